Context: an optimization exercise on an open-source flow, tuned for small area. The choices shown serve that exercise and are no tape-out recipe.
RTL that was checked went through simulation tests only; none was proved equivalent to the original.
The runs stand in the order in which they began. Some may have run side by side, so a run need not build on the results above it, and the first need not be the original design.
The series may have gaps, and a smaller design here may also do less where the tests do not look.
No functional check of the RTL was part of run 4.
Power and IR drop assume default switching activity.

File: run.sh
#!/bin/bash
# synth_recipe.tcl (not shown) runs the flow's synth.tcl, then flattens the netlist and writes it again
# the make line also repeats each setting of config.mk as NAME=value (left out here)
make -C /OpenROAD-flow-scripts/flow DESIGN_CONFIG=/design/flow/config.mk WORK_HOME=/design/flow/orfs CLKGATE_MAP_FILE= SYNTH_SCRIPT=/design/flow/synth_recipe.tcl finish
File: config.mk
export PLATFORM = sky130hd
export DESIGN_NAME = joltage
export DESIGN_NICKNAME = joltage
export VERILOG_FILES = /design/flow/design.v
export SDC_FILE = /design/flow/constraint.sdc
export NUM_CORES = 4
export LEC_CHECK = 0
export CAP_MARGIN = 20
export CORE_MARGIN = 2
export CORE_UTILIZATION = 70
export SLEW_MARGIN = 20
File: constraint.sdc
create_clock -name core_clock -period 25.0 [get_ports {clk}]
set_input_delay 5.0000 -clock core_clock [delete_from_list [all_inputs] [get_ports {clk}]]
set_output_delay 5.0000 -clock core_clock [all_outputs]
set_load 0.01 [all_outputs]
File: design.v
module joltage #(parameter int LENGTH = 100) (
    input logic clk, rst, start, data_valid,
    input logic [4*LENGTH-1:0] line_flat,
    output logic [15:0] joltage1_out,
    output logic [63:0] joltage2_out,
    output logic done
    );
    localparam int NB = LENGTH - 12;           
    localparam logic [7:0] T0 = 8'd28;         
    function automatic logic [3:0] half(input logic cin, input logic [3:0] d);
        half[0] = d[1] ^ cin;
        half[1] = d[2] ^ (cin & d[1]);
        half[2] = d[3] ^ (cin & ~(d[2] & d[1]));
        half[3] = cin & (d[3] | (d[2] & d[1]));
    endfunction
    function automatic logic ge(input logic [3:0] a, input logic [3:0] b);
        logic g3, g2, g1, e3, e2, e1;
        g3 = a[3] & ~b[3];  e3 = ~(a[3] ^ b[3]);
        g2 = a[2] & ~b[2];  e2 = ~(a[2] ^ b[2]);
        g1 = a[1] & ~b[1];  e1 = ~(a[1] ^ b[1]);
        ge = g3 | (e3 & (g2 | (e2 & (g1 | (e1 & (a[0] | ~b[0]))))));
    endfunction
    logic [7:0] t;
    logic run, clr, done_q;
    assign done = done_q;
    logic ph_r, ph_s, ph_d, p1_force, fin;
    logic [6:0] c;
    assign c        = t[6:0];
    assign ph_d     = run & t[7];
    assign ph_r     = run & ~t[7] & (t < 8'd40);
    assign ph_s     = run & ~t[7] & (t >= 8'd40);
    assign p1_force = ph_r & (t < 8'd30);
    assign fin      = run & (t == 8'd207);
    always_ff @(posedge clk) begin : ctrl
        t <= data_valid ? T0 : t + 8'd1;
        if (rst) begin
            run    <= 1'b0;
            done_q <= 1'b0;
            clr    <= 1'b1;
        end else begin
            if (data_valid) run <= 1'b1;
            else if (fin) run <= 1'b0;
            if (start) done_q <= 1'b0;
            else if (fin) done_q <= 1'b1;
            if (fin) clr <= 1'b0;
        end
    end
    logic [3:0] buf_q [0:NB-1];
    genvar s;
    generate
        for (s = 0; s < NB; s++) begin : g_buf
            localparam int DIG = (s + 12) % NB;
            always_ff @(posedge clk)
                buf_q[s] <= ~((line_flat[4*DIG +: 4] & {4{data_valid}}) |
                              (buf_q[(s + NB - 1) % NB] & {4{run}}));
        end
    endgenerate
    logic [3:0] x;            
    assign x = buf_q[NB-1] ^ {4{~t[0]}};
    logic [3:0] cur [0:11];
    logic [3:0] y;
    assign y = ph_r ? cur[11] : x;
    logic en [0:11];
    always_comb begin : p2_en
        en[0] = ph_r | (ph_s & ge(y, cur[0]));
        for (int z = 1; z < 12; z++)
            en[z] = en[z-1] & (ph_r | ge(cur[z-1], cur[z]));
    end
    logic p2_dd;
    assign p2_dd = ph_d & (c >= 7'd16);
    genvar i;
    generate
        for (i = 0; i < 12; i++) begin : g_cur
            always_ff @(posedge clk) begin
                if (data_valid)
                    cur[i] <= line_flat[4*(NB+i) +: 4];
                else if (p2_dd)
                    cur[i] <= (i == 0) ? half(1'b0, cur[0]) : half(cur[(i+11)%12][0], cur[i]);
                else if (en[i])
                    cur[i] <= (i == 0) ? y : cur[(i+11)%12];
            end
        end
    endgenerate
    logic [3:0] p1 [0:1];
    logic en1_0, en1_1;
    assign en1_0 = p1_force | ((ph_r | ph_s) & ge(y, p1[0]));
    assign en1_1 = en1_0 & (p1_force | ge(p1[0], p1[1]));
    always_ff @(posedge clk) begin : p1_seq
        if (ph_d) begin
            p1[0] <= half(1'b0, p1[0]);
            p1[1] <= half(p1[0][0], p1[1]);
        end else begin
            if (en1_0) p1[0] <= y;
            if (en1_1) p1[1] <= p1[0];
        end
    end
    logic [79:0] ring;
    logic cy, a_bit, r_bit, sum_bit, cout;
    assign a_bit   = (c < 7'd16) ? p1[1][0] : cur[11][0];
    assign r_bit   = ring[0] & ~clr;
    assign sum_bit = r_bit ^ a_bit ^ cy;
    assign cout    = (r_bit & a_bit) | (r_bit & cy) | (a_bit & cy);
    always_ff @(posedge clk) begin : totals
        if (ph_d)
            ring <= {sum_bit, ring[79:1]};
        cy <= ph_d & (c != 7'd15) & cout;
    end
    assign joltage1_out = ring[15:0];
    assign joltage2_out = ring[79:16];
endmodule
==> results of run 1 <==
==> power by group through the flow <==
stage / combinational, µW / clock, µW / sequential (µW)
after floorplan: 111 / 0 / 937
after detailed placement: 204 / 0 / 954
after global placement: 186 / 0 / 949
==> per-stage QoR <==
| step | instance area (µm²) | hold slack, ns | cells | total power (µW) | utilization (%) |
|---|---|---|---|---|---|
| 2_1_floorplan | 17500 | 0.390 | 1466 | 1050 | - |
| 3_3_place_gp | 22400 | 0.392 | 2176 | 1140 | 91.7 |
| 3_5_place_dp | 22400 | 0.397 | 2176 | 1160 | 91.7 |
==> Yosys cell counts, types with 3 or more instances <==
master    number
a21o_1         4
nand2b_1      11
ha_1          56
buf_2          4
nand3_1        5
a211o_1        3
clkbuf_1      99
mux2i_1       14
o211ai_1       3
a22oi_1      352
o31ai_1        6
buf_1          3
xnor2_1       28
edfxtp_1     135
dfxtp_1      365
nand2_1       80
inv_1         73
o21ai_0       63
a211oi_1      25
a21oi_1       50
nor2_1        45
o21ai_1        4
xor2_1         6
nor3_1         6
and3_1         3
==> worst min-delay path by stage <==
| stage | start | endpoint | slack, ns |
|---|---|---|---|
| floorplan | buf_q[9][0] | buf_q[10][0] | 0.39 |
| global placement | buf_q[51][0] | buf_q[52][0] | 0.39 |
| detailed placement | buf_q[83][2] | buf_q[84][2] | 0.40 |
==> cells by family after synthesis <==
| logic type | after synthesis | share of synthesized area (%) |
|---|---|---|
| XOR/XNOR | 34 | 1.70 |
| AND/OR/NAND/NOR | 157 | 3.83 |
| flip-flops | 500 | 64.8 |
| multiplexers | 15 | 0.864 |
| buffers and inverters | 181 | 3.95 |
| adder cells (fa/ha/maj) | 57 | 4.11 |
| AO/OA/AOI/OAI | 522 | 20.7 |
==> metrics.cfg, run 1 <==
[die]
start_util_pct=71.7
io_pins=485
dieHeight_um=162
die_w_um=162
row_count=57

[clock_network]
clockBufferDepth=3
numCtsBuffers=46
htree_num_levels=2
cts_hold_buf=0
postCtsResizedCells=0
cts_sinks=500
cts-root-buf=clkbuf_16
postCtsSetupBuffers=0

[logic_synthesis]
async_flop_share_pct=0
synth_edf_count=135
syn_nets=1927
yosysSeqAreaShare_pct=64.8
synth_warnings=5
ys_types=44
synth_top_area_share_pct=41.7
ys_ff_latch=500
yosys-top-cells-area=dfxtp_1, edfxtp_1, a22oi_1
synth_area_um2=17500
synthCells=1466
synthFlopType=dfxtp_1
avgSynthCellArea_um2=12.0
synth_area_leader_cell=dfxtp_1

[placed_design]
dp_hpwl_mm=39.8
port_buffers=484
place.gp.congestion=0.875
pre_cts_slack_ns=17.10

[status]
outcome=stopped before the end
lastStage=4_1_cts
stop_error=[ERROR DPL-0033] detailed placement checks failed during check placement.

==> run 2: changes to the inputs <==
==> design.v (replaced) <==
module joltage #(parameter int LENGTH = 100) (
    input logic clk, rst, start, data_valid,
    input logic [4*LENGTH-1:0] line_flat,
    output logic [15:0] joltage1_out,
    output logic [63:0] joltage2_out,
    output logic done
    );
    localparam int NB = 87;                    
    function automatic logic [3:0] half(input logic cin, input logic [3:0] d);
        half[0] = d[1] ^ cin;
        half[1] = d[2] ^ (cin & d[1]);
        half[2] = d[3] ^ (cin & ~(d[2] & d[1]));
        half[3] = cin & (d[3] | (d[2] & d[1]));
    endfunction
    function automatic logic ge(input logic [3:0] a, input logic [3:0] b);
        logic g3, g2, g1, e3, e2, e1;
        g3 = a[3] & ~b[3];  e3 = ~(a[3] ^ b[3]);
        g2 = a[2] & ~b[2];  e2 = ~(a[2] ^ b[2]);
        g1 = a[1] & ~b[1];  e1 = ~(a[1] ^ b[1]);
        ge = g3 | (e3 & (g2 | (e2 & (g1 | (e1 & (a[0] | ~b[0]))))));
    endfunction
    logic [2:0] q;            
    logic [7:0] sw;           
    logic run, clr, done_q;
    assign done = done_q;
    logic q0, q6, ph_r, ph_s, s_first, ph_d, ph_c, fin;
    assign q0      = (q == 3'd0);
    assign q6      = (q == 3'd6);
    assign ph_r    = run & (sw < 8'd10);
    assign ph_s    = run & (sw >= 8'd10) & (sw < 8'd98);
    assign s_first = (sw == 8'd10);
    assign ph_d    = run & (sw >= 8'd98) & (sw < 8'd138);
    assign ph_c    = run & (((sw >= 8'd138) & (sw < 8'd141)) | ((sw == 8'd141) & (q < 3'd3)));
    assign fin     = run & (sw == 8'd141) & (q == 3'd2);
    always_ff @(posedge clk) begin : ctrl
        if (data_valid) begin
            q  <= 3'd0;
            sw <= 8'd0;
        end else begin
            q  <= q6 ? 3'd0 : q + 3'd1;
            if (q6) sw <= sw + 8'd1;
        end
        if (rst) begin
            run    <= 1'b0;
            done_q <= 1'b0;
            clr    <= 1'b1;
        end else begin
            if (data_valid) run <= 1'b1;
            else if (fin) run <= 1'b0;
            if (start) done_q <= 1'b0;
            else if (fin) done_q <= 1'b1;
            if (fin) clr <= 1'b0;
        end
    end
    logic [3:0] buf_q [0:NB-1];
    genvar s;
    generate
        for (s = 0; s < NB; s++) begin : g_buf
            localparam int DIG = (25 * s + 35) % NB;
            always_ff @(posedge clk)
                buf_q[s] <= ~((line_flat[4*DIG +: 4] & {4{data_valid}}) |
                              (buf_q[(s + NB - 1) % NB] & {4{run}}));
        end
    endgenerate
    logic [3:0] x;            
    assign x = buf_q[NB-1] ^ {4{~sw[0]}};
    logic [7:0] rot [0:6];
    logic [3:0] prev;
    logic act;
    logic [3:0] h0, h1, pe, y_sel, o0, o1;
    logic ae, force_sh, e0, e1, cin;
    assign h0 = rot[0][3:0];
    assign h1 = rot[0][7:4];
    assign y_sel    = (ph_r | s_first) ? prev : x;
    assign pe       = q0 ? y_sel : prev;
    assign ae       = (q < 3'd2) | act;
    assign force_sh = ph_r & ~q0;
    assign e0       = (ph_r | ph_s) & ae & (force_sh | ge(pe, h0));
    assign e1       = e0 & (force_sh | ge(h0, h1));
    assign cin      = (q >= 3'd2) & prev[0];
    always_comb begin : unit
        if (ph_d) begin
            o0 = half(cin, h0);
            o1 = half(h0[0], h1);
        end else begin
            o0 = e0 ? pe : h0;
            o1 = e1 ? h0 : h1;
        end
    end
    always_ff @(posedge clk) begin : unit_seq
        if (data_valid)
            prev <= line_flat[4*97 +: 4];
        else
            prev <= q0 ? y_sel : h1;
        act <= e1;
    end
    genvar j;
    generate
        for (j = 0; j < 7; j++) begin : g_rot
            localparam int D0 = (j < 2) ? 98 : 83 + 2 * j;
            logic [7:0] nxt;
            if (j == 6) begin : g_tail
                assign nxt = {o1, o0};
            end else begin : g_mid
                assign nxt = rot[j+1];
            end
            always_ff @(posedge clk)
                rot[j] <= ({line_flat[4*(D0+1) +: 4], line_flat[4*D0 +: 4]} & {8{data_valid}}) |
                          (nxt & {8{run}});
        end
    endgenerate
    logic [15:0] j1;
    logic [63:0] j2;
    logic cy1, cy2, st1, st2, r1, r2, a1, a2, s1, s2, c1, c2;
    assign st1 = ph_d & q0 & (sw < 8'd114);
    assign st2 = (ph_d & q6) | ph_c;
    assign a1  = h1[0];
    assign a2  = ph_d & h1[0];
    assign r1  = j1[0] & ~clr;
    assign r2  = j2[0] & ~clr;
    assign s1  = r1 ^ a1 ^ cy1;
    assign s2  = r2 ^ a2 ^ cy2;
    assign c1  = (r1 & a1) | (r1 & cy1) | (a1 & cy1);
    assign c2  = (r2 & a2) | (r2 & cy2) | (a2 & cy2);
    always_ff @(posedge clk) begin : totals
        if (st1) j1 <= {s1, j1[15:1]};
        if (st2) j2 <= {s2, j2[63:1]};
        if (data_valid) begin
            cy1 <= 1'b0;
            cy2 <= 1'b0;
        end else begin
            if (st1) cy1 <= c1;
            if (st2) cy2 <= c2;
        end
    end
    assign joltage1_out = j1;
    assign joltage2_out = j2;
endmodule
==> flow/run.sh (new file) <==
#!/bin/bash
# The standard layout (standard.sh), with two changes:
#  - port buffers are buf_1 instead of the default clkdlybuf4s50_1;
#  - the clock tree uses clkbuf_8 buffers, each driving up to 14 registers,
#    and no dummy loads.
export BUFFER_PORTS_ARGS="-buffer_cell sky130_fd_sc_hd__buf_1"
export CTS_ARGS="-sink_clustering_enable -repair_clock_nets -dont_use_dummy_load -buf_list {sky130_fd_sc_hd__clkbuf_8} -sink_clustering_size 14 -sink_clustering_max_diameter 50"
bash standard.sh > standard.log 2>&1
==> standard.sh (new file) <==
#!/bin/bash
# synth_recipe.tcl (not shown) runs the flow's synth.tcl, then flattens the netlist and writes it again
# the make line also repeats each setting of config.mk as NAME=value (left out here)
make -C /OpenROAD-flow-scripts/flow DESIGN_CONFIG=/design/flow/config.mk WORK_HOME=/design/flow/orfs CLKGATE_MAP_FILE= SYNTH_SCRIPT=/design/flow/synth_recipe.tcl "${@:-finish}"
--- a/config.mk
+++ b/config.mk
@@ -7,5 +7,5 @@
 export LEC_CHECK = 0
 export CAP_MARGIN = 20
 export CORE_MARGIN = 2
-export CORE_UTILIZATION = 70
+export CORE_UTILIZATION = 60
 export SLEW_MARGIN = 20
removed: run.sh
==> run 2 against run 1 <==
  * Now clean on timing, DRC and antenna
  * Synthesized cell count fell by 17%
  * Area after synthesis decreased by 9.9%
==> metrics.cfg, run 2 <==
[detailed_routing]
drt-vias-per-instance=5.68
postRouteAntennaNets=0
drtIter0Drc=1003
routed_wl_mm=38.4
first_pass_iters=5
vias=11300
wire_per_inst_um=19.3
drc=0

[die]
dieHeight_um=166  ; was 162 µm
die_w_um=166  ; was 162 µm
start_util_pct=60.8  ; was 71.7%
die-area_um2=27600
row_count=59  ; was 57
core_um2=26000
io_pins=485  ; unchanged

[layout]
areaGrowthSynthToFinish_pct=16.5
largest_reg_flops=348
finalNonFillerCells=1993
fin_nets=2070
fillers=2051
top_register=buf_q
drive_gt1_share_pct=4.07
layout_common_cells=buf_1, dfxtp_1, a22oi_1, edfxtp_1, a22o_1
final_util_pct=70.8
reg.largest.list=buf_q: 348 flops, j2: 64 flops, rot: 56 flops
final_common_cell=buf_1

[power]
power_density_nw_per_um2=77.4
combPwrFrac_pct=8.4
intPower_uw=1100
power.total_uw=1420
ir_drop_uv=63.0
pwr-share-clk_pct=27.4
switching_power_uw=321
p_sw_share_pct=22.6
power.leakage_uw=0.00684
p_seq_share_pct=64.2

[logic_synthesis]
synthTopCellsByCount=dfxtp_1, a22oi_1, clkbuf_1  ; was dfxtp_1, a22oi_1, edfxtp_1
synthCells=1213  ; was 1466
synth_top_area_share_pct=53.9  ; was 41.7%
ys_ff_latch=505  ; was 500
ys_types=54  ; was 44
synth.most_common_cell=dfxtp_1  ; unchanged
syn_nets=1634  ; was 1927
async_flop_share_pct=0  ; unchanged
synth_area_leader_cell=dfxtp_1  ; unchanged
synth_area_um2=15800  ; was 17500 µm²
synth_warnings=3  ; was 5
synthFlopType=dfxtp_1  ; unchanged
yosys-top-cells-area=dfxtp_1, a22oi_1, edfxtp_1  ; was dfxtp_1, edfxtp_1, a22oi_1
yosysSeqAreaShare_pct=69.1  ; was 64.8%
avgSynthCellArea_um2=13.0  ; was 12.0 µm²
synth_edf_count=80  ; was 135

[clock_network]
cts_tree=done
cts_hold_buf=0  ; unchanged
postCtsResizedCells=0  ; unchanged
worstSkewPairLatency_ns=0.57
cts_sinks=505  ; was 500
clk_pin_slew_worst_paths_ns=0.08
cts-root-buf=clkbuf_8  ; was clkbuf_16
postCtsSetupBuffers=0  ; unchanged
numCtsBuffers=43  ; was 46
clockBufferDepth=3  ; unchanged
htree_num_levels=2  ; unchanged

[placed_design]
port_buffers=484  ; unchanged
dp_cells=1937  ; was 2176
place.gp.congestion=0.875  ; about the same
dp_hpwl_mm=26.5  ; was 39.8 mm

[sta]
report.final.slew_viol_count=0
min_period_over_period_pct=27.2
setup_violations=0
max_freq_mhz=147
period_minus_slack_ns=6.80
tns_ns=0
fin_skew_ns=0.0754
worstMarginPinSlew_ns=1.00
rsz0062_at_grt=no
max_slew_margin_pct=33.3
hold_violations=0

[grt]
grt_use_met3_pct=8.79
antenna_found_initial=19
grt_usage_pct=26.9
gr-max-usage-layer=met2
grt_use_met2_pct=44.4
grt_remaining_overflow=0
grt_use_met1_pct=32.6
grt_pass1_vias=11100
grt_pass1_wl_mm=58.9
grt_max_degree=240

[run]
maxCapViolations=0

[worst_setup_path]
cp-startpoint=data_valid
required_ns=25.42
critPathKind=in2reg
path_max_fanout=239
critPathCaptureType=flip-flop
startpoint_type=input port
arrival_ns=7.23
crit-reg2reg-launch=sw[0]

[worst_hold_path]
worstHoldPathType=reg2reg
hp-start=buf_q[80][1]

[status]
outcome=complete, no violations  ; was stopped before the end

run 2: cell count changes after synthesis, moves of 20 or more:
cell and delta:
xnor2_1 -20, dfxtp_1 +60, nor2_1 -23, edfxtp_1 -55, nand2_1 -68, ha_1 -41, o21ai_0 -51, a22o_1 +48
inv_1 -55, a21oi_1 -39
run 2: critical path, cell delays in order:
cell and delay [ns]:
clkbuf_4 0.74, buf_12 0.71, and2_1 0.29, a2111oi_0 0.07, and3_1 0.19, nor3_1 0.15
run 2: power by group through the flow:
stage	Combinational [µW]	Clock, µW	Sequential, µW
3_3_place_gp	112	0	933
6_report	120	390	913
4_1_cts	117	401	916
5_1_grt	136	433	919
2_1_floorplan	83.4	0	920
3_5_place_dp	116	0	933
run 2: final timing paths:
check                               endpoint  slack (ns)  cells past startpoint
worst min-delay path            buf_q[81][1]        0.39                      1
worst max register to register     rot[6][4]       21.42                     12
worst min register to register  buf_q[81][1]        0.39                      1
worst max-delay path               rot[6][3]       18.20                      6
run 2: per-stage QoR:
step | hold slack, ns | instance area (µm²) | worst slack, ns
2_1_floorplan | 0.390 | 15800 | 18.94
3_3_place_gp | 0.390 | 17700 | 17.64
3_5_place_dp | 0.396 | 17700 | 17.63
4_1_cts | 0.388 | 18300 | 18.17
5_1_grt | 0.393 | 18400 | 17.91
6_report | 0.388 | 18400 | 18.20
run 2: layer usage:
layer | share of wire (%) | vias up | wire [µm]
met1 | 39 | 5340 | 15200
met5 | 0.29 | - | 110
li1 | - | 5465 | -
met3 | 8.5 | 97 | 3270
met4 | 3.6 | 16 | 1390
met2 | 48 | 411 | 18500
run 2: cell families (layout without fill, tap and decap cells):
logic type      Yosys count  count (layout)  share of synthesized area [%]
xor+xnor                 15              15                          0.832
flops                   505             505                           69.1
buf+inv                 120             554                           2.96
mux                       7               7                          0.444
simple gates             78              78                           2.61
other cells               0              11                              0
compound gates          471             471                           22.6
fa+ha+maj                17              17                           1.44
run 2: layout make-up:
cell class	count	area [µm²]	area share, %
flip-flops and latches	505	10900	59.3
multi-input cells	588	4420	24.0
repair buffers	493	1950	10.6
clock buffers	43	592	3.22
well taps	335	419	2.28
inverters	18	67.6	0.367
diodes	11	27.5	0.150
==> run 3: changes to the inputs <==
==> flow/run.sh (replaced) <==
#!/bin/bash
# The standard layout (standard.sh), with two changes:
#  - port buffers are buf_1 instead of the default clkdlybuf4s50_1;
#  - the clock tree uses clkbuf_4 buffers, each driving up to 8 registers,
#    and no dummy loads.
export BUFFER_PORTS_ARGS="-buffer_cell sky130_fd_sc_hd__buf_1"
export CTS_ARGS="-sink_clustering_enable -repair_clock_nets -dont_use_dummy_load -buf_list {sky130_fd_sc_hd__clkbuf_4} -sink_clustering_size 8 -sink_clustering_max_diameter 40"
bash standard.sh > standard.log 2>&1
==> run 3 against run 2 <==
  * Critical endpoint unchanged
  * Wire length is 1.2% higher
  * Sequential share of layout area is 0.10 points higher
  * Maximum frequency is 1.6% higher
==> metrics.cfg, run 3 <==
[status]
outcome=complete, no violations  ; unchanged

[detailed_routing]
drc=0  ; unchanged
routed_wl_mm=38.9  ; was 38.4 mm
vias=11600  ; was 11300
drt-vias-per-instance=5.71  ; was 5.68
first_pass_iters=5  ; unchanged
drtIter0Drc=949  ; was 1003
postRouteAntennaNets=0  ; unchanged
wire_per_inst_um=19.2  ; was 19.3 µm

[clock_network]
cts_hold_buf=0  ; unchanged
cts_sinks=505  ; unchanged
cts-root-buf=clkbuf_4  ; was clkbuf_8
postCtsSetupBuffers=0  ; unchanged
numCtsBuffers=74  ; was 43
clk_pin_slew_worst_paths_ns=0.09  ; was 0.08 ns
postCtsResizedCells=0  ; unchanged
cts_tree=done  ; unchanged
htree_num_levels=3  ; was 2
worstSkewPairLatency_ns=0.68  ; was 0.57 ns
clockBufferDepth=3  ; unchanged

[sta]
rsz0062_at_grt=no  ; unchanged
max_slew_margin_pct=32.9  ; was 33.3%
period_minus_slack_ns=6.70  ; was 6.80 ns
hold_violations=0  ; unchanged
setup_violations=0  ; unchanged
min_period_over_period_pct=26.8  ; was 27.2%
tns_ns=0  ; unchanged
max_freq_mhz=149  ; was 147 MHz
worstMarginPinSlew_ns=1.01  ; was 1.00 ns
fin_skew_ns=0.0730  ; was 0.0754 ns
report.final.slew_viol_count=0  ; unchanged

[logic_synthesis]
synthCells=1213  ; unchanged
synth_area_um2=15800  ; unchanged
async_flop_share_pct=0  ; unchanged
synthFlopType=dfxtp_1  ; unchanged
yosys-top-cells-area=dfxtp_1, a22oi_1, edfxtp_1  ; unchanged
synthTopCellsByCount=dfxtp_1, a22oi_1, clkbuf_1  ; unchanged
ys_types=54  ; unchanged
synth_warnings=3  ; unchanged
synth_edf_count=80  ; unchanged
synth_top_area_share_pct=53.9  ; unchanged
synth_area_leader_cell=dfxtp_1  ; unchanged
ys_ff_latch=505  ; unchanged
avgSynthCellArea_um2=13.0  ; unchanged
synth.most_common_cell=dfxtp_1  ; unchanged
syn_nets=1634  ; unchanged
yosysSeqAreaShare_pct=69.1  ; unchanged

[layout]
fin_area_um2=18400  ; about the same
largest_reg_flops=348  ; unchanged
fillers=2066  ; was 2051
layout_common_cells=buf_1, dfxtp_1, a22oi_1, edfxtp_1, clkbuf_4  ; was buf_1, dfxtp_1, a22oi_1, edfxtp_1, a22o_1
final_common_cell=buf_1  ; unchanged
reg.largest.list=buf_q: 348 flops, j2: 64 flops, rot: 56 flops  ; unchanged
areaGrowthSynthToFinish_pct=16.3  ; was 16.5%
fin_nets=2101  ; was 2070
drive_gt1_share_pct=5.84  ; was 4.07%
finalNonFillerCells=2026  ; was 1993
top_register=buf_q  ; unchanged

[worst_setup_path]
critPathKind=in2reg  ; unchanged
crit-reg2reg-launch=sw[0]  ; unchanged
r2r-end=rot[6][3]  ; was rot[6][4]
critPathCaptureType=flip-flop  ; unchanged
arrival_ns=7.23  ; about the same
path_max_fanout=239  ; unchanged
startpoint_type=input port  ; unchanged
rrSetupSlack_ns=21.39  ; was 21.42 ns
required_ns=25.53  ; was 25.42 ns
r2r_cells=12  ; unchanged

[die]
io_pins=485  ; unchanged
start_util_pct=60.8  ; unchanged
row_count=59  ; unchanged
die-area_um2=27600  ; unchanged
die_w_um=166  ; unchanged
core_um2=26000  ; unchanged
dieHeight_um=166  ; unchanged

[grt]
grt_pass1_vias=11300  ; was 11100
grt_usage_pct=27.3  ; was 26.9%
grt_pass1_wl_mm=59.8  ; was 58.9 mm
grt_remaining_overflow=0  ; unchanged
antenna_found_initial=21  ; was 19
grt_max_degree=240  ; unchanged

[run]
maxCapViolations=0  ; unchanged

[power]
power.leakage_uw=0.00687  ; was 0.00684 µW
intPower_uw=1080  ; was 1100 µW
ir_drop_uv=50.0  ; was 63.0 µV
p_sw_share_pct=23.3  ; was 22.6%
p_seq_share_pct=64.5  ; was 64.2%
switching_power_uw=330  ; was 321 µW
pwr-share-clk_pct=26.9  ; was 27.4%
combPwrFrac_pct=8.5  ; was 8.4%
power_density_nw_per_um2=77.0  ; was 77.4 nW/µm²
power.total_uw=1410  ; was 1420 µW

[worst_hold_path]
worstHoldPathType=reg2reg  ; unchanged
holdPathStages=1  ; unchanged
hold_end=buf_q[79][3]  ; was buf_q[81][1]
hp-start=buf_q[78][3]  ; was buf_q[80][1]

[placed_design]
dp_cells=1937  ; unchanged
dp_hpwl_mm=26.5  ; unchanged
place.gp.congestion=0.875  ; unchanged
port_buffers=484  ; unchanged
placed_cell_area_um2=17700  ; unchanged

## run 3: changes by cell type in the layout (fill, tap and decap cells not counted), sizes merged
cell | previous run | this run
diode | 11 | 13
clkbuf | 44 | 75
## run 3: kinds of logic after synthesis
kind of cell | count (synthesis) | share of synthesized area (%)
xor gates and xnor gates | 15 | 0.832
buffers and inverters | 120 | 2.96
DFF | 505 | 69.1
AOI/OAI and AO/OA | 471 | 22.6
muxes | 7 | 0.444
adders and majority gates | 17 | 1.44
and+or+nand+nor | 78 | 2.61
## run 3: worst max-delay path: stages
cell	delay, ns
clkbuf_4	0.74
buf_12	0.74
and2_1	0.29
a2111oi_0	0.07
and3_1	0.20
nor3_1	0.15
## run 3: layer usage
layer | part of all wire [%] | track usage [%] | wire, µm
met1 | 39 | 32.7 | 15200
met2 | 48 | 44.0 | 18600
met3 | 8.7 | 9.58 | 3380
met4 | 4.2 | 14.1 | 1630
met5 | 0.28 | 0 | 110
## run 3: worst max-delay path by stage
stage / from / depth (start not counted) / end
finish: data_valid / 6 / rot[6][3]
global route: data_valid / 6 / rot[6][3]
CTS: data_valid / 6 / rot[6][3]
detailed placement: data_valid / 6 / rot[6][3]
global placement: data_valid / 6 / rot[6][3]
floorplan: data_valid / 4 / buf_q[83][3]
## run 3: area by class of cell
type | instances | area, µm² | area share [%]
diodes | 13 | 32.5 | 0.177
clock buffers | 74 | 556 | 3.03
flip-flops and latches | 505 | 10900 | 59.4
well taps | 335 | 419 | 2.28
repair buffers | 493 | 1950 | 10.6
multi-input cells | 588 | 4420 | 24.1
inverters | 18 | 67.6 | 0.368
## run 3: power by group through the flow
stage | logic [µW] | registers, µW | clock network [µW]
finish | 120 | 913 | 381
global route | 136 | 919 | 428
CTS | 117 | 916 | 395
detailed placement | 116 | 933 | 0
global placement | 112 | 933 | 0
floorplan | 83.4 | 920 | 0
## run 3: stage by stage
stage	utilization [%]	setup slack, ns	hold slack, ns
2_1_floorplan	-	18.94	0.390
5_1_grt	70.7	18.04	0.390
6_report	70.7	18.30	0.376
4_1_cts	70.3	18.31	0.369
3_5_place_dp	68.2	17.63	0.396
3_3_place_gp	68.2	17.64	0.390
==> run 4: changes to the inputs <==
--- a/design.v
+++ b/design.v
@@ -23,19 +23,21 @@
     logic [7:0] sw;           
     logic run, clr, done_q;
     assign done = done_q;
-    logic q0, q6, ph_r, ph_s, s_first, ph_d, ph_c, fin;
+    logic q0, q6, ph_r, ph_s, s_first, ph_d, ph_c, fin, d_hi, c_last;
     assign q0      = (q == 3'd0);
     assign q6      = (q == 3'd6);
-    assign ph_r    = run & (sw < 8'd10);
-    assign ph_s    = run & (sw >= 8'd10) & (sw < 8'd98);
-    assign s_first = (sw == 8'd10);
-    assign ph_d    = run & (sw >= 8'd98) & (sw < 8'd138);
-    assign ph_c    = run & (((sw >= 8'd138) & (sw < 8'd141)) | ((sw == 8'd141) & (q < 3'd3)));
-    assign fin     = run & (sw == 8'd141) & (q == 3'd2);
+    assign d_hi    = sw[7] & sw[6] & (sw[5] | (sw[4] & sw[3]));
+    assign ph_r    = run & ~sw[7] & sw[6];
+    assign ph_s    = run & sw[7] & ~d_hi;
+    assign s_first = (sw == 8'd128);
+    assign ph_d    = run & d_hi;
+    assign c_last  = sw[1] & sw[0];
+    assign ph_c    = run & ~sw[7] & ~sw[6] & ~(c_last & (q >= 3'd3));
+    assign fin     = run & ~sw[7] & ~sw[6] & c_last & (q == 3'd2);
     always_ff @(posedge clk) begin : ctrl
         if (data_valid) begin
             q  <= 3'd0;
-            sw <= 8'd0;
+            sw <= 8'd118;
         end else begin
             q  <= q6 ? 3'd0 : q + 3'd1;
             if (q6) sw <= sw + 8'd1;
@@ -79,7 +81,7 @@
     assign e1       = e0 & (force_sh | ge(h0, h1));
     assign cin      = (q >= 3'd2) & prev[0];
     always_comb begin : unit
-        if (ph_d) begin
+        if (ph_d & (~q0 | (sw[7:4] == 4'b1110))) begin
             o0 = half(cin, h0);
             o1 = half(h0[0], h1);
         end else begin
@@ -112,7 +114,7 @@
     logic [15:0] j1;
     logic [63:0] j2;
     logic cy1, cy2, st1, st2, r1, r2, a1, a2, s1, s2, c1, c2;
-    assign st1 = ph_d & q0 & (sw < 8'd114);
+    assign st1 = ph_d & q0 & (sw[7:4] == 4'b1110);
     assign st2 = (ph_d & q6) | ph_c;
     assign a1  = h1[0];
     assign a2  = ph_d & h1[0];
==> flow/run.sh (replaced) <==
#!/bin/bash
# The standard layout (standard.sh), with two changes:
#  - port buffers are buf_1 instead of the default clkdlybuf4s50_1;
#  - the clock tree uses clkbuf_4 buffers, each driving up to 10 registers,
#    and no dummy loads.
export BUFFER_PORTS_ARGS="-buffer_cell sky130_fd_sc_hd__buf_1"
export CTS_ARGS="-sink_clustering_enable -repair_clock_nets -dont_use_dummy_load -buf_list {sky130_fd_sc_hd__clkbuf_4} -sink_clustering_size 10 -sink_clustering_max_diameter 45"
bash standard.sh > standard.log 2>&1
==> run 4 against run 3 <==
  * Wire length rose by 1.9%
  * Critical path depth decreased by 1
  * Utilization down 0.81 points
  * Sequential share of layout area grew 1.2 points
  * Still clean
  * Clock power decreased by 12%
==> metrics.cfg, run 4 <==
[status]
outcome=complete, no violations  ; unchanged

[logic_synthesis]
synthCells=1183  ; was 1213
synthFlopType=dfxtp_1  ; unchanged
synth_area_leader_cell=dfxtp_1  ; unchanged
yosysSeqAreaShare_pct=70.0  ; was 69.1%
ys_types=51  ; was 54
yosys-top-cells-area=dfxtp_1, a22oi_1, edfxtp_1  ; unchanged
syn_nets=1603  ; was 1634
synthTopCellsByCount=dfxtp_1, a22oi_1, clkbuf_1  ; unchanged
synth.most_common_cell=dfxtp_1  ; unchanged
synth_warnings=3  ; unchanged
synth_area_um2=15600  ; was 15800 µm²
synth_edf_count=80  ; unchanged
ys_ff_latch=505  ; unchanged
async_flop_share_pct=0  ; unchanged
avgSynthCellArea_um2=13.2  ; was 13.0 µm²
synth_top_area_share_pct=54.6  ; was 53.9%

[sta]
fin_skew_ns=0.0507  ; was 0.0730 ns
period_minus_slack_ns=7.01  ; was 6.70 ns
worstMarginPinSlew_ns=1.09  ; was 1.01 ns
min_period_over_period_pct=28.0  ; was 26.8%
report.final.slew_viol_count=0  ; unchanged
max_freq_mhz=143  ; was 149 MHz
max_slew_margin_pct=27.5  ; was 32.9%
tns_ns=0  ; unchanged
setup_violations=0  ; unchanged
rsz0062_at_grt=no  ; unchanged
hold_violations=0  ; unchanged

[worst_setup_path]
slowest_stage=buf_4  ; was clkbuf_4
path_max_fanout=104  ; was 239
cp_top_family=buffers and inverters  ; unchanged
critPathCaptureType=flip-flop  ; unchanged
critPathBufInv=4  ; was 2
startpoint_type=input port  ; unchanged
arrival_ns=7.64  ; was 7.23 ns
crit_chain=clkbuf_4 -> buf_4 -> buf_4 -> inv_1 -> o211ai_1  ; was clkbuf_4 -> buf_12 -> and2_1 -> a2111oi_0 -> and3_1 -> nor3_1
crit_top_cell=buf_4
required_ns=25.63  ; was 25.53 ns
critPathKind=in2reg  ; unchanged
slowest_delay_ns=0.91  ; was 0.74 ns

[grt]
grt_pass1_vias=10500  ; was 11300
grt_remaining_overflow=0  ; unchanged
grt_max_degree=105  ; was 240
grt_pass1_wl_mm=56.4  ; was 59.8 mm
grt_usage_pct=27.1  ; was 27.3%
antenna_found_initial=16  ; was 21

[placed_design]
dp_hpwl_mm=28.1  ; was 26.5 mm
placed_cell_area_um2=17600  ; was 17700 µm²
place.gp.congestion=0.827  ; was 0.875
port_buffers=484  ; unchanged

[clock_network]
clk_pin_slew_worst_paths_ns=0.10  ; was 0.09 ns
cts-root-buf=clkbuf_4  ; unchanged
numCtsBuffers=56  ; was 74
postCtsSetupBuffers=0  ; unchanged
cts_hold_buf=0  ; unchanged
cts_tree=done  ; unchanged
clockBufferDepth=3  ; unchanged
worstSkewPairLatency_ns=0.70  ; was 0.68 ns
cts_sinks=505  ; unchanged
postCtsResizedCells=0  ; unchanged
htree_num_levels=2  ; was 3

[layout]
fillers=2049  ; was 2066
multiInputGateArea_um2=4260  ; was 4420 µm²
fin_area_um2=18000  ; was 18400 µm²
reg.largest.list=buf_q: 348 flops, j2: 64 flops, rot: 56 flops  ; unchanged
fin_nets=2057  ; was 2101
top_register=buf_q  ; unchanged
final_common_cell=buf_1  ; unchanged
areaGrowthSynthToFinish_pct=15.4  ; was 16.3%
drive_gt1_share_pct=5.14  ; was 5.84%
layout_common_cells=buf_1, dfxtp_1, a22oi_1, edfxtp_1, clkbuf_4  ; unchanged
largest_reg_flops=348  ; unchanged
seq_area_um2=10900  ; unchanged

[die]
die_w_um=165  ; was 166 µm
row_count=59  ; unchanged
dieHeight_um=165  ; was 166 µm
io_pins=485  ; unchanged
core_um2=25800  ; was 26000 µm²
die-area_um2=27300  ; was 27600 µm²
start_util_pct=60.5  ; was 60.8%

[worst_hold_path]
worstHoldPathType=reg2reg  ; unchanged

[detailed_routing]
routed_wl_mm=39.6  ; was 38.9 mm
wire_per_inst_um=20.0  ; was 19.2 µm
drtIter0Drc=953  ; was 949
vias=11200  ; was 11600
drt-vias-per-instance=5.65  ; was 5.71
first_pass_iters=5  ; unchanged
postRouteAntennaNets=0  ; unchanged
drc=0  ; unchanged

[power]
ir_drop_uv=53.0  ; was 50.0 µV
power.leakage_uw=0.00660  ; was 0.00687 µW
power_density_nw_per_um2=75.8  ; was 77.0 nW/µm²

[run]
maxCapViolations=0  ; unchanged

-- run 4: cell count changes in the layout (fill, tap and decap cells not counted), moves of 5 or more --
cell and delta:
nand2_1 +10, buf_4 +5, o31ai_1 -5, a21oi_1 +8, nor2_1 -8, clkbuf_4 -18, a211oi_1 -7, a21o_1 -7
-- run 4: logic make-up (layout without fill, tap and decap cells) --
group | after synthesis | count (layout) | share of synthesized area [%]
compound gates | 451 | 451 | 21.9
xor+xnor | 13 | 13 | 0.730
fa+ha+maj | 16 | 16 | 1.38
buf+inv | 114 | 566 | 2.79
flops | 505 | 505 | 70.0
mux | 11 | 11 | 0.738
other cells | 0 | 11 | 0
simple gates | 73 | 73 | 2.53
-- run 4: routing by layer --
layer  track usage [%]  up-vias  routed length [µm]
met3              10.1       63                3940
li1                  -     5401                   -
met1              32.7     5314               15300
met4              10.3       10                 857
met5                 0        -                  69
met2              44.2      405               19500
-- run 4: path summary, 6_finish.rpt --
path              slack (ns)    startpoint            to  depth (start not counted)
setup / recovery       17.99    data_valid         sw[1]                          5
hold / removal          0.38  buf_q[72][3]  buf_q[73][3]                          1
setup reg to reg       21.29         sw[0]     rot[6][3]                         10
hold reg to reg         0.38  buf_q[72][3]  buf_q[73][3]                          1
-- run 4: worst reg2reg max path: stages, from the launching register on --
cell,delay (ns)
dfxtp_1,0.57
inv_1,0.09
ha_1,0.21
and4bb_4,0.22
a211oi_4,0.37
mux2_2,0.41
ha_1,0.22
or3b_2,0.48
a31oi_2,0.26
a21oi_1,0.22
o311ai_0,0.49
-- run 4: area by class of cell --
class	count	area share, %
Antenna cell	11	0.153
Clock buffer	56	2.34
Inverter	16	0.334
Multi-Input combinational cell	564	23.7
Sequential cell	505	60.6
Tap cell	335	2.33
Timing Repair Buffer	494	10.5
-- run 4: power breakdown --
part           switching, µW  total [µW]  internal [µW]
Clock                    234         337            103
Sequential              24.4         912            888
Combinational           58.5         115           56.6
Total                    317        1360           1050
-- run 4: metrics by stage --
stage | power [µW] | setup WS (ns) | utilization [%] | hold WS [ns] | std cells
after floorplan | 999 | 18.89 | - | 0.390 | 1183
after global placement | 1040 | 17.33 | 68.1 | 0.391 | 1914
after detailed placement | 1040 | 17.25 | 68.1 | 0.397 | 1914
after CTS | 1380 | 18.03 | 69.8 | 0.369 | 1970
after global routing | 1430 | 17.83 | 69.8 | 0.361 | 1979
final | 1360 | 17.99 | 69.9 | 0.378 | 1981
==> run 5: changes to the inputs <==
--- a/design.v
+++ b/design.v
@@ -59,9 +59,15 @@
     generate
         for (s = 0; s < NB; s++) begin : g_buf
             localparam int DIG = (25 * s + 35) % NB;
-            always_ff @(posedge clk)
-                buf_q[s] <= ~((line_flat[4*DIG +: 4] & {4{data_valid}}) |
-                              (buf_q[(s + NB - 1) % NB] & {4{run}}));
+            if (s == 0 || s % 2 == 1) begin : g_gated
+                always_ff @(posedge clk)
+                    buf_q[s] <= ~((line_flat[4*DIG +: 4] | {4{~data_valid}}) &
+                                  (buf_q[(s + NB - 1) % NB] | {4{~run}}));
+            end else begin : g_free
+                always_ff @(posedge clk)
+                    buf_q[s] <= ~((line_flat[4*DIG +: 4] & {4{data_valid}}) |
+                                  buf_q[s - 1]);
+            end
         end
     endgenerate
     logic [3:0] x;            
==> flow/run.sh (replaced) <==
#!/bin/bash
# The standard layout (standard.sh), with two changes:
#  - port buffers are buf_1 instead of the default clkdlybuf4s50_1;
#  - the clock tree uses clkbuf_4 buffers, each driving up to 9 registers,
#    and no dummy loads.
export BUFFER_PORTS_ARGS="-buffer_cell sky130_fd_sc_hd__buf_1"
export CTS_ARGS="-sink_clustering_enable -repair_clock_nets -dont_use_dummy_load -buf_list {sky130_fd_sc_hd__clkbuf_4} -sink_clustering_size 9 -sink_clustering_max_diameter 45"
bash standard.sh > standard.log 2>&1
==> run 5 against run 4 <==
  * Critical path type unchanged
  * Power is 1.4% higher
  * Cell area is 3.4% lower
  * Die area is 4.7% lower
  * Clock power is 7.1% higher
  * Via count is 2.0% lower
  * Synthesized cell count is 1.5% lower
  * Non-clock buffer count is 2 lower
  * Sequential share of layout area is 2.1 points higher
  * Combinational power is 6% lower
  * Register-to-register slack worse by 0.15 ns
  * Final cell count is 0.20% higher
==> metrics.cfg, run 5 <==
[placed_design]
port_buffers=484  ; unchanged
place.gp.congestion=0.883  ; was 0.827
pre_cts_slack_ns=17.50  ; was 17.25 ns
dp_hpwl_mm=26.2  ; was 28.1 mm

[clock_network]
cts_hold_buf=0  ; unchanged
postCtsSetupBuffers=0  ; unchanged
postCtsResizedCells=0  ; unchanged
htree_num_levels=3  ; was 2
cts_sinks=505  ; unchanged
cts_tree=done  ; unchanged
cts-root-buf=clkbuf_4  ; unchanged
clockBufferDepth=3  ; unchanged
numCtsBuffers=66  ; was 56
clk_pin_slew_worst_paths_ns=0.09  ; was 0.10 ns
worstSkewPairLatency_ns=0.67  ; was 0.70 ns

[power]
pwr-share-clk_pct=26.1  ; was 24.7%
power.leakage_uw=0.00635  ; was 0.00660 µW
ir_drop_uv=54.2  ; was 53.0 µV
switching_power_uw=319  ; was 317 µW
p_seq_share_pct=66.1  ; was 66.9%
intPower_uw=1060  ; was 1050 µW
combPwrFrac_pct=7.8  ; was 8.4%
power_density_nw_per_um2=79.6  ; was 75.8 nW/µm²
p_sw_share_pct=23.1  ; was 23.2%

[logic_synthesis]
synth_fa_ha_area_share_pct=1.45  ; was 1.38%
synthFlopType=dfxtp_1  ; unchanged
synthCells=1165  ; was 1183
synth.most_common_cell=dfxtp_1  ; unchanged
async_flop_share_pct=0  ; unchanged
synth_compound_area_share_pct=18.6  ; was 21.9%
yosys-top-cells-area=dfxtp_1, edfxtp_1, o22ai_1  ; was dfxtp_1, a22oi_1, edfxtp_1
synth_xor_xnor_area_share_pct=0.767  ; was 0.730%
synth_top_family_by_area=compound AO/OA/AOI/OAI gates  ; unchanged
synthMuxAreaShare_pct=0.733  ; was 0.738%
synthSimpleGateAreaFrac_pct=2.52  ; was 2.53%
yosysSeqAreaShare_pct=73.5  ; was 70.0%
synth_top_area_share_pct=57.3  ; was 54.6%
ys_ff_latch=505  ; unchanged
ys_types=50  ; was 51
synth_warnings=3  ; unchanged
synthTopCellsByCount=dfxtp_1, a21oi_1, o22ai_1  ; was dfxtp_1, a22oi_1, clkbuf_1
avgSynthCellArea_um2=12.7  ; was 13.2 µm²
syn_nets=1585  ; was 1603
synth_edf_count=80  ; unchanged
synth_area_um2=14800  ; was 15600 µm²
synth_area_leader_cell=dfxtp_1  ; unchanged

[layout]
final_common_cell=buf_1  ; unchanged
layout_common_cells=buf_1, dfxtp_1, a21oi_1, o22ai_1, edfxtp_1  ; was buf_1, dfxtp_1, a22oi_1, edfxtp_1, clkbuf_4
drive_gt1_share_pct=5.29  ; was 5.14%
largest_reg_flops=348  ; unchanged
reg.largest.list=buf_q: 348 flops, j2: 64 flops, rot: 56 flops  ; unchanged
fin_nets=2068  ; was 2057
areaGrowthSynthToFinish_pct=17.2  ; was 15.4%
top_register=buf_q  ; unchanged

[run]
maxCapViolations=0  ; unchanged

[detailed_routing]
vias=11000  ; was 11200
drc=0  ; unchanged
routed_wl_mm=38.1  ; was 39.6 mm
wire_per_inst_um=19.2  ; was 20.0 µm
postRouteAntennaNets=0  ; unchanged
first_pass_iters=7  ; was 5
drt-vias-per-instance=5.53  ; was 5.65
drtIter0Drc=869  ; was 953

[die]
start_util_pct=61.0  ; was 60.5%
io_pins=485  ; unchanged
dieHeight_um=161  ; was 165 µm
core_um2=24300  ; was 25800 µm²
die_w_um=161  ; was 165 µm
die-area_um2=26000  ; was 27300 µm²
row_count=57  ; was 59

[sta]
max_freq_mhz=144  ; was 143 MHz
setup_violations=0  ; unchanged
report.final.slew_viol_count=0  ; unchanged
rsz0062_at_grt=no  ; unchanged
tns_ns=0  ; unchanged
setup_ws_ns=18.07  ; was 17.99 ns
period_minus_slack_ns=6.93  ; was 7.01 ns
hold-worst-slack_ns=0.350  ; was 0.378 ns
worstMarginPinSlew_ns=1.02  ; was 1.09 ns
max_slew_margin_pct=32.0  ; was 27.5%
min_period_over_period_pct=27.7  ; was 28.0%
hold_violations=0  ; unchanged
fin_skew_ns=0.0629  ; was 0.0507 ns

[grt]
grt_usage_pct=28.5  ; was 27.1%
grt_remaining_overflow=0  ; unchanged
antenna_found_initial=16  ; unchanged
grt_max_degree=110  ; was 105
grt_pass1_vias=10700  ; was 10500
grt_pass1_wl_mm=57.2  ; was 56.4 mm

[status]
outcome=complete, no violations  ; unchanged

[worst_setup_path]
required_ns=25.53  ; was 25.63 ns
slowest_stage=buf_4  ; unchanged
crit-reg2reg-launch=sw[0]  ; unchanged
arrival_ns=7.46  ; was 7.64 ns
path_max_fanout=98  ; was 104
critPathCaptureType=flip-flop  ; unchanged
startpoint_type=input port  ; unchanged
slowest_delay_ns=0.92  ; was 0.91 ns
r2r-end=rot[6][3]  ; unchanged
critPathKind=in2reg  ; unchanged
crit_chain=clkbuf_4 -> buf_4 -> buf_4 -> nand2_1 -> and3_1 -> a221oi_1  ; was clkbuf_4 -> buf_4 -> buf_4 -> inv_1 -> o211ai_1
cp-startpoint=data_valid  ; unchanged
crit_path_end=rot[6][7]  ; was sw[1]
r2r_cells=11  ; was 10
crit_top_cell=buf_4  ; unchanged
rrSetupSlack_ns=21.14  ; was 21.29 ns

[worst_hold_path]
worstHoldPathType=reg2reg  ; unchanged

-- run 5: cell types whose count changed in the layout (fill, tap and decap cells not counted), sizes merged, moves of 4 or more --
| cell | before | now |
|---|---|---|
| a22oi | 352 | 3 |
| o22ai | 0 | 176 |
| clkbuf | 57 | 67 |
| diode | 11 | 15 |
| a21oi | 20 | 187 |
| nand3 | 4 | 9 |
-- run 5: how the worst min path moves through the flow --
stage / end / slack [ns] / start / cells past startpoint
2_1_floorplan: buf_q[10][0] / 0.37 / buf_q[9][0] / 1
3_3_place_gp: buf_q[58][1] / 0.37 / buf_q[57][1] / 1
3_5_place_dp: buf_q[10][1] / 0.37 / buf_q[9][1] / 1
4_1_cts: buf_q[10][2] / 0.35 / buf_q[9][2] / 1
5_1_grt: buf_q[10][2] / 0.35 / buf_q[9][2] / 1
6_report: buf_q[62][3] / 0.35 / buf_q[61][3] / 1
-- run 5: layout make-up --
| class | count | area (µm²) |
|---|---|---|
| fillers | 1962 | 6930 |
| diodes | 15 | 37.5 |
| multi-input cells | 565 | 3580 |
| clock buffers | 66 | 495 |
| inverters | 18 | 77.6 |
| repair buffers | 492 | 1880 |
| flip-flops and latches | 505 | 10900 |
| well taps | 324 | 405 |
-- run 5: worst max-delay path: cells and delay by family --
family,cells,cell delay (ns)
AO/OA/AOI/OAI,1,0.21
AND/OR/NAND/NOR,2,0.44
buffers and inverters,3,1.69
-- run 5: through the flow --
stage	instances	cell area [µm²]	util [%]	power [µW]
4_1_cts	1970	17300	71.3	1390
6_report	1985	17400	71.5	1380
5_1_grt	1979	17400	71.4	1450
2_1_floorplan	1165	14800	-	993
3_5_place_dp	1904	16900	69.3	1040
3_3_place_gp	1904	16900	69.3	1040
-- run 5: power by group through the flow --
stage | sequential [µW] | combinational (µW) | clock, µW
3_3_place_gp | 932 | 104 | 0
5_1_grt | 921 | 121 | 403
4_1_cts | 914 | 108 | 370
6_report | 914 | 108 | 361
3_5_place_dp | 931 | 108 | 0
2_1_floorplan | 923 | 70.1 | 0
-- run 5: metal layers --
metal / vias to the layer above / part of all wire, % / global-route usage (%)
met1: 5152 / 39 / 33.9
met2: 428 / 48 / 45.7
met3: 110 / 8.8 / 10.0
met5: - / 0.14 / 0
met4: 8 / 4.2 / 15.2
li1: 5273 / - / -
-- run 5: logic make-up (layout without fill, tap and decap cells) --
family / Yosys count / count (layout)
flops: 505 / 505
fa+ha+maj: 16 / 16
xor+xnor: 13 / 13
simple gates: 76 / 76
buf+inv: 95 / 576
compound gates: 450 / 450
mux: 10 / 10
other cells: 0 / 15
==> run 6: changes to the inputs <==
==> flow/run.sh (replaced) <==
#!/bin/bash
# The standard layout (standard.sh), with two changes:
#  - port buffers are buf_1 instead of the default clkdlybuf4s50_1;
#  - the clock tree uses clkbuf_4 buffers, each driving up to 10 registers,
#    and no dummy loads.
export BUFFER_PORTS_ARGS="-buffer_cell sky130_fd_sc_hd__buf_1"
export CTS_ARGS="-sink_clustering_enable -repair_clock_nets -dont_use_dummy_load -buf_list {sky130_fd_sc_hd__clkbuf_4} -sink_clustering_size 10 -sink_clustering_max_diameter 45"
bash standard.sh > standard.log 2>&1
--- a/config.mk
+++ b/config.mk
@@ -5,7 +5,8 @@
 export SDC_FILE = /design/flow/constraint.sdc
 export NUM_CORES = 4
 export LEC_CHECK = 0
-export CAP_MARGIN = 20
+export CAP_MARGIN = 10
 export CORE_MARGIN = 2
 export CORE_UTILIZATION = 60
-export SLEW_MARGIN = 20
+export GPL_TIMING_DRIVEN = 0
+export SLEW_MARGIN = 10
==> run 6 against run 5 <==
  * Synthesized cell count stayed put
  * Sequential power hardly changed
  * Register-to-register slack better by 0.08 ns
  * Setup slack better by 0.65 ns
  * Non-clock buffer count is 72 higher
  * Wire length is 4.2% higher
  * Still clean on timing, DRC and antenna
  * Power is 1.1% lower
  * Maximum frequency is 10% higher
  * Largest power group unchanged
  * Sequential cell count stayed put
  * Combinational power is 6% higher
  * Final cell count is 3.5% higher
==> metrics.cfg, run 6 <==
[worst_setup_path]
startpoint_type=flip-flop  ; was input port
cp_top_family=flip-flops  ; was buffers and inverters
critPathKind=reg2out  ; was in2reg
required_ns=20.00  ; was 25.53 ns
slowest_delay_ns=0.43  ; was 0.92 ns
crit-reg2reg-launch=sw[0]  ; unchanged
arrival_ns=1.28  ; was 7.46 ns
critPathBufInv=1  ; was 3
cp-startpoint=j1[12]  ; was data_valid
slowest_stage=edfxtp_1  ; was buf_4
crit_chain=buf_1  ; was clkbuf_4 -> buf_4 -> buf_4 -> nand2_1 -> and3_1 -> a221oi_1
critPathCaptureType=primary output  ; was flip-flop
path_max_fanout=2  ; was 98

[worst_hold_path]
worstHoldPathType=reg2reg  ; unchanged
hp-start=buf_q[81][2]  ; was buf_q[61][3]

[logic_synthesis]
synth.most_common_cell=dfxtp_1  ; unchanged
synthSimpleGateAreaFrac_pct=2.52  ; unchanged
synth_top_area_share_pct=57.3  ; unchanged
synth_top_family_by_area=compound AO/OA/AOI/OAI gates  ; unchanged
synth_compound_area_share_pct=18.6  ; unchanged
synth_area_um2=14800  ; unchanged
avgSynthCellArea_um2=12.7  ; unchanged
syn_nets=1585  ; unchanged
synthTopCellsByCount=dfxtp_1, a21oi_1, o22ai_1  ; unchanged
yosysSeqAreaShare_pct=73.5  ; unchanged
synthFlopType=dfxtp_1  ; unchanged
yosys-top-cells-area=dfxtp_1, edfxtp_1, o22ai_1  ; unchanged
synth_xor_xnor_area_share_pct=0.767  ; unchanged
synth_area_leader_cell=dfxtp_1  ; unchanged
synth_edf_count=80  ; unchanged
async_flop_share_pct=0  ; unchanged
ys_types=50  ; unchanged
ys_ff_latch=505  ; unchanged
synth_warnings=3  ; unchanged
synth_fa_ha_area_share_pct=1.45  ; unchanged
synthCells=1165  ; unchanged
synthMuxAreaShare_pct=0.733  ; unchanged

[placed_design]
port_buffers=484  ; unchanged
dp_hpwl_mm=29.3  ; was 26.2 mm
place.gp.congestion=0.895  ; was 0.883

[sta]
tns_ns=0  ; unchanged
fin_skew_ns=0.128  ; was 0.0629 ns
worstMarginPinSlew_ns=0.710  ; was 1.02 ns
max_freq_mhz=159  ; was 144 MHz
max_slew_margin_pct=52.7  ; was 32.0%
rsz0062_at_grt=no  ; unchanged
period_minus_slack_ns=6.28  ; was 6.93 ns
setup_violations=0  ; unchanged
report.final.slew_viol_count=0  ; unchanged
hold_violations=0  ; unchanged
min_period_over_period_pct=25.1  ; was 27.7%

[detailed_routing]
postRouteAntennaNets=0  ; unchanged
first_pass_iters=8  ; was 7
vias=11300  ; was 11000
routed_wl_mm=39.7  ; was 38.1 mm
wire_per_inst_um=19.3  ; was 19.2 µm
drt-vias-per-instance=5.49  ; was 5.53
drtIter0Drc=665  ; was 869
drc=0  ; unchanged

[clock_network]
cts_sinks=505  ; unchanged
cts-root-buf=clkbuf_4  ; unchanged
cts_hold_buf=0  ; unchanged
htree_num_levels=2  ; was 3
numCtsBuffers=57  ; was 66
cts_tree=done  ; unchanged
postCtsSetupBuffers=0  ; unchanged
worstSkewPairLatency_ns=0.73  ; was 0.67 ns
clk_pin_slew_worst_paths_ns=0.11  ; was 0.09 ns
clockBufferDepth=3  ; unchanged
postCtsResizedCells=0  ; unchanged

[layout]
drive_gt1_share_pct=4.27  ; was 5.29%
layout_common_cells=buf_1, dfxtp_1, a21oi_1, o22ai_1, edfxtp_1  ; unchanged
fillers=1910  ; was 1962
multiInputGateArea_um2=3580  ; unchanged
largest_reg_flops=348  ; unchanged
seq_area_um2=10900  ; about the same
reg.largest.list=buf_q: 348 flops, j2: 64 flops, rot: 56 flops  ; unchanged
fin_nets=2131  ; was 2068
areaGrowthSynthToFinish_pct=18.6  ; was 17.2%
final_common_cell=buf_1  ; unchanged
top_register=buf_q  ; unchanged

[grt]
grt_remaining_overflow=0  ; unchanged
grt_pass1_wl_mm=59.2  ; was 57.2 mm
grt_usage_pct=29.6  ; was 28.5%
grt_max_degree=35  ; was 110
antenna_found_initial=21  ; was 16
grt_pass1_vias=11300  ; was 10700

[status]
outcome=complete, no violations  ; unchanged

[die]
dieHeight_um=161  ; unchanged
io_pins=485  ; unchanged
die_w_um=161  ; unchanged
core_um2=24300  ; unchanged
row_count=57  ; unchanged
start_util_pct=61.0  ; unchanged
die-area_um2=26000  ; unchanged

[power]
ir_drop_uv=55.5  ; was 54.2 µV
power.total_uw=1370  ; was 1380 µW
power_density_nw_per_um2=77.8  ; was 79.6 nW/µm²
power.leakage_uw=0.00638  ; was 0.00635 µW

[run]
maxCapViolations=0  ; unchanged

## run 6: worst paths after layout
path                 endpoint  slack (ns)  depth (start not counted)
max          joltage1_out[12]       18.72                          1
min              buf_q[82][2]        0.36                          1
max reg2reg         rot[6][3]       21.22                         13
min reg2reg      buf_q[82][2]        0.36                          1
## run 6: layout make-up
type,count,share of cell area [%]
Buffer,77,1.70
Sequential cell,505,62.0
Tap cell,324,2.30
Inverter,18,0.384
Timing Repair Buffer,487,10.6
Antenna cell,22,0.313
Multi-Input combinational cell,565,20.3
Clock buffer,57,2.43
## run 6: logic make-up after synthesis
family	Yosys count
buf+inv	95
simple gates	76
compound gates	450
flops	505
mux	10
xor+xnor	13
fa+ha+maj	16
## run 6: power breakdown
group	switching, µW	internal [µW]	leakage (µW)
sequential	23.5	890	0.00424
clock	237	105	0.000262
combinational	59.3	54.4	0.00188
## run 6: layer usage
metal	routed length, µm	GRT usage, %
met3	3690	11.0
met2	19100	47.7
met1	15000	34.0
met5	62	0
met4	1880	17.1
## run 6: per-stage QoR
step	setup slack, ns	utilization (%)	instance area, µm²	instances	hold slack (ns)
4_1_cts	18.65	72.2	17600	2033	0.367
3_3_place_gp	17.97	70.2	17100	1973	0.366
6_report	18.72	72.4	17600	2055	0.356
5_1_grt	18.63	72.3	17600	2045	0.362
3_5_place_dp	18.01	70.4	17100	1976	0.368
2_1_floorplan	18.98	-	14800	1165	0.365
==> run 7: changes to the inputs <==
==> config.mk (replaced) <==
export PLATFORM = sky130hd
export DESIGN_NAME = joltage
export DESIGN_NICKNAME = joltage
export VERILOG_FILES = /design/flow/design.v
export SDC_FILE = /design/flow/constraint.sdc
export NUM_CORES = 4
export LEC_CHECK = 0
export CAP_MARGIN = 20
export CORE_MARGIN = 2
export CORE_UTILIZATION = 70
export SLEW_MARGIN = 20
==> run 7 against run 6 <==
  * Synthesized cell count unchanged
  * Worst hold slack better by 0.024 ns
  * Wire length down 0.78%
  * Maximum frequency decreased by 2.2%
  * Register-to-register slack got worse by 0.28 ns
  * Clock power is 2% lower
  * Critical path depth increased by 4
  * Sequential share of layout area is 1.3 points higher
  * Utilization increased by 10 points
  * Via count fell by 1.2%
  * Critical path type is now in2reg
  * Highest routed layer is now met4
==> metrics.cfg, run 7 <==
[status]
outcome=complete, no violations  ; unchanged

[grt]
grt_max_degree=229  ; was 35
grt_pass1_wl_mm=58.0  ; was 59.2 mm
antenna_found_initial=9  ; was 21
grt_usage_pct=33.9  ; was 29.6%
grt_remaining_overflow=0  ; unchanged
grt_pass1_vias=11000  ; was 11300

[worst_setup_path]
startpoint_type=input port  ; was flip-flop
arrival_ns=6.96  ; was 1.28 ns
critPathCaptureType=flip-flop  ; was primary output
r2r_cells=11  ; was 13
slowest_stage=buf_12  ; was edfxtp_1
r2r-end=rot[6][3]  ; unchanged
rrSetupSlack_ns=20.94  ; was 21.22 ns
slowest_delay_ns=0.56  ; was 0.43 ns
crit_chain=clkbuf_4 -> buf_12 -> nand2_1 -> nor3b_1 -> a221oi_1  ; was buf_1
critPathKind=in2reg  ; was reg2out
path_max_fanout=228  ; was 2
crit-reg2reg-launch=run  ; was sw[0]
required_ns=25.54  ; was 20.00 ns

[detailed_routing]
wire_per_inst_um=20.5  ; was 19.3 µm
drtIter0Drc=880  ; was 665
drt-vias-per-instance=5.81  ; was 5.49
routed_wl_mm=39.4  ; was 39.7 mm
vias=11200  ; was 11300
postRouteAntennaNets=0  ; unchanged
drc=0  ; unchanged
first_pass_iters=5  ; was 8

[sta]
period_minus_slack_ns=6.42  ; was 6.28 ns
min_period_over_period_pct=25.7  ; was 25.1%
max_slew_margin_pct=20.2  ; was 52.7%
tns_ns=0  ; unchanged
rsz0062_at_grt=no  ; unchanged
setup_ws_ns=18.58  ; was 18.72 ns
hold_violations=0  ; unchanged
max_freq_mhz=156  ; was 159 MHz
fin_skew_ns=0.0757  ; was 0.128 ns
worstMarginPinSlew_ns=1.20  ; was 0.710 ns
setup_violations=0  ; unchanged
report.final.slew_viol_count=0  ; unchanged

[clock_network]
clk_pin_slew_worst_paths_ns=0.10  ; was 0.11 ns
cts-root-buf=clkbuf_4  ; unchanged
numCtsBuffers=56  ; was 57
htree_num_levels=2  ; unchanged
worstSkewPairLatency_ns=0.70  ; was 0.73 ns
clockBufferDepth=3  ; unchanged
cts_hold_buf=0  ; unchanged
postCtsSetupBuffers=0  ; unchanged
cts_sinks=505  ; unchanged
postCtsResizedCells=0  ; unchanged
cts_tree=done  ; unchanged

[placed_design]
pre_cts_slack_ns=17.97  ; was 18.01 ns
placed_cell_area_um2=16800  ; was 17100 µm²
place.gp.congestion=0.938  ; was 0.895
port_buffers=484  ; unchanged
dp_hpwl_mm=27.4  ; was 29.3 mm

[layout]
top_register=buf_q  ; unchanged
final_common_cell=buf_1  ; unchanged
areaGrowthSynthToFinish_pct=16.1  ; was 18.6%
largest_reg_flops=348  ; unchanged
layout_common_cells=buf_1, dfxtp_1, a21oi_1, o22ai_1, edfxtp_1  ; unchanged
fin_area_um2=17200  ; was 17600 µm²
reg.largest.list=buf_q: 348 flops, j2: 64 flops, rot: 56 flops  ; unchanged
drive_gt1_share_pct=4.59  ; was 4.27%
fillers=1277  ; was 1910
final_util_pct=82.5  ; was 72.4%
fin_nets=2056  ; was 2131
multiInputGateArea_um2=3580  ; unchanged
seq_area_um2=10900  ; about the same

[logic_synthesis]
synthFlopType=dfxtp_1  ; unchanged
synthSimpleGateAreaFrac_pct=2.52  ; unchanged
synth_top_family_by_area=compound AO/OA/AOI/OAI gates  ; unchanged
syn_nets=1585  ; unchanged
synth_top_area_share_pct=57.3  ; unchanged
synthCells=1165  ; unchanged
ys_types=50  ; unchanged
synthMuxAreaShare_pct=0.733  ; unchanged
synth_compound_area_share_pct=18.6  ; unchanged
synth.most_common_cell=dfxtp_1  ; unchanged
async_flop_share_pct=0  ; unchanged
synth_area_leader_cell=dfxtp_1  ; unchanged
ys_ff_latch=505  ; unchanged
yosys-top-cells-area=dfxtp_1, edfxtp_1, o22ai_1  ; unchanged
yosysSeqAreaShare_pct=73.5  ; unchanged
synth_edf_count=80  ; unchanged
synth_fa_ha_area_share_pct=1.45  ; unchanged
synthTopCellsByCount=dfxtp_1, a21oi_1, o22ai_1  ; unchanged
avgSynthCellArea_um2=12.7  ; unchanged
synth_warnings=3  ; unchanged
synth_xor_xnor_area_share_pct=0.767  ; unchanged
synth_area_um2=14800  ; unchanged

[power]
p_seq_share_pct=67.3  ; was 66.7%
pwr-share-clk_pct=24.5  ; was 25.0%
power.total_uw=1360  ; was 1370 µW
p_sw_share_pct=23.1  ; was 23.4%
combPwrFrac_pct=8.2  ; was 8.3%
ir_drop_uv=63.5  ; was 55.5 µV
power_density_nw_per_um2=79.0  ; was 77.8 nW/µm²
intPower_uw=1050  ; about the same
switching_power_uw=315  ; was 320 µW
power.leakage_uw=0.00629  ; was 0.00638 µW

[worst_hold_path]
holdPathStages=1  ; unchanged
hold_end=buf_q[84][1]  ; was buf_q[82][2]
worstHoldPathType=reg2reg  ; unchanged
hp-start=buf_q[83][1]  ; was buf_q[81][2]

[die]
row_count=53  ; was 57
start_util_pct=71.1  ; was 61.0%
die_w_um=150  ; was 161 µm
io_pins=485  ; unchanged
dieHeight_um=150  ; was 161 µm
die-area_um2=22400  ; was 26000 µm²
core_um2=20900  ; was 24300 µm²

[run]
maxCapViolations=0  ; unchanged

==> run 7: changes by cell type in the layout (fill, tap and decap cells not counted), moves of 2 or more <==
cell	delta
clkbuf_1	-71
diode_2	-12
buf_1	-4
buf_4	+4
buf_2	-2
inv_6	+2
==> run 7: area by class of cell <==
class	count	area share, %
Antenna cell	10	0.145
Sequential cell	505	63.3
Multi-Input combinational cell	565	20.8
Tap cell	275	2.00
Timing Repair Buffer	490	10.9
Inverter	18	0.450
Clock buffer	56	2.44
==> run 7: worst max path at each step <==
stage	start	end	slack [ns]	cells after the start
after floorplan	data_valid	buf_q[30][1]	18.98	4
after global placement	data_valid	buf_q[37][1]	18.01	4
after detailed placement	data_valid	sw[2]	17.97	4
after CTS	j1[6]	joltage1_out[6]	18.69	1
after global routing	data_valid	buf_q[29][2]	18.56	4
final	data_valid	rot[6][4]	18.58	5
==> run 7: power by group through the flow <==
| stage | logic [µW] | registers [µW] | clock network, µW |
|---|---|---|---|
| 2_1_floorplan | 70.1 | 923 | 0 |
| 3_3_place_gp | 104 | 931 | 0 |
| 3_5_place_dp | 109 | 932 | 0 |
| 4_1_cts | 110 | 915 | 339 |
| 5_1_grt | 123 | 921 | 369 |
| 6_report | 112 | 916 | 334 |
==> run 7: per-stage QoR <==
| step | hold WS (ns) | cells |
|---|---|---|
| 2_1_floorplan | 0.365 | 1165 |
| 3_5_place_dp | 0.369 | 1853 |
| 4_1_cts | 0.373 | 1909 |
| 5_1_grt | 0.387 | 1916 |
| 6_report | 0.380 | 1919 |
| 3_3_place_gp | 0.367 | 1853 |
==> run 7: logic make-up (layout without fill, tap and decap cells) <==
logic type,Yosys count,count (layout)
and+or+nand+nor,76,76
buffers and inverters,95,564
adders and majority gates,16,16
muxes,10,10
other,0,10
DFF,505,505
xor gates and xnor gates,13,13
AOI/OAI and AO/OA,450,450
==> run 7: worst max-delay path: cells and delay by family <==
| family | cells | cell delay (ns) |
|---|---|---|
| buffers and inverters | 2 | 0.85 |
| and+or+nand+nor | 2 | 0.45 |
| AOI/OAI and AO/OA | 1 | 0.26 |
==> run 7: per-layer routing <==
metal  GRT usage, %  vias to the layer above  wire (µm)
li1               -                     5230          -
met1           39.6                     5223      14400
met2           55.6                      563      18900
met3           10.9                      142       3900
met4           19.0                        0       2210
met5              0                        -          0
==> run 8: changes to the inputs <==
==> flow/run.sh (replaced) <==
#!/bin/bash
# The standard layout (standard.sh), with two changes:
#  - port buffers are buf_1 instead of the default clkdlybuf4s50_1;
#  - the clock tree uses clkbuf_4 buffers, each driving up to 11 registers,
#    and no dummy loads.
export BUFFER_PORTS_ARGS="-buffer_cell sky130_fd_sc_hd__buf_1"
export CTS_ARGS="-sink_clustering_enable -repair_clock_nets -dont_use_dummy_load -buf_list {sky130_fd_sc_hd__clkbuf_4} -sink_clustering_size 11 -sink_clustering_max_diameter 45"
bash standard.sh > standard.log 2>&1
--- a/config.mk
+++ b/config.mk
@@ -7,5 +7,5 @@
 export LEC_CHECK = 0
 export CAP_MARGIN = 20
 export CORE_MARGIN = 2
-export CORE_UTILIZATION = 70
+export CORE_UTILIZATION = 76
 export SLEW_MARGIN = 20
==> run 8 against run 7 <==
  * Critical path type unchanged
  * Setup slack worse by 0.43 ns
  * Sequential share of layout area rose by 0.16 points
  * Still clean
  * Largest cell class unchanged
  * Non-clock buffer count up 1
==> metrics.cfg, run 8 <==
[status]
outcome=complete, no violations  ; unchanged

[placed_design]
place.gp.congestion=0.886  ; was 0.938
port_buffers=484  ; unchanged
dp_cells=1844  ; was 1853
dp_hpwl_mm=28.7  ; was 27.4 mm
pre_cts_slack_ns=17.50  ; was 17.97 ns

[clock_network]
clk_pin_slew_worst_paths_ns=0.11  ; was 0.10 ns
worstSkewPairLatency_ns=0.70  ; about the same
cts-root-buf=clkbuf_4  ; unchanged
postCtsResizedCells=0  ; unchanged
cts_sinks=505  ; unchanged
clockBufferDepth=3  ; unchanged
cts_tree=done  ; unchanged
postCtsSetupBuffers=0  ; unchanged
numCtsBuffers=51  ; was 56
htree_num_levels=2  ; unchanged
cts_hold_buf=0  ; unchanged

[logic_synthesis]
synth_area_leader_cell=dfxtp_1  ; unchanged
avgSynthCellArea_um2=12.7  ; unchanged
synthSimpleGateAreaFrac_pct=2.52  ; unchanged
synth.most_common_cell=dfxtp_1  ; unchanged
syn_nets=1585  ; unchanged
synth_top_family_by_area=compound AO/OA/AOI/OAI gates  ; unchanged
synth_top_area_share_pct=57.3  ; unchanged
synth_compound_area_share_pct=18.6  ; unchanged
ys_ff_latch=505  ; unchanged
synth_xor_xnor_area_share_pct=0.767  ; unchanged
yosys-top-cells-area=dfxtp_1, edfxtp_1, o22ai_1  ; unchanged
yosysSeqAreaShare_pct=73.5  ; unchanged
synth_area_um2=14800  ; unchanged
synthCells=1165  ; unchanged
synthTopCellsByCount=dfxtp_1, a21oi_1, o22ai_1  ; unchanged
ys_types=50  ; unchanged
async_flop_share_pct=0  ; unchanged
synthFlopType=dfxtp_1  ; unchanged
synthMuxAreaShare_pct=0.733  ; unchanged
synth_warnings=3  ; unchanged
synth_fa_ha_area_share_pct=1.45  ; unchanged
synth_edf_count=80  ; unchanged

[detailed_routing]
vias=11500  ; was 11200
drt-vias-per-instance=6.01  ; was 5.81
first_pass_iters=6  ; was 5
wire_per_inst_um=21.5  ; was 20.5 µm
postRouteAntennaNets=0  ; unchanged
drtIter0Drc=1042  ; was 880
drc=0  ; unchanged
routed_wl_mm=41.0  ; was 39.4 mm

[power]
p_sw_share_pct=23.4  ; was 23.1%
power_density_nw_per_um2=78.8  ; was 79.0 nW/µm²
intPower_uw=1040  ; was 1050 µW
p_seq_share_pct=67.7  ; was 67.3%
pwr-share-clk_pct=23.9  ; was 24.5%
power.leakage_uw=0.00627  ; was 0.00629 µW
switching_power_uw=317  ; was 315 µW
ir_drop_uv=65.1  ; was 63.5 µV
combPwrFrac_pct=8.4  ; was 8.2%

[sta]
tns_ns=0  ; unchanged
worstMarginPinSlew_ns=1.02  ; was 1.20 ns
report.final.slew_viol_count=0  ; unchanged
min_period_over_period_pct=27.4  ; was 25.7%
max_freq_mhz=146  ; was 156 MHz
max_slew_margin_pct=31.8  ; was 20.2%
hold_violations=0  ; unchanged
period_minus_slack_ns=6.84  ; was 6.42 ns
fin_skew_ns=0.0395  ; was 0.0757 ns
rsz0062_at_grt=no  ; unchanged
setup_violations=0  ; unchanged
setup_ws_ns=18.16  ; was 18.58 ns

[layout]
layout_common_cells=buf_1, dfxtp_1, a21oi_1, o22ai_1, edfxtp_1  ; unchanged
final_common_cell=buf_1  ; unchanged
multiInputGateArea_um2=3580  ; unchanged
finalNonFillerCells=1908  ; was 1919
seq_area_um2=10900  ; unchanged
top_register=buf_q  ; unchanged
fin_nets=2052  ; was 2056
areaGrowthSynthToFinish_pct=15.8  ; was 16.1%
drive_gt1_share_pct=4.36  ; was 4.59%
fillers=928  ; was 1277
reg.largest.list=buf_q: 348 flops, j2: 64 flops, rot: 56 flops  ; unchanged
largest_reg_flops=348  ; unchanged

[worst_setup_path]
slowest_stage=buf_4  ; was buf_12
slowest_delay_ns=0.81  ; was 0.56 ns
critPathKind=in2reg  ; unchanged
critPathCaptureType=flip-flop  ; unchanged
path_max_fanout=95  ; was 228
arrival_ns=7.38  ; was 6.96 ns
required_ns=25.53  ; was 25.54 ns
startpoint_type=input port  ; unchanged
crit_chain=clkbuf_4 -> inv_6 -> buf_4 -> o22ai_1  ; was clkbuf_4 -> buf_12 -> nand2_1 -> nor3b_1 -> a221oi_1

[die]
core_um2=19300  ; was 20900 µm²
io_pins=485  ; unchanged
die_w_um=144  ; was 150 µm
start_util_pct=76.8  ; was 71.1%
dieHeight_um=144  ; was 150 µm
row_count=51  ; was 53
die-area_um2=20700  ; was 22400 µm²

[grt]
grt_max_degree=115  ; was 229
antenna_found_initial=8  ; was 9
grt_pass1_vias=11500  ; was 11000
grt_remaining_overflow=0  ; unchanged
grt_pass1_wl_mm=59.1  ; was 58.0 mm
grt_usage_pct=37.9  ; was 33.9%

[run]
maxCapViolations=0  ; unchanged

[worst_hold_path]
worstHoldPathType=reg2reg  ; unchanged

[run 8: cell counts after synthesis]
Identical to the previous run, type by type.
[run 8: area by class of cell]
cell class                      count  share of cell area (%)
Sequential cell                   505                    63.5
Timing Repair Buffer              491                    10.9
Clock buffer                       51                    2.23
Multi-Input combinational cell    565                    20.8
Inverter                           18                   0.451
Antenna cell                       13                   0.189
Tap cell                          265                    1.93
[run 8: worst max-delay path, delay by kind of cell]
| kind | cells | cell delay [ns] |
|---|---|---|
| AO/OA/AOI/OAI | 1 | 0.24 |
| buffers and inverters | 3 | 2.10 |
[run 8: per-stage QoR]
step	power [µW]	hold slack, ns	util (%)	instance area, µm²
2_1_floorplan	993	0.365	-	14800
3_3_place_gp	1030	0.366	86.7	16800
3_5_place_dp	1040	0.368	86.7	16800
4_1_cts	1350	0.378	88.7	17200
5_1_grt	1400	0.393	88.9	17200
6_report	1350	0.377	88.9	17200
[run 8: metal layers]
layer	wire [µm]	GRT usage, %	vias up	part of all wire (%)
met3	4270	12.5	184	10
met1	14300	42.7	5378	35
met5	0	0	-	0
li1	-	-	5217	-
met2	19800	61.5	684	48
met4	2630	25.3	0	6.4
[run 8: worst paths after layout]
kind / startpoint / end / slack, ns / depth (start not counted)
worst min register to register: buf_q[63][3] / buf_q[64][3] / 0.38 / 1
worst max-delay path: data_valid / buf_q[29][2] / 18.16 / 4
worst min-delay path: buf_q[63][3] / buf_q[64][3] / 0.38 / 1
worst max register to register: run / rot[6][3] / 20.82 / 11
[run 8: cell families (layout without fill, tap and decap cells)]
logic type	after synthesis	count (layout)
mux	10	10
fa+ha+maj	16	16
buf+inv	95	560
compound gates	450	450
xor+xnor	13	13
other cells	0	13
flops	505	505
simple gates	76	76
[run 8: power groups by stage]
stage	Clock [µW]	Combinational (µW)	Sequential, µW
6_report	324	113	917
5_1_grt	356	124	922
4_1_cts	325	111	916
3_5_place_dp	0	110	933
3_3_place_gp	0	102	931
2_1_floorplan	0	70.1	923
==> run 9: changes to the inputs <==
==> flow/run.sh (replaced) <==
#!/bin/bash
# The standard layout (standard.sh), with two changes:
#  - port buffers are buf_1 instead of the default clkdlybuf4s50_1;
#  - the clock tree uses clkbuf_4 buffers, each driving up to 11 registers,
#    and no dummy loads.
export BUFFER_PORTS_ARGS="-buffer_cell sky130_fd_sc_hd__buf_1"
export CTS_ARGS="-sink_clustering_enable -repair_clock_nets -dont_use_dummy_load -buf_list {sky130_fd_sc_hd__clkbuf_4} -sink_clustering_size 11 -sink_clustering_max_diameter 32"
bash standard.sh > standard.log 2>&1
--- a/config.mk
+++ b/config.mk
@@ -7,5 +7,5 @@
 export LEC_CHECK = 0
 export CAP_MARGIN = 20
 export CORE_MARGIN = 2
-export CORE_UTILIZATION = 76
+export CORE_UTILIZATION = 72
 export SLEW_MARGIN = 20
==> run 9 against run 8 <==
  * Critical endpoint is now buf_q[10][0]
  * Critical path depth unchanged
  * Area after synthesis unchanged
  * Sequential cell count unchanged
  * Maximum frequency decreased by 3.1%
  * Combinational power about the same
  * Still clean on timing, DRC and antenna
  * Utilization decreased by 3.7 points
==> metrics.cfg, run 9 <==
[sta]
rsz0062_at_grt=no  ; unchanged
hold_violations=0  ; unchanged
tns_ns=0  ; unchanged
setup_ws_ns=17.94  ; was 18.16 ns
worstMarginPinSlew_ns=1.06  ; was 1.02 ns
fin_skew_ns=0.0817  ; was 0.0395 ns
min_period_over_period_pct=28.2  ; was 27.4%
max_slew_margin_pct=29.2  ; was 31.8%
report.final.slew_viol_count=0  ; unchanged
setup_violations=0  ; unchanged
period_minus_slack_ns=7.06  ; was 6.84 ns
max_freq_mhz=142  ; was 146 MHz

[logic_synthesis]
synthTopCellsByCount=dfxtp_1, a21oi_1, o22ai_1  ; unchanged
syn_nets=1585  ; unchanged
synth_area_leader_cell=dfxtp_1  ; unchanged
yosysSeqAreaShare_pct=73.5  ; unchanged
async_flop_share_pct=0  ; unchanged
synth_top_area_share_pct=57.3  ; unchanged
ys_types=50  ; unchanged
synthCells=1165  ; unchanged
yosys-top-cells-area=dfxtp_1, edfxtp_1, o22ai_1  ; unchanged
synth_warnings=3  ; unchanged
synth_area_um2=14800  ; unchanged
synth.most_common_cell=dfxtp_1  ; unchanged
synthFlopType=dfxtp_1  ; unchanged
ys_ff_latch=505  ; unchanged
synth_edf_count=80  ; unchanged
avgSynthCellArea_um2=12.7  ; unchanged

[detailed_routing]
drc=0  ; unchanged
vias=11200  ; was 11500
drtIter0Drc=1002  ; was 1042
routed_wl_mm=39.5  ; was 41.0 mm
postRouteAntennaNets=0  ; unchanged
first_pass_iters=5  ; was 6
wire_per_inst_um=20.6  ; was 21.5 µm
drt-vias-per-instance=5.85  ; was 6.01

[clock_network]
postCtsResizedCells=0  ; unchanged
clk_pin_slew_worst_paths_ns=0.11  ; about the same
cts_sinks=505  ; unchanged
cts_hold_buf=0  ; unchanged
clockBufferDepth=3  ; unchanged
cts_tree=done  ; unchanged
cts-root-buf=clkbuf_4  ; unchanged
numCtsBuffers=57  ; was 51
htree_num_levels=2  ; unchanged
postCtsSetupBuffers=0  ; unchanged
worstSkewPairLatency_ns=0.70  ; about the same

[layout]
fin_area_um2=17200  ; about the same
reg.largest.list=buf_q: 348 flops, j2: 64 flops, rot: 56 flops  ; unchanged
fillers=1171  ; was 928
drive_gt1_share_pct=4.71  ; was 4.36%
top_register=buf_q  ; unchanged
final_common_cell=buf_1  ; unchanged
layout_common_cells=buf_1, dfxtp_1, a21oi_1, o22ai_1, edfxtp_1  ; unchanged
areaGrowthSynthToFinish_pct=16.2  ; was 15.8%
largest_reg_flops=348  ; unchanged
fin_nets=2058  ; was 2052

[die]
start_util_pct=73.4  ; was 76.8%
row_count=52  ; was 51
die-area_um2=21800  ; was 20700 µm²
core_um2=20200  ; was 19300 µm²
dieHeight_um=148  ; was 144 µm
io_pins=485  ; unchanged
die_w_um=148  ; was 144 µm

[power]
power.leakage_uw=0.00630  ; was 0.00627 µW
p_seq_share_pct=67.1  ; was 67.7%
power_density_nw_per_um2=79.1  ; was 78.8 nW/µm²
intPower_uw=1050  ; was 1040 µW
pwr-share-clk_pct=24.7  ; was 23.9%
combPwrFrac_pct=8.2  ; was 8.4%
ir_drop_uv=56.8  ; was 65.1 µV
switching_power_uw=317  ; about the same
p_sw_share_pct=23.2  ; was 23.4%

[worst_setup_path]
path_max_fanout=99  ; was 95
crit_top_cell=buf_4
r2r-end=rot[6][3]  ; unchanged
r2r_cells=11  ; unchanged
startpoint_type=input port  ; unchanged
critPathBufInv=3  ; unchanged
rrSetupSlack_ns=20.90  ; was 20.82 ns
arrival_ns=7.59  ; was 7.38 ns
critPathKind=in2reg  ; unchanged
required_ns=25.53  ; about the same
cp_top_family=buffers and inverters  ; unchanged
critPathCaptureType=flip-flop  ; unchanged
crit-reg2reg-launch=run  ; unchanged
slowest_delay_ns=0.87  ; was 0.81 ns
slowest_stage=buf_4  ; unchanged
cp-startpoint=data_valid  ; unchanged
crit_chain=clkbuf_4 -> buf_4 -> buf_4 -> a21oi_1  ; was clkbuf_4 -> inv_6 -> buf_4 -> o22ai_1

[placed_design]
place.gp.congestion=0.953  ; was 0.886
dp_hpwl_mm=28.2  ; was 28.7 mm
pre_cts_slack_ns=17.28  ; was 17.50 ns
placed_cell_area_um2=16800  ; about the same
port_buffers=484  ; unchanged

[run]
maxCapViolations=0  ; unchanged

[grt]
grt_usage_pct=35.5  ; was 37.9%
grt_remaining_overflow=0  ; unchanged
grt_pass1_wl_mm=59.5  ; was 59.1 mm
grt_max_degree=113  ; was 115
antenna_found_initial=7  ; was 8
grt_pass1_vias=11300  ; was 11500

[worst_hold_path]
hp-start=buf_q[21][1]  ; was buf_q[63][3]
hold_end=buf_q[22][1]  ; was buf_q[64][3]
worstHoldPathType=reg2reg  ; unchanged
holdPathStages=1  ; unchanged

[status]
outcome=complete, no violations  ; unchanged

[run 9: cell count changes in the layout (fill, tap and decap cells not counted), sizes merged]
cell    previous run  this run
diode             13        12
clkbuf            52        58
[run 9: cell families (layout without fill, tap and decap cells)]
family	count (synthesis)	count (layout)	share of synthesized area, %
compound gates	450	450	18.6
xor+xnor	13	13	0.767
fa+ha+maj	16	16	1.45
buf+inv	95	566	2.47
flops	505	505	73.5
mux	10	10	0.733
other cells	0	12	0
simple gates	76	76	2.52
[run 9: area by class of cell]
class	instances	area, µm²	share of cell area [%]
diodes	12	30.0	0.174
clock buffers	57	428	2.48
inverters	18	77.6	0.450
multi-input cells	565	3580	20.8
flip-flops and latches	505	10900	63.3
well taps	270	338	1.96
repair buffers	491	1880	10.9
[run 9: power by group through the flow]
stage / clock network (µW) / logic, µW / registers (µW)
after CTS: 340 / 111 / 915
after detailed placement: 0 / 110 / 932
final: 337 / 112 / 915
after floorplan: 0 / 70.1 / 923
after global routing: 372 / 124 / 921
after global placement: 0 / 104 / 931
[run 9: worst max path at each step]
stage | to | slack [ns] | cells after the start
6_report | buf_q[10][0] | 17.94 | 4
2_1_floorplan | buf_q[30][1] | 18.98 | 4
5_1_grt | buf_q[10][0] | 17.78 | 4
3_5_place_dp | buf_q[10][0] | 17.28 | 4
4_1_cts | buf_q[10][0] | 18.04 | 4
3_3_place_gp | buf_q[40][0] | 17.35 | 4
[run 9: metal layers]
metal  vias up  routed length (µm)  track usage, %
met5         -                   0               0
met1      5276               14300            42.0
met2       583               19300            59.0
li1       5232                   -               -
met3       126                4020            10.4
met4         0                1890            18.7
[run 9: metrics by stage]
stage	utilization (%)	power [µW]	hold WS (ns)	instances
final	85.2	1360	0.355	1918
after global routing	85.2	1420	0.369	1914
after CTS	85.0	1370	0.354	1906
after detailed placement	82.9	1040	0.368	1849
after global placement	82.9	1030	0.366	1849
after floorplan	-	993	0.365	1165
==> run 10: changes to the inputs <==
--- a/design.v
+++ b/design.v
@@ -112,9 +112,15 @@
             end else begin : g_mid
                 assign nxt = rot[j+1];
             end
-            always_ff @(posedge clk)
-                rot[j] <= ({line_flat[4*(D0+1) +: 4], line_flat[4*D0 +: 4]} & {8{data_valid}}) |
-                          (nxt & {8{run}});
+            if (j % 2 == 1) begin : g_free
+                always_ff @(posedge clk)
+                    rot[j] <= ({line_flat[4*(D0+1) +: 4], line_flat[4*D0 +: 4]} & {8{data_valid}}) |
+                              nxt;
+            end else begin : g_gated
+                always_ff @(posedge clk)
+                    rot[j] <= ({line_flat[4*(D0+1) +: 4], line_flat[4*D0 +: 4]} & {8{data_valid}}) |
+                              (nxt & {8{run}});
+            end
         end
     endgenerate
     logic [15:0] j1;
==> flow/run.sh (replaced) <==
#!/bin/bash
# The standard layout (standard.sh), with two changes:
#  - port buffers are buf_1 instead of the default clkdlybuf4s50_1;
#  - the clock tree uses clkbuf_4 buffers, each driving up to 10 registers,
#    and no dummy loads.
export BUFFER_PORTS_ARGS="-buffer_cell sky130_fd_sc_hd__buf_1"
export CTS_ARGS="-sink_clustering_enable -repair_clock_nets -dont_use_dummy_load -buf_list {sky130_fd_sc_hd__clkbuf_4} -sink_clustering_size 10 -sink_clustering_max_diameter 45"
bash standard.sh > standard.log 2>&1
--- a/config.mk
+++ b/config.mk
@@ -7,5 +7,5 @@
 export LEC_CHECK = 0
 export CAP_MARGIN = 20
 export CORE_MARGIN = 2
-export CORE_UTILIZATION = 72
+export CORE_UTILIZATION = 70
 export SLEW_MARGIN = 20
==> run 10 against run 9 <==
  * Still clean
  * Synthesized cell count decreased by 0.17%
  * Non-clock buffer count decreased by 1
  * Sequential cell count unchanged
  * Cell area decreased by 0.23%
  * Combinational power about the same
  * Clock skew decreased by 0.011 ns
  * Register-to-register slack improved by 0.30 ns
  * Die area increased by 2.5%
  * Power about the same
  * Setup slack improved by 0.41 ns
  * Clock-buffer cell count decreased by 1
  * Critical path type unchanged
==> metrics.cfg, run 10 <==
[status]
outcome=complete, no violations  ; unchanged

[logic_synthesis]
synthFlopType=dfxtp_1  ; unchanged
ys_types=50  ; unchanged
synth_edf_count=80  ; unchanged
yosysSeqAreaShare_pct=73.7  ; was 73.5%
synth_area_leader_cell=dfxtp_1  ; unchanged
syn_nets=1583  ; was 1585
synth_area_um2=14800  ; about the same
synth_top_area_share_pct=57.5  ; was 57.3%
synth_warnings=3  ; unchanged
synth.most_common_cell=dfxtp_1  ; unchanged
avgSynthCellArea_um2=12.7  ; about the same
ys_ff_latch=505  ; unchanged
synthCells=1163  ; was 1165
synthTopCellsByCount=dfxtp_1, a21oi_1, o22ai_1  ; unchanged
async_flop_share_pct=0  ; unchanged
yosys-top-cells-area=dfxtp_1, edfxtp_1, o22ai_1  ; unchanged

[detailed_routing]
drtIter0Drc=924  ; was 1002
postRouteAntennaNets=0  ; unchanged
first_pass_iters=7  ; was 5
vias=11000  ; was 11200
drt-vias-per-instance=5.76  ; was 5.85
routed_wl_mm=38.1  ; was 39.5 mm
drc=0  ; unchanged
wire_per_inst_um=19.9  ; was 20.6 µm

[layout]
top_register=buf_q  ; unchanged
drive_gt1_share_pct=4.53  ; was 4.71%
fillers=1250  ; was 1171
seq_area_um2=10900  ; about the same
largest_reg_flops=348  ; unchanged
final_common_cell=buf_1  ; unchanged
areaGrowthSynthToFinish_pct=16.2  ; about the same
fin_nets=2056  ; was 2058
multiInputGateArea_um2=3550  ; was 3580 µm²
reg.largest.list=buf_q: 348 flops, j2: 64 flops, rot: 56 flops  ; unchanged
layout_common_cells=buf_1, dfxtp_1, a21oi_1, o22ai_1, edfxtp_1  ; unchanged

[worst_setup_path]
r2r-end=rot[6][3]  ; unchanged
path_max_fanout=113  ; was 99
slowest_delay_ns=0.72  ; was 0.87 ns
slowest_stage=buf_6  ; was buf_4
crit_chain=clkbuf_4 -> inv_4 -> buf_6 -> o22ai_1  ; was clkbuf_4 -> buf_4 -> buf_4 -> a21oi_1
r2r_cells=11  ; unchanged
critPathCaptureType=flip-flop  ; unchanged
rrSetupSlack_ns=21.20  ; was 20.90 ns
arrival_ns=7.20  ; was 7.59 ns
critPathKind=in2reg  ; unchanged
required_ns=25.55  ; was 25.53 ns
startpoint_type=input port  ; unchanged
crit-reg2reg-launch=sw[0]  ; was run

[die]
io_pins=485  ; unchanged
row_count=53  ; was 52
start_util_pct=70.9  ; was 73.4%
dieHeight_um=149  ; was 148 µm
die-area_um2=22300  ; was 21800 µm²
die_w_um=149  ; was 148 µm
core_um2=20900  ; was 20200 µm²

[clock_network]
postCtsResizedCells=0  ; unchanged
worstSkewPairLatency_ns=0.72  ; was 0.70 ns
clk_pin_slew_worst_paths_ns=0.11  ; about the same
cts-root-buf=clkbuf_4  ; unchanged
postCtsSetupBuffers=0  ; unchanged
htree_num_levels=2  ; unchanged
numCtsBuffers=56  ; was 57
cts_hold_buf=0  ; unchanged
clockBufferDepth=3  ; unchanged
cts_tree=done  ; unchanged
cts_sinks=505  ; unchanged

[sta]
period_minus_slack_ns=6.65  ; was 7.06 ns
report.final.slew_viol_count=0  ; unchanged
hold_violations=0  ; unchanged
setup_violations=0  ; unchanged
worstMarginPinSlew_ns=1.10  ; was 1.06 ns
rsz0062_at_grt=no  ; unchanged
setup_ws_ns=18.35  ; was 17.94 ns
max_freq_mhz=150  ; was 142 MHz
tns_ns=0  ; unchanged
max_slew_margin_pct=26.6  ; was 29.2%
min_period_over_period_pct=26.6  ; was 28.2%
fin_skew_ns=0.0702  ; was 0.0817 ns

[grt]
grt_pass1_vias=11000  ; was 11300
grt_usage_pct=33.1  ; was 35.5%
grt_pass1_wl_mm=56.9  ; was 59.5 mm
antenna_found_initial=6  ; was 7
grt_max_degree=189  ; was 113
grt_remaining_overflow=0  ; unchanged

[power]
ir_drop_uv=57.6  ; was 56.8 µV
power.leakage_uw=0.00638  ; was 0.00630 µW
power_density_nw_per_um2=79.4  ; was 79.1 nW/µm²

[worst_hold_path]
hold_end=buf_q[4][1]  ; was buf_q[22][1]
worstHoldPathType=reg2reg  ; unchanged
holdPathStages=1  ; unchanged
hp-start=buf_q[3][1]  ; was buf_q[21][1]

[placed_design]
port_buffers=484  ; unchanged
dp_hpwl_mm=26.2  ; was 28.2 mm
place.gp.congestion=0.903  ; was 0.953
pre_cts_slack_ns=17.43  ; was 17.28 ns

[run]
maxCapViolations=0  ; unchanged

run 10: worst max-delay path by stage:
stage / to / startpoint / cells after the start / slack, ns
final: buf_q[51][2] / data_valid / 4 / 18.35
after global routing: buf_q[45][1] / data_valid / 4 / 18.27
after CTS: buf_q[51][2] / data_valid / 4 / 18.19
after detailed placement: buf_q[63][2] / data_valid / 4 / 17.43
after global placement: sw[2] / data_valid / 4 / 17.47
after floorplan: buf_q[30][1] / data_valid / 4 / 18.98
run 10: layout make-up:
class | instances | share of cell area, %
sequential | 505 | 63.4
antenna | 8 | 0.116
clock buffer | 56 | 2.44
tap | 275 | 2.00
inverter | 18 | 0.436
timing repair buffer | 490 | 10.9
multi-input combinational | 565 | 20.6
run 10: worst max-delay path, delay by kind of cell:
kind / cells / cell delay (ns)
buffers and inverters: 3 / 1.82
AOI/OAI and AO/OA: 1 / 0.22
run 10: per-stage QoR:
stage	cell area [µm²]	total power (µW)	cells	utilization, %	hold slack (ns)
floorplan	14800	996	1163	-	0.365
global placement	16800	1040	1853	80.2	0.366
detailed placement	16800	1040	1853	80.2	0.369
CTS	17200	1370	1909	82.2	0.338
global route	17200	1420	1914	82.3	0.365
finish	17200	1370	1917	82.3	0.343
run 10: cell families after synthesis:
kind of cell	Yosys count	synth area share, %
xor+xnor	13	0.769
mux	10	0.735
fa+ha+maj	16	1.45
simple gates	76	2.53
compound gates	450	18.4
buf+inv	93	2.43
flops	505	73.7
run 10: metal layers:
layer  routed length [µm]  up-vias  share of wire (%)  GRT usage [%]
met1                14500     5181                 38           41.4
met4                 1770        0                4.6           18.1
met2                18400      528                 48           52.2
met3                 3450      127                9.0           9.39
met5                    0        -                  0              0
li1                     -     5213                  -              -
run 10: power breakdown:
part	switching (µW)	internal [µW]
Combinational	57.6	53.5
Sequential	25.5	892
Clock	234	103
Total	317	1050
==> run 11: changes to the inputs <==
--- a/design.v
+++ b/design.v
@@ -54,18 +54,29 @@
             if (fin) clr <= 1'b0;
         end
     end
+    logic bshift, bsh_q;      
+    assign bshift = bsh_q & ~rst;
+    always_ff @(posedge clk) begin : bsh
+        if (rst) bsh_q <= 1'b0;
+        else if (data_valid) bsh_q <= 1'b1;
+        else if (d_hi) bsh_q <= 1'b0;
+    end
     logic [3:0] buf_q [0:NB-1];
     genvar s;
     generate
         for (s = 0; s < NB; s++) begin : g_buf
             localparam int DIG = (25 * s + 35) % NB;
-            if (s == 0 || s % 2 == 1) begin : g_gated
+            if (s % 3 == 0) begin : g_gated
                 always_ff @(posedge clk)
                     buf_q[s] <= ~((line_flat[4*DIG +: 4] | {4{~data_valid}}) &
-                                  (buf_q[(s + NB - 1) % NB] | {4{~run}}));
-            end else begin : g_free
+                                  (buf_q[(s + NB - 1) % NB] | {4{~bshift}}));
+            end else if (s % 3 == 1) begin : g_free0
                 always_ff @(posedge clk)
                     buf_q[s] <= ~((line_flat[4*DIG +: 4] & {4{data_valid}}) |
+                                  buf_q[s - 1]);
+            end else begin : g_free1
+                always_ff @(posedge clk)
+                    buf_q[s] <= ~((line_flat[4*DIG +: 4] | {4{~data_valid}}) &
                                   buf_q[s - 1]);
             end
         end
==> run 11 against run 10 <==
  * Cell area barely moved
  * Via count fell by 1.2%
  * Largest power group unchanged
  * Clock skew fell by 0.029 ns
  * Combinational power fell by 7%
  * First-iteration DRC count fell by 27%
==> metrics.cfg, run 11 <==
[placed_design]
dp_hpwl_mm=27.6  ; was 26.2 mm
pre_cts_slack_ns=17.67  ; was 17.43 ns
port_buffers=484  ; unchanged
place.gp.congestion=0.871  ; was 0.903

[logic_synthesis]
yosys-top-cells-area=dfxtp_1, edfxtp_1, o22ai_1  ; unchanged
synthTopCellsByCount=dfxtp_1, o21ai_0, a21oi_1  ; was dfxtp_1, a21oi_1, o22ai_1
synth_warnings=3  ; unchanged
synth_top_area_share_pct=57.6  ; was 57.5%
synth_area_leader_cell=dfxtp_1  ; unchanged
ys_ff_latch=506  ; was 505
synthFlopType=dfxtp_1  ; unchanged
ys_types=44  ; was 50
async_flop_share_pct=0  ; unchanged
avgSynthCellArea_um2=12.7  ; about the same
synthCells=1164  ; was 1163
synth_edf_count=80  ; unchanged
synth_area_um2=14800  ; about the same
syn_nets=1584  ; was 1583
yosysSeqAreaShare_pct=73.9  ; was 73.7%
synth.most_common_cell=dfxtp_1  ; unchanged

[detailed_routing]
drtIter0Drc=674  ; was 924
vias=10900  ; was 11000
first_pass_iters=5  ; was 7
wire_per_inst_um=20.2  ; was 19.9 µm
routed_wl_mm=38.9  ; was 38.1 mm
drt-vias-per-instance=5.66  ; was 5.76
drc=0  ; unchanged
postRouteAntennaNets=0  ; unchanged

[status]
outcome=complete, no violations  ; unchanged

[sta]
setup_violations=0  ; unchanged
max_slew_margin_pct=30.8  ; was 26.6%
period_minus_slack_ns=6.67  ; was 6.65 ns
report.final.slew_viol_count=0  ; unchanged
worstMarginPinSlew_ns=1.04  ; was 1.10 ns
max_freq_mhz=150  ; about the same
fin_skew_ns=0.0410  ; was 0.0702 ns
hold_violations=0  ; unchanged
rsz0062_at_grt=no  ; unchanged
setup_ws_ns=18.33  ; was 18.35 ns
tns_ns=0  ; unchanged
hold-worst-slack_ns=0.366  ; was 0.343 ns
min_period_over_period_pct=26.7  ; was 26.6%

[die]
io_pins=485  ; unchanged
core_um2=20900  ; unchanged
start_util_pct=70.8  ; was 70.9%
die-area_um2=22300  ; about the same
row_count=53  ; unchanged
die_w_um=149  ; about the same
dieHeight_um=149  ; about the same

[clock_network]
postCtsSetupBuffers=0  ; unchanged
cts_tree=done  ; unchanged
cts_hold_buf=0  ; unchanged
postCtsResizedCells=0  ; unchanged
clockBufferDepth=3  ; unchanged
clk_pin_slew_worst_paths_ns=0.11  ; about the same
htree_num_levels=2  ; unchanged
cts_sinks=506  ; was 505
numCtsBuffers=56  ; unchanged
worstSkewPairLatency_ns=0.72  ; about the same
cts-root-buf=clkbuf_4  ; unchanged

[layout]
drive_gt1_share_pct=4.94  ; was 4.53%
areaGrowthSynthToFinish_pct=16.3  ; was 16.2%
reg.largest.list=buf_q: 348 flops, j2: 64 flops, rot: 56 flops  ; unchanged
top_register=buf_q  ; unchanged
final_common_cell=buf_1  ; unchanged
fin_nets=2063  ; was 2056
layout_common_cells=buf_1, dfxtp_1, o21ai_0, a21oi_1, o22ai_1  ; was buf_1, dfxtp_1, a21oi_1, o22ai_1, edfxtp_1
largest_reg_flops=348  ; unchanged

[power]
ir_drop_uv=59.8  ; was 57.6 µV
power.leakage_uw=0.00638  ; about the same
power_density_nw_per_um2=78.2  ; was 79.4 nW/µm²

[grt]
grt_remaining_overflow=0  ; unchanged
grt_max_degree=121  ; was 189
antenna_found_initial=11  ; was 6
grt_usage_pct=33.7  ; was 33.1%
grt_pass1_wl_mm=56.8  ; was 56.9 mm
grt_pass1_vias=10700  ; was 11000

[run]
maxCapViolations=0  ; unchanged

[worst_hold_path]
holdPathStages=1  ; unchanged
worstHoldPathType=reg2reg  ; unchanged

[worst_setup_path]
startpoint_type=input port  ; unchanged
arrival_ns=7.21  ; was 7.20 ns
required_ns=25.54  ; was 25.55 ns
r2r_cells=11  ; unchanged
path_max_fanout=92  ; was 113
critPathCaptureType=flip-flop  ; unchanged
critPathKind=in2reg  ; unchanged

## run 11: changes by cell type in the layout (fill, tap and decap cells not counted), sizes merged, moves of 2 or more
cell / delta
nand4: -3
nand2b: -2
a21oi: -58
o22ai: -60
nor3b: -3
nor3: +2
mux2i: +4
diode: +4
nor2: -2
and3: +3
o21ai: +123
## run 11: report_power, final
part           switching, µW  internal (µW)  total, µW
clock network            233            103        336
logic                   54.1           48.6        103
registers               22.3            886        908
total                    309           1040       1350
## run 11: worst max-delay path, cell delays in order
cell and delay (ns):
clkbuf_4 0.26, buf_4 0.80, buf_4 0.81, o21ai_0 0.22
## run 11: cell families (layout without fill, tap and decap cells)
family                   after synthesis  after routing  synth area share (%)
flip-flops                           506            506                  73.9
AO/OA/AOI/OAI                        454            454                  18.2
buffers and inverters                 89            566                  2.31
AND/OR/NAND/NOR                       71             71                  2.40
adder cells (fa/ha/maj)               16             16                  1.45
XOR/XNOR                              14             14                 0.829
multiplexers                          14             14                 0.981
other                                  0             12                     0
## run 11: per-layer routing
| layer | GRT usage [%] | vias to the layer above | part of all wire (%) |
|---|---|---|---|
| met5 | 0 | - | 0 |
| met4 | 18.6 | 0 | 5.3 |
| met3 | 11.3 | 119 | 10 |
| met2 | 56.1 | 508 | 49 |
| met1 | 38.2 | 5117 | 36 |
| li1 | - | 5173 | - |
## run 11: cell type report
cell class	count	area (µm²)
Timing Repair Buffer	491	1870
Multi-Input combinational cell	569	3540
Tap cell	275	344
Sequential cell	506	10900
Clock buffer	56	420
Inverter	19	76.3
Antenna cell	12	30.0
Fill cell	1301	3670
## run 11: metrics by stage
step	area, µm²	total power (µW)	utilization, %	std cells
5_1_grt	17200	1400	82.4	1926
3_3_place_gp	16800	1020	80.3	1860
2_1_floorplan	14800	980	-	1164
4_1_cts	17200	1350	82.3	1916
6_report	17200	1350	82.4	1928
3_5_place_dp	16800	1030	80.3	1860
## run 11: worst paths after layout
kind | from | endpoint | slack, ns
max | data_valid | prev[2] | 18.33
min reg2reg | buf_q[75][0] | buf_q[76][0] | 0.37
max reg2reg | q[1] | rot[6][7] | 21.37
min | buf_q[75][0] | buf_q[76][0] | 0.37

what the ideal ports hide:
Ports are ideal in the flow. The routed layouts listed here were re-timed in OpenROAD.
Step 1, drivers: a clkbuf_16 drives clk and a buf_2 each remaining input, both assumed.
Step 2, shift: input delay + t, output delay - t, t = (earliest + latest rising clock arrival at the registers) / 2. This alone moves slack from input paths to output paths.
Slacks: ideal ports / drivers / drivers and shift; pairs: ideal ports / drivers.
run | shift t [ns] | slack for setup (ns) | hold WS [ns] | worst setup path after step 2 | worst data-port slew with drivers (ns)
run 2 | 0.584 | 18.196 / 18.214 / 17.630 | 0.388 / 0.388 / 0.388 | input to register | 0.10
run 3 | 0.694 | 18.301 / 18.318 / 17.625 | 0.376 / 0.376 / 0.376 | input to register | 0.10
run 4 | 0.726 | 17.993 / 18.003 / 17.277 | 0.378 / 0.378 / 0.378 | input to register | 0.13
run 5 | 0.697 | 18.069 / 18.090 / 17.393 | 0.350 / 0.350 / 0.350 | input to register | 0.12
run 6 | 0.716 | 18.724 / 18.675 / 18.010 | 0.356 / 0.356 / 0.356 | input to register | 0.13
run 7 | 0.710 | 18.582 / 18.603 / 17.893 | 0.380 / 0.380 / 0.380 | input to register | 0.10
run 8 | 0.725 | 18.155 / 18.180 / 17.455 | 0.377 / 0.377 / 0.377 | input to register | 0.15
run 9 | 0.710 | 17.938 / 17.960 / 17.250 | 0.355 / 0.355 / 0.355 | input to register | 0.10
run 10 | 0.729 | 18.348 / 18.372 / 17.643 | 0.343 / 0.343 / 0.343 | input to register | 0.10
run 11 | 0.746 | 18.331 / 18.355 / 17.609 | 0.366 / 0.366 / 0.366 | input to register | 0.11
After both steps every run listed still meets setup and hold. For run 11, which loses most, drivers alone change the setup slack by +0.024 ns; drivers and shift together by -0.722 ns.
